From an optimization exercise on the open Yosys and OpenROAD flow, aimed at small area and a short achievable clock period; shortcuts taken in it are not production practice. RTL that was checked went through simulation tests only; none was proved equivalent to the original. The runs stand in the order in which they began. Some may have run side by side, so a run need not build on the results above it, and the first need not be the original design. Some runs may be left out. An edit can pass the tests and still lose a function that they never use. No functional check of the RTL was part of runs 1 to 3.

## flow/config.mk

```make
export PLATFORM = sky130hd
export DESIGN_NAME = viterbi_decode
export DESIGN_NICKNAME = viterbi_decode
export VERILOG_FILES = /design/flow/design.v
export SDC_FILE = /design/flow/constraint.sdc
export NUM_CORES = 8
export LEC_CHECK = 0
export CAP_MARGIN = 20
export CORE_MARGIN = 2
export CORE_UTILIZATION = 40
export SLEW_MARGIN = 20
export SYNTH_MEMORY_MAX_BITS = 65536
```

## flow/constraint.sdc

```tcl
create_clock -name core_clock -period 6.0 [get_ports {clk}]
set_input_delay 1.2000 -clock core_clock [delete_from_list [all_inputs] [get_ports {clk}]]
set_output_delay 1.2000 -clock core_clock [all_outputs]
set_load 0.01 [all_outputs]
```

## flow/design.v

```verilog
module viterbi_add_select(
    x,
    y,
    bma,
    bmb,
    dab,
    dba,
    m_lo,
    m_hi,
    d_lo,
    d_hi
);
input  [11:0] x;
input  [11:0] y;
input  [11:0] bma;
input  [11:0] bmb;
input  [11:0] dab;      
input  [11:0] dba;      
output [11:0] m_lo;
output [11:0] m_hi;
output        d_lo;
output        d_hi;
wire [11:0] ny = ~y;
wire [11:0] nd = dba;
wire [11:0] s_lo = x ^ ny ^ dab;
wire [11:0] c_lo = (x & ny) | (x & dab) | (ny & dab);
wire [11:0] s_hi = x ^ ny ^ nd;
wire [11:0] c_hi = (x & ny) | (x & nd) | (ny & nd);
wire [11:0] diff_lo = s_lo + {c_lo[10:0], 1'b1};
wire [11:0] diff_hi = s_hi + {c_hi[10:0], 1'b1};
assign d_lo = ~diff_lo[11];
assign d_hi = ~diff_hi[11];
wire [11:0] up_lo = x + bma;
wire [11:0] dn_lo = y + bmb;
wire [11:0] up_hi = x + bmb;
wire [11:0] dn_hi = y + bma;
assign m_lo = d_lo ? dn_lo : up_lo;
assign m_hi = d_hi ? dn_hi : up_hi;
endmodule
module viterbi_data_forward(
    clk,
    rst,
    LLR0,
    LLR1,
    data_in_v,
    tail,
    dec,
    dec_v,
    dec_tail
);
input         clk;
input         rst;
input  [7:0]  LLR0;
input  [7:0]  LLR1;
input         data_in_v;
input         tail;
output [63:0] dec;
output        dec_v;
output        dec_tail;
reg  [11:0] bm1, bm2, bm3;    
reg  [11:0] df0, df1, df2;    
reg         v1, t1;
wire [11:0] a = {{4{LLR0[7]}}, LLR0};
wire [11:0] b = {{4{LLR1[7]}}, LLR1};
always @(posedge clk) begin
    if (rst) begin
        v1 <= 1'b0;
        t1 <= 1'b0;
    end
    else begin
        v1 <= data_in_v;
        t1 <= data_in_v & tail;
    end
    if (data_in_v) begin
        bm1 <= a;
        bm2 <= b;
        bm3 <= a + b;
        df0 <= -(a + b);
        df1 <= a - b;
        df2 <= b - a;
    end
end
wire [64*12-1:0] m_cur;
wire [64*12-1:0] m_new;
wire [63:0]      d_new;
genvar i;
generate
for (i = 0; i < 32; i = i + 1) begin : bf
    localparam [63:0] ATAB = 64'b00_01_00_01_11_10_11_10_11_10_11_10_00_01_00_01_10_11_10_11_01_00_01_00_01_00_01_00_10_11_10_11;
    localparam integer A = (ATAB >> (2*(31-i))) & 3;
    wire [11:0] bma = (A == 0) ? 12'd0 : (A == 1) ? bm1 : (A == 2) ? bm2 : bm3;
    wire [11:0] bmb = (A == 3) ? 12'd0 : (A == 2) ? bm1 : (A == 1) ? bm2 : bm3;
    wire [11:0] dab = (A == 0) ? df0 : (A == 1) ? df1 : (A == 2) ? df2 : bm3;
    wire [11:0] dba = (A == 3) ? df0 : (A == 2) ? df1 : (A == 1) ? df2 : bm3;
    viterbi_add_select u_acs(
        .x      (m_cur[(2*i)*12 +: 12]),
        .y      (m_cur[(2*i+1)*12 +: 12]),
        .bma    (bma),
        .bmb    (bmb),
        .dab    (dab),
        .dba    (dba),
        .m_lo   (m_new[i*12 +: 12]),
        .m_hi   (m_new[(i+32)*12 +: 12]),
        .d_lo   (d_new[i]),
        .d_hi   (d_new[i+32])
    );
end
endgenerate
reg [64*12-1:0] m;
reg [63:0]      d;
reg             v2, t2;
assign m_cur = m;
always @(posedge clk) begin
    if (rst) begin
        m  <= {64*12{1'b0}};
        v2 <= 1'b0;
        t2 <= 1'b0;
    end
    else begin
        v2 <= v1;
        t2 <= t1;
        if (v1)
            m <= t1 ? {64*12{1'b0}} : m_new;
    end
    if (v1)
        d <= d_new;
end
assign dec      = d;
assign dec_v    = v2;
assign dec_tail = t2;
endmodule
module viterbi_data_back(
    clk,
    rst,
    dec,
    dec_v,
    dec_tail,
    decode_out,
    decode_out_v,
    tail_v,
    tail_length
);
input          clk;
input          rst;
input  [63:0]  dec;
input          dec_v;
input          dec_tail;
output [127:0] decode_out;
output reg     decode_out_v;
output reg     tail_v;
output reg [7:0] tail_length;
reg        flush;       
reg  [6:0] ucnt;        
reg        ge;          
reg  [7:0] zcnt;        
wire       step = dec_v | flush;
wire [63:0] d = flush ? 64'd0 : dec;
wire [64*250-1:0] pw;
genvar j;
generate
for (j = 0; j < 64; j = j + 1) begin : st
    localparam integer P0 = (2 * j) % 64;
    localparam integer P1 = P0 + 1;
    reg [255:6] p;
    always @(posedge clk) begin
        if (step)
            p <= {d[j] ? pw[P1*250 +: 249] : pw[P0*250 +: 249], d[j]};
    end
    assign pw[j*250 +: 250] = p;
end
endgenerate
genvar k;
generate
for (k = 0; k < 128; k = k + 1) begin : ob
    assign decode_out[k] = pw[255-k-6];
end
endgenerate
wire       blk  = (ucnt == 7'd127) & ge;
wire       last = flush & zcnt[7] | flush & (zcnt == 8'd127);
always @(posedge clk) begin
    if (rst) begin
        flush        <= 1'b0;
        ucnt         <= 7'd0;
        ge           <= 1'b0;
        zcnt         <= 8'd0;
        decode_out_v <= 1'b0;
        tail_v       <= 1'b0;
    end
    else begin
        decode_out_v <= step & blk;
        tail_v       <= step & blk & last;
        if (step) begin
            ucnt <= ucnt + 7'd1;
            if (ucnt == 7'd127)
                ge <= 1'b1;
        end
        if (dec_v & dec_tail) begin
            flush <= 1'b1;
            zcnt  <= 8'd0;
        end
        else if (flush) begin
            zcnt <= zcnt + 8'd1;
            if (blk & last) begin
                flush <= 1'b0;
                ucnt  <= 7'd0;
                ge    <= 1'b0;
            end
        end
    end
    if (dec_v & dec_tail)
        tail_length <= {1'b0, ucnt} + 8'd1;
end
endmodule
module viterbi_decode(
    clk,
    rst,
    LLR0,
    LLR1,
    data_in_v,
    tail,
    decode_out,
    decode_out_v,
    tail_v,
    tail_length
);
input          clk;
input          rst;
input  [7:0]   LLR0;
input  [7:0]   LLR1;
input          data_in_v;
input          tail;
output [127:0] decode_out;
output         decode_out_v;
output         tail_v;
output [7:0]   tail_length;
wire [63:0] dec;
wire        dec_v;
wire        dec_tail;
viterbi_data_forward u_viterbi_data_forward(
    .clk       (clk),
    .rst       (rst),
    .LLR0      (LLR0),
    .LLR1      (LLR1),
    .data_in_v (data_in_v),
    .tail      (tail),
    .dec       (dec),
    .dec_v     (dec_v),
    .dec_tail  (dec_tail)
);
viterbi_data_back u_viterbi_data_back(
    .clk          (clk),
    .rst          (rst),
    .dec          (dec),
    .dec_v        (dec_v),
    .dec_tail     (dec_tail),
    .decode_out   (decode_out),
    .decode_out_v (decode_out_v),
    .tail_v       (tail_v),
    .tail_length  (tail_length)
);
endmodule
```

## flow/run.sh

```bash
#!/bin/bash
# synth_recipe.tcl (not shown) runs the flow's synth.tcl, then flattens the netlist and writes it again
# the make line also repeats each setting of config.mk as NAME=value (left out here)
make -C /OpenROAD-flow-scripts/flow DESIGN_CONFIG=/design/flow/config.mk WORK_HOME=/design/flow/orfs CLKGATE_MAP_FILE= SYNTH_SCRIPT=/design/flow/synth_recipe.tcl finish
```

==> out/results.ini, run 1 <==
[worst_setup_path]
reg2reg_depth=11
worstSetupEndpointType=register
worstPathRequired_ns=7.31
cpPeakStageDelay_ns=0.90
r2r_start=u_viterbi_data_forward.df1[4]
worstSetupStartpoint=u_viterbi_data_forward.df1[4]
path_delay_family=buffers and inverters
startpoint_type=register
cp_slowest_cell=mux2i_1
path_class=reg -> reg
cp_max_fo=15
arrival_ns=6.22
path_depth=11
critPathBufInv=2
cp_cell_sequence=buf_4 -> fa_1 -> ha_1 -> o211ai_1 -> a21oi_1 -> o21ai_1 -> a21oi_1 -> xnor2_2 -> buf_4 -> mux2i_1 -> a22o_1
reg2reg_slack_ns=1.09

[clock_tree]
cts_resized=0
cts_sinks=16594
cts_tree=yes
h-tree-depth=7
clockRootBuffer=clkbuf_16
cts_made_buffers=1776
clock_path_buffers=6
cts_setup_buffers=0
path_clk_slew_ns=0.06
insertion_delay_ns=1.53

[grt]
grt_pass1_vias=428587
grt_pass1_wl_mm=3530
gr-total-overflow=0
grt_use_total_pct=25.8
antenna_found_initial=147
grt_max_degree=187

[place]
dp_hpwl_mm=1730
gp_routability_congestion=0.901
portBuffers=157
pre_cts_ws_ns=1.17

[routing]
post_drt_wl_per_cell_um=34.7
dr.first_iter.drc_count=46492
ant_nets=0
first_pass_iters=6
viasPerCell=5.74
dr_total_vias=426199
drc=0
routed_wirelength_mm=2580

[timing]
fin_ws_ns=1.09
hold_violations=0
slew_violations=0
fmax_ghz=0.204
fin_crit_ns=4.91
rsz0062_at_grt=no
period_share_pct=81.9
fin_setup_tns_ns=0
fin_skew_ns=0.201
report.final.setup_viol=0
tightest_slew_ns=1.42
relSlewSlack_pct=5.24

[synthesis]
synth-async-reset-ratio_pct=0
ys_top_cells_by_count=edfxtp_1 (15,803), mux2_2 (15,621), ha_1 (1,899)
synth_most_common_cell=edfxtp_1
synth_top_area_share_pct=61.8
synth_area_leaders=edfxtp_1 (62%), mux2_2 (23%), ha_1 (3.1%)
syn_area_um2=768000
synth_top_area_cell=edfxtp_1
synth-seq-cells=16594
yosys_warnings=2
syn_inst=46033
yosysUniqueCellTypes=87
synth_edf_count=15803
synth_top_flop_cell=edfxtp_1
syn_area_per_cell_um2=16.7
synth-seq-area-share_pct=63.8

[cells_and_area]
layout-drive-gt1-share_pct=40.4
syn2layout_area_growth_pct=12.8
nets=49876

[floorplan]
die_w_mm=1.39
fp-row-count=509
pin_count=158
die-area_um2=1930000
dieHeight_mm=1.39
start_util_pct=40.1
design.core.area_um2=1920000

[hold_path]
hold_class=in -> reg
worstHoldStart=rst
hold_depth=3

[status]
status=no timing/DRC/antenna violations

[job]
max-cap-violations=0

==> metrics by stage <==
stage               hold slack (ns)  utilization, %  area, µm²  instances
finish                        0.350            45.2     866000      74237
detailed placement            0.458            42.2     809000      70954
global route                  0.291            45.2     866000      74198
global placement              0.450            42.2     809000      70921
CTS                           0.208            45.2     866000      74176
floorplan                     0.438               -     768000      46033
==> routing by layer <==
layer	global-route usage, %	vias to the layer above	share of wire (%)
li1	-	178678	-
met1	35.9	228369	43
met2	41.9	15688	47
met3	3.45	3444	5.9
met4	8.59	20	3.9
met5	0	-	0.0045
==> cell type report <==
class / instances / area (µm²)
antenna: 58 / 145
clock buffer: 2172 / 46500
clock inverter: 1049 / 10200
fill: 164017 / 1050000
inverter: 1604 / 6050
multi-input combinational: 25670 / 264000
sequential: 16594 / 490000
tap: 25550 / 32000
timing repair buffer: 1540 / 17500
==> state kept, by name (all words and copies together), names as in the netlist, 7 cells and up <==
name,count
u_viterbi_data_forward.bm1,8
u_viterbi_data_back.ucnt,7
u_viterbi_data_back.st.p,15679
u_viterbi_data_forward.df0,11
u_viterbi_data_back.zcnt,8
u_viterbi_data_back.tail_length,8
u_viterbi_data_forward.m,768
u_viterbi_data_forward.bm2,8
u_viterbi_data_forward.df1,8
u_viterbi_data_forward.df2,9
u_viterbi_data_forward.d,64
u_viterbi_data_forward.bm3,8
==> worst min-delay path: stages <==
cell	delay [ns]
buf_2	0.21
buf_4	0.23
nor2_1	0.09
==> cell usage in the layout (no fill, tap or decap), types with 55 or more instances in the layout <==
master           synthesis  final
xor2_1                 397    393
buf_12                   0    425
nor2b_1                248    184
dfxtp_1                791    785
nand2_1                967    967
clkinv_2                 0    311
o21ai_0               1048   1047
a22o_1                 115    115
nand2b_1               186    186
fa_1                   771    771
a21o_1                 341    341
buf_4                  152    947
a211oi_1                63     63
clkbuf_16                0   1793
mux2_2               15621  15621
a31oi_1                 67     67
clkinv_1                 2    429
xnor2_2                 13     55
o31ai_1                 86     86
clkdlybuf4s50_1          0    149
bufinv_16                0    169
inv_1                 1602   1587
nor2b_4                  0     64
edfxtp_1             15803  15803
xnor2_1                850    802
nor3_1                 116    116
o21a_1                 171    171
ha_1                  1899   1899
o21bai_1               100    100
nor2_1                 593    590
mux2i_1                541    538
clkbuf_1              1545    359
a21oi_1                744    743
diode_2                  0     58
==> repair_timing <==
action / CTS / global route
hold buffers: 1 / 0
hold endpoints to repair: 7 / 0
setup endpoints to repair: 0 / 0
==> kinds of logic (layout without fill, tap and decap cells) <==
kind of cell | after synthesis | after routing | share of synthesized area [%]
other | 0 | 58 | 0
and+or+nand+nor | 2369 | 2369 | 1.41
adders and majority gates | 2670 | 2670 | 5.10
buffers and inverters | 3769 | 6365 | 1.96
muxes | 16162 | 16162 | 23.6
DFF | 16594 | 16594 | 63.8
AOI/OAI and AO/OA | 3208 | 3208 | 2.63
xor gates and xnor gates | 1261 | 1261 | 1.45
==> path summary, 6_finish.rpt <==
kind | endpoint
worst max-delay path | u_viterbi_data_forward.m[241]
worst min-delay path | u_viterbi_data_forward.t2
worst max register to register | u_viterbi_data_forward.m[241]
worst min register to register | u_viterbi_data_back.st[46].p[80]
Power of run 1 is not shown: the default activity estimate is doubtful for this run.
==> inputs of run 2 (changes only) <==
--- a/flow/design.v
+++ b/flow/design.v
@@ -48,3 +48,4 @@
     dec_v,
-    dec_tail
+    dec_tail,
+    pre_v
 );
@@ -59,2 +60,5 @@
 output        dec_tail;
+output        pre_v;
+reg  [7:0]  la, lb;            
+reg         v0, t0;
 reg  [11:0] bm1, bm2, bm3;    
@@ -62,6 +66,8 @@
 reg         v1, t1;
-wire [11:0] a = {{4{LLR0[7]}}, LLR0};
-wire [11:0] b = {{4{LLR1[7]}}, LLR1};
+wire [11:0] a = {{4{la[7]}}, la};
+wire [11:0] b = {{4{lb[7]}}, lb};
 always @(posedge clk) begin
     if (rst) begin
+        v0 <= 1'b0;
+        t0 <= 1'b0;
         v1 <= 1'b0;
@@ -70,6 +76,12 @@
     else begin
-        v1 <= data_in_v;
-        t1 <= data_in_v & tail;
+        v0 <= data_in_v;
+        t0 <= data_in_v & tail;
+        v1 <= v0;
+        t1 <= t0;
     end
     if (data_in_v) begin
+        la <= LLR0;
+        lb <= LLR1;
+    end
+    if (v0) begin
         bm1 <= a;
@@ -109,4 +121,4 @@
 reg [64*12-1:0] m;
-reg [63:0]      d;
-reg             v2, t2;
+reg [63:0]      d, d2;
+reg             v2, t2, v3, t3;
 assign m_cur = m;
@@ -117,2 +129,4 @@
         t2 <= 1'b0;
+        v3 <= 1'b0;
+        t3 <= 1'b0;
     end
@@ -121,2 +135,4 @@
         t2 <= t1;
+        v3 <= v2;
+        t3 <= t2;
         if (v1)
@@ -124,8 +140,9 @@
     end
-    if (v1)
-        d <= d_new;
-end
-assign dec      = d;
-assign dec_v    = v2;
-assign dec_tail = t2;
+    d  <= v1 ? d_new : 64'd0;
+    d2 <= d;
+end
+assign dec      = d2;
+assign dec_v    = v3;
+assign dec_tail = t3;
+assign pre_v    = v2;
 endmodule
@@ -137,2 +154,3 @@
     dec_tail,
+    pre_v,
     decode_out,
@@ -147,2 +165,3 @@
 input          dec_tail;
+input          pre_v;       
 output [127:0] decode_out;
@@ -152,2 +171,3 @@
 reg        flush;       
+reg        step;        
 reg  [6:0] ucnt;        
@@ -155,5 +175,3 @@
 reg  [7:0] zcnt;        
-wire       step = dec_v | flush;
-wire [63:0] d = flush ? 64'd0 : dec;
-wire [64*250-1:0] pw;
+wire [64*250-1:0] qw;
 genvar j;
@@ -163,8 +181,8 @@
     localparam integer P1 = P0 + 1;
-    reg [255:6] p;
+    reg [255:6] q;
     always @(posedge clk) begin
         if (step)
-            p <= {d[j] ? pw[P1*250 +: 249] : pw[P0*250 +: 249], d[j]};
-    end
-    assign pw[j*250 +: 250] = p;
+            q <= {~(dec[j] ? qw[P1*250 +: 249] : qw[P0*250 +: 249]), dec[j]};
+    end
+    assign qw[j*250 +: 250] = q;
 end
@@ -174,3 +192,6 @@
 for (k = 0; k < 128; k = k + 1) begin : ob
-    assign decode_out[k] = pw[255-k-6];
+    if ((255 - k) % 2)
+        assign decode_out[k] = ~qw[255-k-6];
+    else
+        assign decode_out[k] = qw[255-k-6];
 end
@@ -178,3 +199,5 @@
 wire       blk  = (ucnt == 7'd127) & ge;
-wire       last = flush & zcnt[7] | flush & (zcnt == 8'd127);
+wire       last = flush & (zcnt[7] | (zcnt == 8'd127));
+wire       fin  = blk & last;                   
+wire       flush_nx = (dec_v & dec_tail) | (flush & ~fin);
 always @(posedge clk) begin
@@ -182,2 +205,3 @@
         flush        <= 1'b0;
+        step         <= 1'b0;
         ucnt         <= 7'd0;
@@ -189,4 +213,6 @@
     else begin
+        flush        <= flush_nx;
+        step         <= pre_v | flush_nx;
         decode_out_v <= step & blk;
-        tail_v       <= step & blk & last;
+        tail_v       <= step & fin;
         if (step) begin
@@ -196,12 +222,9 @@
         end
-        if (dec_v & dec_tail) begin
-            flush <= 1'b1;
-            zcnt  <= 8'd0;
-        end
+        if (dec_v & dec_tail)
+            zcnt <= 8'd0;
         else if (flush) begin
             zcnt <= zcnt + 8'd1;
-            if (blk & last) begin
-                flush <= 1'b0;
-                ucnt  <= 7'd0;
-                ge    <= 1'b0;
+            if (fin) begin
+                ucnt <= 7'd0;
+                ge   <= 1'b0;
             end
@@ -238,2 +261,3 @@
 wire        dec_tail;
+wire        pre_v;
 viterbi_data_forward u_viterbi_data_forward(
@@ -247,3 +271,4 @@
     .dec_v     (dec_v),
-    .dec_tail  (dec_tail)
+    .dec_tail  (dec_tail),
+    .pre_v     (pre_v)
 );
@@ -255,2 +280,3 @@
     .dec_tail     (dec_tail),
+    .pre_v        (pre_v),
     .decode_out   (decode_out),
--- a/flow/config.mk
+++ b/flow/config.mk
@@ -9,3 +9,4 @@
 export CORE_MARGIN = 2
-export CORE_UTILIZATION = 40
+export CORE_UTILIZATION = 60
+export CTS_BUF_LIST = sky130_fd_sc_hd__clkbuf_4 sky130_fd_sc_hd__clkbuf_8
 export SLEW_MARGIN = 20
==> run 2 against run 1 <==
  * Routed wire length is 3.4% lower
  * Critical path depth increased by 2
  * Maximum frequency down 4.2%
  * Largest cell class unchanged
  * Utilization up 21 points
  * Setup slack worse by 0.21 ns
  * Synthesized cell count increased by 0.83%
  * Highest routed layer unchanged
  * Clock skew up 0.030 ns
  * Cell count decreased by 9.4%
==> out/results.ini, run 2 <==
[status]
status=no timing/DRC/antenna violations

[synthesis]
syn_inst=46416  ; +0.83%
synth_edf_count=15755  ; -0.30%
yosysUniqueCellTypes=90  ; +3.4%
syn_area_um2=752000  ; -2.1%
synth-async-reset-ratio_pct=0  ; unchanged
ys_top_cells_by_count=mux2i_1 (16,251), edfxtp_1 (15,755), ha_1 (1,899)
synth_top_area_share_pct=62.9  ; +1.1 points
syn_area_per_cell_um2=16.2  ; -2.9%
synth_most_common_cell=mux2i_1
synth_area_leaders=edfxtp_1 (63%), mux2i_1 (22%), ha_1 (3.2%)
synth_top_area_cell=edfxtp_1
yosys_warnings=2  ; unchanged
synth-seq-cells=16679  ; +0.51%
synth_top_flop_cell=edfxtp_1
synth-seq-area-share_pct=65.4  ; +1.5 points

[place]
dp_hpwl_mm=1650  ; -4.4%
gp_routability_congestion=0.931  ; +3.3%
dpl_cell_area_um2=781000  ; -3.5%
portBuffers=157  ; unchanged

[timing]
slew_violations=0  ; unchanged
relSlewSlack_pct=14.4  ; +9.1 points
fmax_ghz=0.195  ; -4.2%
fin_setup_tns_ns=0  ; unchanged
fin_crit_ns=5.13  ; +0.215 ns
rsz0062_at_grt=no
fin_skew_ns=0.231  ; +0.0299 ns
hold_violations=0  ; unchanged
period_share_pct=85.5  ; +3.6 points
tightest_slew_ns=1.28  ; -0.137 ns
report.final.setup_viol=0  ; unchanged

[cells_and_area]
syn2layout_area_growth_pct=10.7
layout-drive-gt1-share_pct=10.9  ; -29 points
final_cell_area_um2=832000  ; -3.9%
largest_reg_flops=15679  ; unchanged
final_common_cell=mux2i_1
final_cell_mix=mux2i_1 (16,251), edfxtp_1 (15,755), clkbuf_8 (2,801)
nets=51120  ; +2.5%
layout_top_registers=u_viterbi_data_back.st.q: 15679 flops, u_viterbi_data_forward.m: 768 flops
postLayoutCoreUtil_pct=66.5  ; +21 points
regMostFlops=u_viterbi_data_back.st.q

[routing]
post_drt_wl_per_cell_um=37.1  ; +6.7%
dr.first_iter.drc_count=64744  ; +39%
drc=0  ; unchanged
viasPerCell=6.64  ; +16%
dr_total_vias=446367  ; +4.7%
routed_wirelength_mm=2490  ; -3.4%
ant_nets=0  ; unchanged
first_pass_iters=8  ; +2

[clock_tree]
clock_path_buffers=6  ; unchanged
path_clk_slew_ns=0.06  ; about the same
cts_made_buffers=2711  ; +53%
clockRootBuffer=clkbuf_8
h-tree-depth=8  ; +1
cts_tree=yes
cts_resized=0  ; unchanged
cts_setup_buffers=0  ; unchanged
cts_hold_buf=1  ; unchanged
cts_sinks=16679  ; +0.51%
insertion_delay_ns=1.65  ; +0.12 ns

[worst_setup_path]
arrival_ns=6.48  ; +0.26 ns
startpoint_type=register
worstPathRequired_ns=7.35  ; +0.04 ns
cp_max_fo=14  ; -1
worstSetupEndpointType=register
reg2reg_slack_ns=0.87  ; -0.21 ns
path_class=reg -> reg

[floorplan]
pin_count=158  ; unchanged
start_util_pct=60.1  ; +20 points
die_w_mm=1.12  ; -19%
design.core.area_um2=1250000  ; -35%
die-area_um2=1260000  ; -35%
dieHeight_mm=1.12  ; -19%
fp-row-count=411  ; -19%

[grt]
antenna_found_initial=118  ; -20%
grt_use_total_pct=38.6  ; +13 points
grt_max_degree=193  ; +3.2%
grt_pass1_wl_mm=3410  ; -3.3%
grt_pass1_vias=438554  ; +2.3%
gr-total-overflow=0  ; unchanged

[hold_path]
hold_class=in -> reg

[job]
max-cap-violations=0  ; unchanged

run 2: cell count changes after synthesis, moves of 372 or more:
cell and change:
buf_1 +1065, clkbuf_1 -969, mux2_2 -15585, mux2i_1 +15710, nand2_1 -372, nor2_1 +373
o22ai_1 +390
run 2: layout make-up:
class	instances	area (µm²)
Timing Repair Buffer	1390	15800
Inverter	1635	6160
Multi-Input combinational cell	26013	246000
Tap cell	16726	20900
Clock buffer	3612	44600
Clock inverter	1113	6460
Antenna cell	62	155
Fill cell	85367	418000
Sequential cell	16679	492000
run 2: worst max-delay path: stages (launching register included):
cell and delay [ns]:
edfxtp_1 0.34, clkinv_1 0.83, buf_4 0.60, fa_1 0.54, inv_1 0.04, ha_1 0.18, a21o_1 0.17, a211oi_1 0.27
a21oi_1 0.14, o211ai_1 0.19, a21oi_1 0.13, xnor2_2 0.87, mux2_2 0.42, o22ai_1 0.10
run 2: path summary, 6_finish.rpt:
check                                  end                     startpoint  cells past startpoint
max          u_viterbi_data_forward.m[157]  u_viterbi_data_forward.df1[3]                     13
min           u_viterbi_data_forward.lb[7]                        LLR1[7]                      1
min reg2reg  u_viterbi_data_forward.d2[20]   u_viterbi_data_forward.d[20]                      0
max reg2reg  u_viterbi_data_forward.m[157]  u_viterbi_data_forward.df1[3]                     13
run 2: kinds of logic (layout without fill, tap and decap cells):
family                     after synthesis  after routing  share of synthesized area, %
adders and majority gates             2670           2670                          5.21
other                                    0             62                             0
muxes                                16289          16289                          21.7
buffers and inverters                 3724           7750                          1.93
and+or+nand+nor                       2887           2887                          1.83
xor gates and xnor gates              1123           1123                          1.33
DFF                                  16679          16679                          65.4
AOI/OAI and AO/OA                     3044           3044                          2.63
run 2: stage by stage:
step | worst slack [ns] | instances | hold slack, ns
after floorplan | -102.91 | 46416 | 0.310
final | 0.873 | 67230 | 0.167
after global routing | 0.875 | 67181 | 0.119
after CTS | 0.935 | 67166 | 0.0299
after detailed placement | 1.14 | 62440 | 0.312
after global placement | 0.998 | 62422 | 0.309
run 2: routing by layer:
metal / wire length [µm] / up-vias / GRT usage (%)
met5: 491 / - / 0
met4: 119000 / 56 / 16.2
met3: 282000 / 4764 / 9.58
met2: 1110000 / 28301 / 57.9
met1: 984000 / 230607 / 54.4
li1: - / 182639 / -
Power of run 2 is not shown: the default activity estimate is doubtful for this run.
==> inputs of run 3 (changes only) <==
--- a/flow/config.mk
+++ b/flow/config.mk
@@ -7,2 +7,3 @@
 export LEC_CHECK = 0
+export ABC_CLOCK_PERIOD_IN_PS = 2500
 export CAP_MARGIN = 20
@@ -11,2 +12,3 @@
 export CTS_BUF_LIST = sky130_fd_sc_hd__clkbuf_4 sky130_fd_sc_hd__clkbuf_8
+export SETUP_SLACK_MARGIN = 3.0
 export SLEW_MARGIN = 20
==> run 3 against run 2 <==
  * Maximum frequency increased by 29%
  * Cell count rose by 1.4%
  * Clock skew down 0.0030 ns
  * Critical path type is now reg -> out
==> out/results.ini, run 3 <==
[synthesis]
synth-seq-cells=16679  ; unchanged
synth_top_area_cell=edfxtp_1
syn_inst=46416  ; unchanged
synth_area_leaders=edfxtp_1 (63%), mux2i_1 (22%), ha_1 (3.2%)
yosys_warnings=2  ; unchanged
synth-seq-area-share_pct=65.4  ; unchanged
yosysUniqueCellTypes=90  ; unchanged
ys_top_cells_by_count=mux2i_1 (16,251), edfxtp_1 (15,755), ha_1 (1,899)
synth_top_flop_cell=edfxtp_1
synth_top_area_share_pct=62.9  ; unchanged
syn_area_per_cell_um2=16.2  ; unchanged
synth_edf_count=15755  ; unchanged
synth-async-reset-ratio_pct=0  ; unchanged
synth_most_common_cell=mux2i_1
syn_area_um2=752000  ; unchanged

[grt]
gr-total-overflow=0  ; unchanged
grt_pass1_vias=444658  ; +1.4%
antenna_found_initial=117  ; -0.85%
grt_pass1_wl_mm=3470  ; +1.8%
grt_use_total_pct=39.4  ; +0.78 points
grt_max_degree=193  ; unchanged

[place]
gp_routability_congestion=0.931  ; unchanged
portBuffers=157  ; unchanged
dp_hpwl_mm=1650  ; unchanged
placed_cells=62440  ; unchanged
dpl_cell_area_um2=781000  ; unchanged

[worst_setup_path]
r2r-end=u_viterbi_data_forward.m[103]
path_class=reg -> out
worstSetupEndpointType=output pin
r2r_start=u_viterbi_data_forward.bm3[2]
arrival_ns=2.77  ; -3.71 ns
worstPathRequired_ns=4.80  ; -2.55 ns
cp_max_fo=2  ; -12
reg2reg_depth=14  ; +1
reg2reg_slack_ns=2.23  ; +1.36 ns
startpoint_type=register

[routing]
first_pass_iters=6  ; -2
drc=0  ; unchanged
post_drt_wl_per_cell_um=37.4  ; +0.82%
dr_total_vias=452033  ; +1.3%
viasPerCell=6.63  ; -0.11%
routed_wirelength_mm=2550  ; +2.2%
ant_nets=0  ; unchanged
dr.first_iter.drc_count=64929  ; +0.29%

[clock_tree]
cts_sinks=16679  ; unchanged
h-tree-depth=8  ; unchanged
clock_path_buffers=6  ; unchanged
clockRootBuffer=clkbuf_8
insertion_delay_ns=1.64  ; about the same
cts_tree=yes
cts_made_buffers=2711  ; unchanged
path_clk_slew_ns=0.06  ; about the same

[cells_and_area]
register_area_um2=492000  ; about the same
layout_top_registers=u_viterbi_data_back.st.q: 15679 flops, u_viterbi_data_forward.m: 768 flops
final_common_cell=mux2i_1
final_cell_area_um2=853000  ; +2.5%
layout-drive-gt1-share_pct=15.3  ; +4.3 points
regMostFlops=u_viterbi_data_back.st.q
instances_no_fill=68160  ; +1.4%
syn2layout_area_growth_pct=13.5
multi_input_area_um2=255000  ; +3.5%
nets=52053  ; +1.8%
final_cell_mix=mux2i_1 (16,085), edfxtp_1 (15,755), clkbuf_8 (2,801)
n_fill_cell=83760  ; -1.9%
largest_reg_flops=15679  ; unchanged

[timing]
fin_skew_ns=0.228  ; -0.00304 ns
fin_crit_ns=3.97  ; -1.16 ns
fin_setup_tns_ns=0  ; unchanged
period_share_pct=66.2  ; -19 points
fmax_ghz=0.252  ; +29%
rsz0062_at_grt=yes
slew_violations=0  ; unchanged
whs_ns=0.166  ; -0.000996 ns
report.final.setup_viol=0  ; unchanged
tightest_slew_ns=1.34  ; +0.0556 ns
hold_violations=0  ; unchanged
relSlewSlack_pct=10.7  ; -3.7 points

[floorplan]
start_util_pct=60.1  ; unchanged
die_w_mm=1.12  ; unchanged
dieHeight_mm=1.12  ; unchanged
die-area_um2=1260000  ; unchanged
design.core.area_um2=1250000  ; unchanged
pin_count=158  ; unchanged
fp-row-count=411  ; unchanged

[hold_path]
hold_depth=1  ; unchanged
hold_path_end=u_viterbi_data_forward.lb[7]
worstHoldStart=LLR1[7]
hold_class=in -> reg

[status]
status=no timing/DRC/antenna violations

[job]
max-cap-violations=0  ; unchanged

run 3: layout make-up:
class,instances,area share [%]
sequential,16679,57.7
multi-input combinational,26021,29.9
inverter,1635,0.761
antenna,59,0.0173
tap,16726,2.45
clock inverter,1113,0.757
timing repair inverter,4,0.00704
timing repair buffer,2311,3.26
clock buffer,3612,5.23
run 3: repair_timing:
item / in CTS / in global routing
hold buffers: 1 / 0
resized for setup: 2543 / 869
cloned: 70 / 6
pin swaps: 358 / 411
setup endpoints to repair: 2739 / 978
endpoints found under the hold margin: 6 / 0
buffers inserted: 671 / 187
run 3: cells by family (layout without fill, tap and decap cells):
logic type      Yosys count  after routing  share of synthesized area, %
compound gates         3044           3044                          2.63
xor+xnor               1123           1128                          1.33
fa+ha+maj              2670           2670                          5.21
buf+inv                3724           8675                          1.93
flops                 16679          16679                          65.4
mux                   16289          16289                          21.7
other cells               0             59                             0
simple gates           2887           2890                          1.83
run 3: critical path, stage by stage, from the launching register on:
cell and delay, ns:
edfxtp_1 0.46, clkinvlp_4 0.43, buf_12 0.32
run 3: layer usage:
| metal | share of wire (%) | vias to the layer above | track usage [%] |
|---|---|---|---|
| met5 | 0.024 | - | 0.0602 |
| met4 | 5.6 | 78 | 18.5 |
| met3 | 12 | 5230 | 9.90 |
| met2 | 44 | 29049 | 58.4 |
| met1 | 39 | 233040 | 55.2 |
| li1 | - | 184636 | - |
run 3: stage by stage:
| step | worst slack (ns) | utilization [%] |
|---|---|---|
| 2_1_floorplan | -102.91 | - |
| 3_3_place_gp | 0.998 | 62.4 |
| 3_5_place_dp | 1.14 | 62.4 |
| 4_1_cts | 2.03 | 67.7 |
| 5_1_grt | 2.03 | 68.2 |
| 6_report | 2.03 | 68.2 |
run 3: worst max path at each step:
stage	start	end	slack (ns)	cells after the start
6_report	u_viterbi_data_back.st[0].q[129]	decode_out[126]	2.03	2
4_1_cts	u_viterbi_data_back.st[0].q[129]	decode_out[126]	2.03	2
3_3_place_gp	u_viterbi_data_forward.df1[3]	u_viterbi_data_forward.m[502]	1.0	12
2_1_floorplan	u_viterbi_data_back.step	u_viterbi_data_back.st[0].q[100]	-102.91	0
3_5_place_dp	u_viterbi_data_forward.df1[3]	u_viterbi_data_forward.m[157]	1.14	13
5_1_grt	u_viterbi_data_back.st[0].q[133]	decode_out[122]	2.03	2
Power of run 3 is not shown: the default activity estimate is doubtful for this run.
==> inputs of run 4 (changes only) <==
==> flow/design.v (replaced) <==
module viterbi_add_select #(
    parameter integer A   = 0,
    parameter integer ODD = 0       
) (
    x,
    y_n,
    bm1,
    bm2,
    bm3,
    df0,
    df1,
    df2,
    df3,
    zero,
    m_lo,
    m_hi,
    d_lo,
    d_hi
);
input  [11:0] x;           
input  [11:0] y_n;         
input  [11:0] bm1;
input  [11:0] bm2;
input  [11:0] bm3;
input  [11:0] df0;
input  [11:0] df1;
input  [11:0] df2;
input  [11:0] df3;
input         zero;      
output [11:0] m_lo;        
output [11:0] m_hi;
output        d_lo;
output        d_hi;
wire [11:0] bma = (A == 0) ? 12'd256 : (A == 1) ? bm1 : (A == 2) ? bm2 : bm3;
wire [11:0] bmb = (A == 3) ? 12'd256 : (A == 2) ? bm1 : (A == 1) ? bm2 : bm3;
wire [11:0] dab = (A == 0) ? df0 : (A == 1) ? df1 : (A == 2) ? df2 : df3;    
wire [11:0] dba = (A == 3) ? df0 : (A == 2) ? df1 : (A == 1) ? df2 : df3;    
wire [11:0] ny = y_n;
wire [11:0] y  = ~y_n;
wire [11:0] s_lo = x ^ ny ^ dab;
wire [11:0] c_lo = (x & ny) | (x & dab) | (ny & dab);
wire [11:0] s_hi = x ^ ny ^ dba;
wire [11:0] c_hi = (x & ny) | (x & dba) | (ny & dba);
wire [11:0] diff_lo = s_lo + {c_lo[10:0], 1'b1};
wire [11:0] diff_hi = s_hi + {c_hi[10:0], 1'b1};
assign d_lo = ~diff_lo[11];
assign d_hi = ~diff_hi[11];
wire [11:0] up_lo = x + bma;
wire [11:0] dn_lo = y + bmb;
wire [11:0] up_hi = x + bmb;
wire [11:0] dn_hi = y + bma;
wire [11:0] nz = {12{~zero}};
wire [11:0] inv = {12{ODD != 0}};
assign m_lo = (d_lo ? (dn_lo & nz) : (up_lo & nz)) ^ inv;
assign m_hi = (d_hi ? (dn_hi & nz) : (up_hi & nz)) ^ inv;
endmodule
module viterbi_data_forward(
    clk,
    rst,
    LLR0,
    LLR1,
    data_in_v,
    tail,
    dec,
    dec_v,
    dec_tail
);
input         clk;
input         rst;
input  [7:0]  LLR0;
input  [7:0]  LLR1;
input         data_in_v;
input         tail;
output [63:0] dec;
output        dec_v;
output        dec_tail;
reg  [7:0]  la, lb;            
reg         v0, t0;
reg  [11:0] bm1, bm2, bm3;    
reg  [11:0] df0, df1, df2, df3;  
reg         v1, t1;
wire [11:0] a = {{4{la[7]}}, la};
wire [11:0] b = {{4{lb[7]}}, lb};
always @(posedge clk) begin
    if (rst) begin
        v0 <= 1'b0;
        t0 <= 1'b0;
        v1 <= 1'b0;
        t1 <= 1'b0;
    end
    else begin
        v0 <= data_in_v;
        t0 <= data_in_v & tail;
        v1 <= v0;
        t1 <= t0;
    end
    la  <= LLR0;
    lb  <= LLR1;
    bm1 <= a + 12'd256;
    bm2 <= b + 12'd256;
    bm3 <= a + b + 12'd256;
    df0 <= -(a + b);
    df1 <= a - b;
    df2 <= b - a;
    df3 <= a + b;
end
wire [64*12-1:0] m_cur;
wire [64*12-1:0] m_new;
wire [63:0]      d_new;
genvar i;
generate
for (i = 0; i < 32; i = i + 1) begin : bf
    localparam [63:0] ATAB = 64'b00_01_00_01_11_10_11_10_11_10_11_10_00_01_00_01_10_11_10_11_01_00_01_00_01_00_01_00_10_11_10_11;
    localparam integer A = (ATAB >> (2*(31-i))) & 3;
    viterbi_add_select #(.A(A), .ODD(i % 2)) u_acs(
        .x      (m_cur[(2*i)*12 +: 12]),
        .y_n    (m_cur[(2*i+1)*12 +: 12]),
        .bm1    (bm1),
        .bm2    (bm2),
        .bm3    (bm3),
        .df0    (df0),
        .df1    (df1),
        .df2    (df2),
        .df3    (df3),
        .zero   (zero),
        .m_lo   (m_new[i*12 +: 12]),
        .m_hi   (m_new[(i+32)*12 +: 12]),
        .d_lo   (d_new[i]),
        .d_hi   (d_new[i+32])
    );
end
endgenerate
reg [64*12-1:0] m;
reg [63:0]      d;
reg             v2, t2;
reg             rst_r;
wire            zero = t1 | rst_r;
assign m_cur = m;
always @(posedge clk) begin
    rst_r <= rst;
    if (rst) begin
        v2 <= 1'b0;
        t2 <= 1'b0;
    end
    else begin
        v2 <= v1;
        t2 <= t1;
    end
    if (v1 | rst_r)
        m <= m_new;
    d <= v1 ? d_new : 64'd0;
end
assign dec      = d;
assign dec_v    = v2;
assign dec_tail = t2;
endmodule
module viterbi_data_back(
    clk,
    rst,
    dec,
    pre_v,
    pre_tail,
    decode_out,
    decode_out_v,
    tail_v,
    tail_length
);
input          clk;
input          rst;
input  [63:0]  dec;         
input          pre_v;       
input          pre_tail;    
output reg [127:0] decode_out;
output reg     decode_out_v;
output reg     tail_v;
output reg [7:0] tail_length;
reg        flush;       
reg        dv, dt;      
reg        step;        
reg [63:0] sel1;        
wire       pol = 1'b0;
reg  [6:0] ucnt;        
reg        ge;          
reg  [7:0] zcnt;        
wire [64*251-1:0] sw;   
genvar j;
generate
for (j = 0; j < 64; j = j + 1) begin : st
    localparam integer P0 = (2 * j) % 64;
    localparam integer P1 = P0 + 1;
    reg [255:6] s;
    assign sw[j*251] = (j % 2) ? pol : ~pol;
    assign sw[j*251+1 +: 250] = s;
    always @(posedge clk)
        if (step)
            s <= ~(sel1[j] ? sw[P1*251 +: 250] : sw[P0*251 +: 250]);
end
endgenerate
wire [127:0] blk_bits;
genvar k;
generate
for (k = 0; k < 128; k = k + 1) begin : ob
    assign blk_bits[k] = sw[255-k-5] ^ pol ^ ((255 - k) % 2);
end
endgenerate
reg blk_v, blk_last;
always @(posedge clk) begin
    decode_out <= blk_bits;
    if (rst) begin
        decode_out_v <= 1'b0;
        tail_v       <= 1'b0;
    end
    else begin
        decode_out_v <= blk_v;
        tail_v       <= blk_last;
    end
end
wire       blk  = (ucnt == 7'd127) & ge;
wire       last = flush & (zcnt[7] | (zcnt == 8'd127));
wire       fin  = blk & last;                   
wire       flush_nx = (dv & dt) | (flush & ~fin);
wire       step_nx  = pre_v | flush_nx;
always @(posedge clk) begin
    if (rst) begin
        flush        <= 1'b0;
        dv           <= 1'b0;
        dt           <= 1'b0;
        ucnt         <= 7'd0;
        ge           <= 1'b0;
        zcnt         <= 8'd0;
        blk_v        <= 1'b0;
        blk_last     <= 1'b0;
    end
    else begin
        flush        <= flush_nx;
        dv           <= pre_v;
        dt           <= pre_tail;
        blk_v        <= step & blk;
        blk_last     <= step & fin;
        if (step) begin
            ucnt <= ucnt + 7'd1;
            if (ucnt == 7'd127)
                ge <= 1'b1;
        end
        if (dv & dt)
            zcnt <= 8'd0;
        else if (flush) begin
            zcnt <= zcnt + 8'd1;
            if (fin) begin
                ucnt <= 7'd0;
                ge   <= 1'b0;
            end
        end
    end
    if (dv & dt)
        tail_length <= {1'b0, ucnt} + 8'd1;
end
always @(posedge clk) begin
    if (rst) begin
        step <= 1'b0;
        sel1 <= 64'd0;
    end
    else begin
        step <= step_nx;
        sel1 <= dec;
    end
end
endmodule
module viterbi_decode(
    clk,
    rst,
    LLR0,
    LLR1,
    data_in_v,
    tail,
    decode_out,
    decode_out_v,
    tail_v,
    tail_length
);
input          clk;
input          rst;
input  [7:0]   LLR0;
input  [7:0]   LLR1;
input          data_in_v;
input          tail;
output [127:0] decode_out;
output         decode_out_v;
output         tail_v;
output [7:0]   tail_length;
wire [63:0] dec;
wire        dec_v;
wire        dec_tail;
viterbi_data_forward u_viterbi_data_forward(
    .clk       (clk),
    .rst       (rst),
    .LLR0      (LLR0),
    .LLR1      (LLR1),
    .data_in_v (data_in_v),
    .tail      (tail),
    .dec       (dec),
    .dec_v     (dec_v),
    .dec_tail  (dec_tail)
);
viterbi_data_back u_viterbi_data_back(
    .clk          (clk),
    .rst          (rst),
    .dec          (dec),
    .pre_v        (dec_v),
    .pre_tail     (dec_tail),
    .decode_out   (decode_out),
    .decode_out_v (decode_out_v),
    .tail_v       (tail_v),
    .tail_length  (tail_length)
);
endmodule
==> flow/config.mk (replaced) <==
export PLATFORM = sky130hd
export DESIGN_NAME = viterbi_decode
export DESIGN_NICKNAME = viterbi_decode
export VERILOG_FILES = /design/flow/design.v
export SDC_FILE = /design/flow/constraint.sdc
export NUM_CORES = 8
export LEC_CHECK = 0
export CAP_MARGIN = 20
export CORE_MARGIN = 2
export CORE_UTILIZATION = 60
export CTS_BUF_LIST = sky130_fd_sc_hd__clkbuf_16
export CTS_CLUSTER_DIAMETER = 100
export CTS_CLUSTER_SIZE = 30
export SETUP_SLACK_MARGIN = 2.8
export SLEW_MARGIN = 20
==> run 4 against run 3 <==
  * Now fails the layout checks on max-slew violations
  * Worst hold slack improved by 0.19 ns
  * Synthesized area decreased by 0.18%
  * Count of clock-buffer cells in the layout down 2910
  * Critical path type is now reg -> reg
  * Critical endpoint is now u_viterbi_data_forward.m[604]
==> out/results.ini, run 4 <==
[cells_and_area]
layout_top_registers=u_viterbi_data_back.st.s: 15679 flops, u_viterbi_data_forward.m: 768 flops, u_viterbi_data_back.decode_out: 128 flops
final_common_cell=edfxtp_1
regMostFlops=u_viterbi_data_back.st.s
layout-drive-gt1-share_pct=10.9  ; -4.4 points
syn2layout_area_growth_pct=9.84
largest_reg_flops=15679  ; unchanged
nets=48680  ; -6.5%
final_cell_mix=edfxtp_1 (16,455), mux2i_1 (15,705), inv_1 (1,484)
register_area_um2=502000  ; +2.0%
n_fill_cell=84906  ; +1.4%
multi_input_area_um2=249000  ; -2.4%

[routing]
routed_wirelength_mm=2480  ; -2.6%
viasPerCell=6.88  ; +3.8%
first_pass_iters=9  ; +3
ant_nets=0  ; unchanged
dr.first_iter.drc_count=61083  ; -5.9%
drc=0  ; unchanged
post_drt_wl_per_cell_um=39.3  ; +5.0%
dr_total_vias=435124  ; -3.7%

[synthesis]
synth_top_area_share_pct=65.8  ; +2.9 points
ys_top_cells_by_count=edfxtp_1 (16,455), mux2i_1 (15,731), ha_1 (1,563)
synth_top_flop_cell=edfxtp_1
syn_inst=45291  ; -2.4%
yosys_warnings=2  ; unchanged
synth-seq-cells=16813  ; +0.80%
synth_area_leaders=edfxtp_1 (66%), mux2i_1 (21%), ha_1 (2.6%)
synth_top_area_cell=edfxtp_1
synth-seq-area-share_pct=66.8  ; +1.4 points
syn_area_per_cell_um2=16.6  ; +2.3%
yosysUniqueCellTypes=86  ; -4.4%
synth_most_common_cell=edfxtp_1
synth_edf_count=16455  ; +4.4%
synth-async-reset-ratio_pct=0  ; unchanged
syn_area_um2=751000  ; -0.18%

[place]
portBuffers=157  ; unchanged
gp_routability_congestion=0.949  ; +2.0%
dp_hpwl_mm=1650  ; -0.24%

[hold_path]
worstHoldStart=u_viterbi_data_forward.d[43]
hold_class=reg -> reg

[worst_setup_path]
startpoint_type=register
arrival_ns=4.79  ; +2.02 ns
cp_max_fo=7  ; +5
worstPathRequired_ns=7.05  ; +2.25 ns
worstSetupStartpoint=u_viterbi_data_forward.m[450]
worstSetupEndpointType=register
path_class=reg -> reg
r2r_start=u_viterbi_data_forward.m[450]

[floorplan]
die-area_um2=1260000  ; -0.18%
pin_count=158  ; unchanged
start_util_pct=60.2  ; +0.085 points
dieHeight_mm=1.12  ; about the same
die_w_mm=1.12  ; about the same
design.core.area_um2=1250000  ; -0.33%
fp-row-count=410  ; -0.24%

[status]
status=complete, but fails checks
so.violations=max-slew violations

[timing]
tightest_slew_ns=1.54  ; +0.202 ns
slew_violations=29  ; +29
hold_violations=0  ; unchanged
fmax_ghz=0.267  ; +6.0%
report.final.setup_viol=0  ; unchanged
fin_crit_ns=3.75  ; -0.223 ns
rsz0062_at_grt=yes
relSlewSlack_pct=-2.79  ; -13 points
fin_skew_ns=0.145  ; -0.0832 ns
period_share_pct=62.4  ; -3.7 points
fin_setup_tns_ns=0  ; unchanged

[grt]
gr-total-overflow=0  ; unchanged
grt_pass1_vias=424392  ; -4.6%
grt_use_total_pct=38.4  ; -0.99 points
grt_pass1_wl_mm=3370  ; -2.9%
grt_max_degree=204  ; +5.7%
antenna_found_initial=149  ; +27%

[clock_tree]
cts_made_buffers=689  ; -75%
cts_hold_buf=0  ; -1
cts_sinks=16813  ; +0.80%
h-tree-depth=6  ; -2
insertion_delay_ns=1.28  ; -0.36 ns
clock_path_buffers=5  ; -1
cts_tree=yes
path_clk_slew_ns=0.11  ; +0.05 ns
clockRootBuffer=clkbuf_16

[job]
max-cap-violations=0  ; unchanged

-- run 4: final cells by class --
cell class                      instances  area share (%)
Timing Repair inverter                  1         0.00243
Antenna cell                           45          0.0137
Tap cell                            16480            2.50
Inverter                             1411           0.690
Timing Repair Buffer                 2298            3.34
Clock buffer                          702            2.13
Sequential cell                     16813            60.9
Clock inverter                        356           0.309
Multi-Input combinational cell      25112            30.1
-- run 4: logic make-up (layout without fill, tap and decap cells) --
logic type                 count (synthesis)  count (layout)  synth area share (%)
DFF                                    16813           16813                  66.8
muxes                                  15748           15748                  21.0
buffers and inverters                   3483            4768                  1.79
AOI/OAI and AO/OA                       3223            3226                  2.86
and+or+nand+nor                         2681            2795                  1.72
adders and majority gates               2334            2334                  4.66
xor gates and xnor gates                1009            1009                  1.18
other                                      0              45                     0
-- run 4: path summary, 6_finish.rpt --
check	to	slack [ns]	cells past startpoint
setup / recovery	u_viterbi_data_forward.m[604]	2.25	13
hold / removal	u_viterbi_data_back.sel1[43]	0.36	1
setup reg to reg	u_viterbi_data_forward.m[604]	2.25	13
hold reg to reg	u_viterbi_data_back.sel1[43]	0.36	1
-- run 4: per-layer routing --
layer,track usage (%),wire (µm),vias to the layer above,share of wire (%)
met5,0,556,-,0.022
met4,17.3,140000,86,5.7
met3,7.94,257000,4829,10
met2,59.8,1130000,25685,46
met1,52.8,951000,227964,38
li1,-,-,176560,-
-- run 4: worst max-delay path, cell delays in order, from the launching register on --
cell	delay [ns]
edfxtp_1	0.83
clkinvlp_4	0.24
buf_6	0.16
fa_1	0.51
inv_2	0.05
ha_4	0.28
a21oi_4	0.06
o22ai_2	0.19
o21ai_2	0.13
buf_4	0.14
and4_4	0.19
or3_4	0.45
a2111oi_4	0.23
a31o_4	0.13
-- run 4: repair_timing --
item | 4_1_cts | 5_1_grt
pin swaps | 668 | 555
setup buffers | 801 | 232
endpoints found under the hold margin | 0 | 0
setup endpoints to repair | 972 | 813
gates resized for setup | 2297 | 1144
gates cloned | 134 | 24
-- run 4: stage by stage --
stage | area, µm² | hold slack (ns) | util [%] | cells | worst slack, ns
finish | 824000 | 0.357 | 66.1 | 63218 | 2.25
detailed placement | 778000 | 0.372 | 62.4 | 60923 | 1.40
floorplan | 751000 | 0.347 | - | 45291 | -102.91
global route | 824000 | 0.341 | 66.1 | 63178 | 2.23
global placement | 777000 | 0.369 | 62.3 | 60910 | 1.44
CTS | 816000 | 0.290 | 65.5 | 62916 | 2.38
Power of run 4 is not shown: the default activity estimate is doubtful for this run.
==> inputs of run 5 (changes only) <==
--- a/flow/config.mk
+++ b/flow/config.mk
@@ -11,5 +11,6 @@
 export CTS_BUF_LIST = sky130_fd_sc_hd__clkbuf_16
-export CTS_CLUSTER_DIAMETER = 100
-export CTS_CLUSTER_SIZE = 30
+export CTS_CLUSTER_DIAMETER = 80
+export CTS_CLUSTER_SIZE = 24
 export SETUP_SLACK_MARGIN = 2.8
 export SLEW_MARGIN = 20
+export SYNTH_HIERARCHICAL = 1
==> run 5 against run 4 <==
  * Now clean on timing, DRC and antenna
  * Register-to-register slack worse by 0.08 ns
  * Global-route usage is 0.54 points higher
  * Sequential share of layout area is 1.9 points lower
  * Non-clock buffer count is 330 higher
  * Critical path depth is 2 lower
  * Setup slack worse by 0.078 ns
  * Critical path type unchanged
  * Synthesized cell count is 4.9% higher
  * Count of clock-buffer cells in the layout is 156 higher
  * Worst hold slack worse by 0.051 ns
  * Cell count is 5.8% higher
  * Synthesized area is 2.5% higher
  * First-iteration DRC count is 3.1% higher
==> out/results.ini, run 5 <==
[worst_setup_path]
reg2reg_depth=11  ; -2
cp_max_fo=8  ; +1
arrival_ns=4.99  ; +0.20 ns
worstSetupEndpointType=register
path_class=reg -> reg
reg2reg_slack_ns=2.18  ; -0.08 ns
r2r_start=u_viterbi_data_forward.df3[5]
r2r-end=u_viterbi_data_forward.m[233]
crit_end=u_viterbi_data_forward.m[233]
worstPathRequired_ns=7.16  ; +0.11 ns
startpoint_type=register
worstSetupStartpoint=u_viterbi_data_forward.df3[5]

[timing]
fin_crit_ns=3.82  ; +0.0776 ns
fin_skew_ns=0.198  ; +0.0530 ns
rsz0062_at_grt=yes
relSlewSlack_pct=8.25  ; +11 points
period_share_pct=63.7  ; +1.3 points
fmax_ghz=0.262  ; -2.0%
report.final.setup_viol=0  ; unchanged
hold_violations=0  ; unchanged
fin_setup_tns_ns=0  ; unchanged
tightest_slew_ns=1.38  ; -0.166 ns
fin_ws_ns=2.18  ; -0.0776 ns
slew_violations=0  ; -100%

[routing]
routed_wirelength_mm=2590  ; +4.2%
dr.first_iter.drc_count=62967  ; +3.1%
first_pass_iters=8  ; -1
ant_nets=0  ; unchanged
post_drt_wl_per_cell_um=38.7  ; -1.5%
dr_total_vias=458420  ; +5.4%
viasPerCell=6.86  ; -0.38%
drc=0  ; unchanged

[cells_and_area]
largest_reg_flops=15679  ; unchanged
layout-drive-gt1-share_pct=12.3  ; +1.4 points
final_cell_mix=edfxtp_1 (16,455), mux2i_1 (15,745), inv_1 (1,996)
final_cell_area_um2=852000  ; +3.3%
nets=51894  ; +6.6%
n_fill_cell=87702  ; +3.3%
final_common_cell=edfxtp_1
register_area_um2=502000  ; about the same
layout_top_registers=u_viterbi_data_back.st.s: 15679 flops, u_viterbi_data_forward.m: 768 flops, u_viterbi_data_back.decode_out: 128 flops
regMostFlops=u_viterbi_data_back.st.s
multi_input_area_um2=265000  ; +6.5%
syn2layout_area_growth_pct=10.7

[clock_tree]
clockRootBuffer=clkbuf_16
h-tree-depth=6  ; unchanged
insertion_delay_ns=1.32  ; +0.04 ns
cts_made_buffers=851  ; +24%
cts_tree=yes
cts_hold_buf=0  ; unchanged
clock_path_buffers=5  ; unchanged
path_clk_slew_ns=0.09  ; -0.02 ns
cts_sinks=16813  ; unchanged

[synthesis]
synth_top_area_cell=edfxtp_1
syn_area_um2=769000  ; +2.5%
yosysUniqueCellTypes=121  ; +41%
synth_most_common_cell=edfxtp_1
synth-seq-area-share_pct=65.2  ; -1.6 points
synth-seq-cells=16813  ; unchanged
yosys_warnings=8  ; +6
ys_top_cells_by_count=edfxtp_1 (16,455), mux2i_1 (15,762), inv_1 (1,884)
synth_area_leaders=edfxtp_1 (64%), mux2i_1 (21%), ha_1 (2.9%)
syn_area_per_cell_um2=16.2  ; -2.3%
syn_inst=47497  ; +4.9%
synth-async-reset-ratio_pct=0  ; unchanged
synth_top_area_share_pct=64.2  ; -1.6 points
synth_top_flop_cell=edfxtp_1
synth_edf_count=16455  ; unchanged

[grt]
grt_pass1_wl_mm=3510  ; +4.1%
antenna_found_initial=143  ; -4.0%
gr-total-overflow=0  ; unchanged
grt_use_total_pct=38.9  ; +0.54 points
grt_pass1_vias=443891  ; +4.6%
grt_max_degree=198  ; -2.9%

[place]
pre_cts_ws_ns=1.36  ; -0.0403 ns
gp_routability_congestion=0.951  ; +0.17%
dpl_cell_area_um2=796000  ; +2.4%
portBuffers=157  ; unchanged
dp_hpwl_mm=1680  ; +2.2%

[floorplan]
start_util_pct=60.1  ; -0.14 points
design.core.area_um2=1280000  ; +2.7%
fp-row-count=416  ; +1.5%
die-area_um2=1290000  ; +2.5%
dieHeight_mm=1.14  ; +1.2%
die_w_mm=1.14  ; +1.2%
pin_count=158  ; unchanged

[hold_path]
worstHoldStart=LLR0[1]
hold_class=in -> reg

[job]
max-cap-violations=0  ; unchanged

[status]
status=no timing/DRC/antenna violations

==> run 5: cell families after synthesis <==
kind of cell	Yosys count	share of synthesized area (%)
other cells	1	0.000488
compound gates	4118	3.63
mux	15766	20.5
buf+inv	3916	2.26
fa+ha+maj	2558	4.94
xor+xnor	1040	1.24
flops	16813	65.2
simple gates	3285	2.24
==> run 5: metrics by stage <==
step	hold WS (ns)	std cells	util [%]
2_1_floorplan	0.347	47784	-
3_3_place_gp	0.362	63914	62.2
3_5_place_dp	0.369	63927	62.2
4_1_cts	0.232	66382	65.7
5_1_grt	0.267	66790	66.5
6_report	0.305	66856	66.5
==> run 5: Yosys stat by module, one instance, submodules excluded, excerpt <==
| module | area [µm²] | cells inside |
|---|---|---|
| viterbi_data_forward | 27700 | 1165 |
| viterbi_data_back | 642000 | 33472 |
==> run 5: repair_timing <==
action	CTS	global route
endpoints found under the hold margin	0	0
setup endpoints to repair	971	825
gates resized for setup	2776	1502
buffers inserted	984	367
pin swaps	882	912
cloned	94	19
==> run 5: worst min-delay path by stage <==
stage / endpoint / slack, ns / depth (start not counted)
3_5_place_dp: u_viterbi_data_back.decode_out[1] / 0.37 / 0
2_1_floorplan: u_viterbi_data_back.decode_out[1] / 0.35 / 0
6_report: u_viterbi_data_forward.la[1] / 0.31 / 1
3_3_place_gp: u_viterbi_data_back.decode_out[1] / 0.36 / 0
5_1_grt: u_viterbi_data_forward.la[1] / 0.27 / 1
4_1_cts: u_viterbi_data_forward.la[0] / 0.23 / 1
==> run 5: area by class of cell <==
class / instances / share of cell area [%]
Clock buffer: 858 / 2.52
Sequential cell: 16813 / 58.9
Timing Repair Buffer: 2628 / 3.62
Inverter: 1906 / 0.876
Multi-Input combinational cell: 27113 / 31.1
Clock inverter: 519 / 0.444
Tap cell: 16929 / 2.49
Timing Repair inverter: 3 / 0.00250
Antenna cell: 87 / 0.0256
==> run 5: metal layers <==
layer | global-route usage [%] | up-vias | wire length, µm | share of wire, %
met3 | 8.39 | 5394 | 279000 | 11
met5 | 0.0331 | - | 501 | 0.019
met4 | 19.1 | 74 | 160000 | 6.2
li1 | - | 186027 | - | -
met2 | 58.7 | 28109 | 1150000 | 44
met1 | 54.3 | 238816 | 999000 | 39
==> run 5: critical path: stages, from the launching register on <==
cell and delay, ns:
dfxtp_4 0.47, buf_12 0.16, buf_4 0.27, fa_1 0.51, ha_1 0.30, o21ai_0 0.28, a21oi_4 0.10, o211ai_4 0.24
nor2_4 0.08, buf_4 0.13, o211ai_1 0.84, buf_8 0.26
Power of run 5 is not shown: the default activity estimate is doubtful for this run.
==> inputs of run 6 (changes only) <==
--- a/flow/design.v
+++ b/flow/design.v
@@ -80,2 +80,4 @@
 reg  [11:0] df0, df1, df2, df3;  
+reg  [11:0] bm1_b, bm2_b, bm3_b;
+reg  [11:0] df0_b, df1_b, df2_b, df3_b;
 reg         v1, t1;
@@ -105,2 +107,9 @@
     df3 <= a + b;
+    bm1_b <= a - 12'hf00;
+    bm2_b <= b - 12'hf00;
+    bm3_b <= a - (~b) + 12'd255;
+    df0_b <= ~b - a + 12'd1;
+    df1_b <= a + ~b + 12'd1;
+    df2_b <= b + ~a + 12'd1;
+    df3_b <= a - (~b) - 12'd1;
 end
@@ -117,9 +126,9 @@
         .y_n    (m_cur[(2*i+1)*12 +: 12]),
-        .bm1    (bm1),
-        .bm2    (bm2),
-        .bm3    (bm3),
-        .df0    (df0),
-        .df1    (df1),
-        .df2    (df2),
-        .df3    (df3),
+        .bm1    (i < 16 ? bm1 : bm1_b),
+        .bm2    (i < 16 ? bm2 : bm2_b),
+        .bm3    (i < 16 ? bm3 : bm3_b),
+        .df0    (i < 16 ? df0 : df0_b),
+        .df1    (i < 16 ? df1 : df1_b),
+        .df2    (i < 16 ? df2 : df2_b),
+        .df3    (i < 16 ? df3 : df3_b),
         .zero   (zero),
@@ -136,3 +145,4 @@
 reg             rst_r;
-wire            zero = t1 | rst_r;
+wire            zero = t1;
+localparam [64*12-1:0] MZERO = {32{{12{1'b1}}, 12'd0}};
 assign m_cur = m;
@@ -148,3 +158,5 @@
     end
-    if (v1 | rst_r)
+    if (rst_r)
+        m <= MZERO;
+    else if (v1)
         m <= m_new;
--- a/flow/config.mk
+++ b/flow/config.mk
@@ -7,3 +7,3 @@
 export LEC_CHECK = 0
-export CAP_MARGIN = 20
+export CAP_MARGIN = 30
 export CORE_MARGIN = 2
@@ -13,4 +13,4 @@
 export CTS_CLUSTER_SIZE = 24
-export SETUP_SLACK_MARGIN = 2.8
-export SLEW_MARGIN = 20
-export SYNTH_HIERARCHICAL = 1
+export SETUP_SLACK_MARGIN = 3.0
+export SLEW_MARGIN = 40
+export TNS_END_PERCENT = 0
==> run 6 against run 5 <==
  * Synthesized cell count decreased by 4.9%
  * Design area is 5.4% lower
  * Utilization down 1.5 points
  * Clock skew rose by 0.016 ns
  * Critical path type unchanged
  * Critical endpoint is now u_viterbi_data_forward.m[116]
  * Largest cell class unchanged
==> out/results.ini, run 6 <==
[synthesis]
synth-seq-cells=16845  ; +0.19%
ys_top_cells_by_count=mux2i_1 (16,110), edfxtp_1 (15,687), ha_1 (1,609)
synth-async-reset-ratio_pct=0  ; unchanged
syn_area_um2=746000  ; -3.1%
yosys_warnings=2  ; -6
synth_top_family_by_area=multiplexers
syn_area_per_cell_um2=16.5  ; +2.0%
synth_area_leaders=edfxtp_1 (63%), mux2i_1 (22%), dfxtp_1 (3.1%)
syn_inst=45162  ; -4.9%
yosysUniqueCellTypes=89  ; -26%
synth-xor-area-share_pct=1.53  ; +0.29 points
synth_most_common_cell=mux2i_1
synth_top_area_cell=edfxtp_1
synth_top_area_share_pct=63.2  ; -1.1 points
synthSimpleGateAreaFrac_pct=1.31  ; -0.93 points
synth_edf_count=15687  ; -4.7%
synth-seq-area-share_pct=66.3  ; +1.1 points
synth_compound_area_share_pct=2.61  ; -1.0 points
synth_top_flop_cell=edfxtp_1
synth_adder_area_share_pct=4.78  ; -0.16 points
synth_mux_area_share_pct=21.7  ; +1.2 points

[timing]
fmax_ghz=0.273  ; +4.4%
fin_setup_tns_ns=0  ; unchanged
relSlewSlack_pct=26.3  ; +18 points
whs_ns=0.337  ; +0.0314 ns
fin_crit_ns=3.66  ; -0.161 ns
slew_violations=0  ; unchanged
period_share_pct=61.0  ; -2.7 points
report.final.setup_viol=0  ; unchanged
fin_skew_ns=0.214  ; +0.0161 ns
hold_violations=0  ; unchanged
rsz0062_at_grt=yes
tightest_slew_ns=1.08  ; -0.301 ns

[routing]
drc=0  ; unchanged
ant_nets=0  ; unchanged
dr_total_vias=428231  ; -6.6%
routed_wirelength_mm=2500  ; -3.4%
dr.first_iter.drc_count=61004  ; -3.1%
viasPerCell=6.83  ; -0.33%
post_drt_wl_per_cell_um=39.9  ; +3.1%
first_pass_iters=9  ; +1

[cells_and_area]
final_common_cell=mux2i_1
instances_no_fill=62658  ; -6.3%
postLayoutCoreUtil_pct=65.0  ; -1.5 points
final_cell_mix=mux2i_1 (16,047), edfxtp_1 (15,687), inv_1 (1,618)
regMostFlops=u_viterbi_data_back.st.s
syn2layout_area_growth_pct=8.00
layout_top_registers=u_viterbi_data_back.st.s: 15679 flops, u_viterbi_data_forward.m: 768 flops, u_viterbi_data_back.decode_out: 128 flops
layout-drive-gt1-share_pct=6.70  ; -5.6 points
largest_reg_flops=15679  ; unchanged
nets=47979  ; -7.5%

[floorplan]
pin_count=158  ; unchanged
die-area_um2=1250000  ; -3.0%
fp-row-count=409  ; -1.7%
die_w_mm=1.12  ; -1.5%
dieHeight_mm=1.12  ; -1.5%
design.core.area_um2=1240000  ; -3.2%
start_util_pct=60.2  ; +0.090 points

[worst_setup_path]
cp_cell_sequence=buf_12 -> buf_12 -> fa_1 -> ha_1 -> nor2b_1 -> o21a_1 -> o21a_1 -> o2111ai_2 -> a31oi_2 -> o22ai_2 -> xnor2_2 -> buf_6 -> buf_12 -> mux2i_1 -> a22oi_1
cp_max_fo=7  ; -1
cp_slowest_cell=fa_1
cpPeakStageDelay_ns=0.42  ; -0.42 ns
worstSetupStartpoint=u_viterbi_data_forward.df2[1]
r2r-end=u_viterbi_data_forward.m[116]
startpoint_type=register
r2r_start=u_viterbi_data_forward.df2[1]
worstPathRequired_ns=7.00  ; -0.16 ns
reg2reg_slack_ns=2.34  ; +0.16 ns
path_class=reg -> reg
reg2reg_depth=15  ; +4
arrival_ns=4.66  ; -0.33 ns
worstSetupEndpointType=register
crit_top_cell=buf_12
crit_end=u_viterbi_data_forward.m[116]

[clock_tree]
clockRootBuffer=clkbuf_16
insertion_delay_ns=1.34  ; +0.02 ns
h-tree-depth=6  ; unchanged
cts_sinks=16845  ; +0.19%
cts_made_buffers=856  ; +0.59%
clock_path_buffers=5  ; unchanged
path_clk_slew_ns=0.08  ; about the same
cts_tree=yes

[hold_path]
hold_class=in -> reg

[grt]
grt_use_total_pct=39.0  ; about the same
grt_pass1_vias=417435  ; -6.0%
met2_usage_pct=59.6  ; +0.87 points
met3_usage_pct=7.98  ; -0.41 points
antenna_found_initial=159  ; +11%
grt_pass1_wl_mm=3380  ; -3.5%
grt_util_met1_pct=54.4  ; +0.086 points
gr-total-overflow=0  ; unchanged
busiest_layer=met2
grt_max_degree=171  ; -14%

[job]
max-cap-violations=0  ; unchanged

[place]
placed_cells=61002  ; -4.6%
dp_hpwl_mm=1710  ; +1.5%
gp_routability_congestion=0.953  ; +0.25%
portBuffers=157  ; unchanged

[status]
status=no timing/DRC/antenna violations

[run 6: changes by cell type after synthesis, sizes merged, moves of 216 or more]
cell / change
o21ai: -352
mux2i: +348
a22oi: +235
edfxtp: -768
inv: -537
nand3: -253
a211oi: -247
buf: -399
dfxtp: +800
xor2: +216
clkbuf: +448
a21oi: -361
[run 6: worst max-delay path: cells and delay by family (launching register included)]
family                   cells  cell delay, ns
multiplexers                 1            0.23
AND/OR/NAND/NOR              1            0.13
flip-flops                   1            0.39
buffers and inverters        4            0.64
AO/OA/AOI/OAI                6            0.98
adder cells (fa/ha/maj)      2            0.71
XOR/XNOR                     1            0.21
[run 6: worst min path at each step]
stage,start,end,slack [ns],cells past startpoint
after floorplan,u_viterbi_data_back.st[0].s[254],u_viterbi_data_back.decode_out[1],0.35,0
after global placement,u_viterbi_data_back.st[0].s[254],u_viterbi_data_back.decode_out[1],0.35,0
after detailed placement,u_viterbi_data_back.st[0].s[252],u_viterbi_data_back.decode_out[3],0.36,0
after CTS,LLR0[6],u_viterbi_data_forward.la[6],0.26,1
after global routing,LLR1[2],u_viterbi_data_forward.lb[2],0.31,1
final,LLR0[6],u_viterbi_data_forward.la[6],0.34,1
[run 6: cells by family (layout without fill, tap and decap cells)]
kind of cell,after synthesis,count (layout)
AO/OA/AOI/OAI,2977,2977
XOR/XNOR,1282,1289
adder cells (fa/ha/maj),2386,2386
buffers and inverters,3422,4286
flip-flops,16845,16845
multiplexers,16181,16181
other,0,185
AND/OR/NAND/NOR,2069,2069
[run 6: stage by stage]
step / area (µm²) / worst slack (ns)
after detailed placement: 776000 / 1.69
after floorplan: 746000 / -102.91
after CTS: 804000 / 2.44
final: 805000 / 2.34
after global routing: 805000 / 2.26
after global placement: 774000 / 1.17
[run 6: per-layer routing]
| metal | vias up | part of all wire, % |
|---|---|---|
| met5 | - | 0.018 |
| met4 | 70 | 5.7 |
| met3 | 4411 | 11 |
| met2 | 25693 | 45 |
| met1 | 224495 | 39 |
| li1 | 173562 | - |
[run 6: final cells by class]
cell class                 count  area, µm²
clock inverter               445       3240
timing repair buffer        1609      19400
sequential                 16845     495000
inverter                    1363       5190
clock buffer                 869      21700
antenna                      185        463
tap                        16440      20600
fill                       86235     434000
multi-input combinational  24902     240000
[run 6: repair_timing]
item / in CTS / in global routing
setup buffers: 92 / 32
pin swaps: 20 / 21
resized for setup: 309 / 51
hold buffers: 0 / 0
endpoints found under the setup margin: 1048 / 1389
cloned: 5 / 4
Power of run 6 is not shown: the default activity estimate is doubtful for this run.
==> inputs of run 7 (changes only) <==
--- a/flow/design.v
+++ b/flow/design.v
@@ -14,2 +14,5 @@
     zero,
+    ld,
+    q_lo,
+    q_hi,
     m_lo,
@@ -29,2 +32,5 @@
 input         zero;      
+input         ld;        
+input  [11:0] q_lo;      
+input  [11:0] q_hi;
 output [11:0] m_lo;        
@@ -51,6 +57,10 @@
 wire [11:0] dn_hi = y + bma;
-wire [11:0] nz = {12{~zero}};
 wire [11:0] inv = {12{ODD != 0}};
-assign m_lo = (d_lo ? (dn_lo & nz) : (up_lo & nz)) ^ inv;
-assign m_hi = (d_hi ? (dn_hi & nz) : (up_hi & nz)) ^ inv;
+wire [11:0] zw  = inv;                        
+wire [11:0] lo0 = zero ? zw : ld ? (up_lo ^ inv) : q_lo;
+wire [11:0] lo1 = zero ? zw : ld ? (dn_lo ^ inv) : q_lo;
+wire [11:0] hi0 = zero ? zw : ld ? (up_hi ^ inv) : q_hi;
+wire [11:0] hi1 = zero ? zw : ld ? (dn_hi ^ inv) : q_hi;
+assign m_lo = d_lo ? lo1 : lo0;
+assign m_hi = d_hi ? hi1 : hi0;
 endmodule
@@ -134,2 +144,5 @@
         .zero   (zero),
+        .ld     (ld),
+        .q_lo   (m_cur[i*12 +: 12]),
+        .q_hi   (m_cur[(i+32)*12 +: 12]),
         .m_lo   (m_new[i*12 +: 12]),
@@ -145,4 +158,4 @@
 reg             rst_r;
-wire            zero = t1;
-localparam [64*12-1:0] MZERO = {32{{12{1'b1}}, 12'd0}};
+wire            zero = t1 | rst_r;
+wire            ld   = v1;
 assign m_cur = m;
@@ -158,6 +171,3 @@
     end
-    if (rst_r)
-        m <= MZERO;
-    else if (v1)
-        m <= m_new;
+    m <= m_new;
     d <= v1 ? d_new : 64'd0;
--- a/flow/config.mk
+++ b/flow/config.mk
@@ -15,2 +15,3 @@
 export SLEW_MARGIN = 40
+export SYNTH_HIERARCHICAL = 1
 export TNS_END_PERCENT = 0
==> run 7 against run 6 <==
  * Clock skew is 0.043 ns lower
  * Cell count is 5.8% higher
  * First-iteration DRC count is 6.9% higher
  * Critical endpoint is now u_viterbi_data_forward.m[70]
  * Non-clock buffer count is 137 higher
  * Largest cell class unchanged
  * Via count is 6.6% higher
  * Die area is 2.8% higher
  * Highest routed layer unchanged
  * Flip-flop and latch count stayed put
  * Count of clock-buffer cells in the layout is 2 lower
==> out/results.ini, run 7 <==
[timing]
report.final.setup_viol=0  ; unchanged
slew_violations=0  ; unchanged
fin_crit_ns=3.51  ; -0.148 ns
rsz0062_at_grt=yes
tightest_slew_ns=1.13  ; +0.0518 ns
fmax_ghz=0.285  ; +4.2%
hold_violations=0  ; unchanged
relSlewSlack_pct=24.8  ; -1.4 points
fin_skew_ns=0.171  ; -0.0426 ns
fin_setup_tns_ns=0  ; unchanged
period_share_pct=58.6  ; -2.5 points

[clock_tree]
clock_path_buffers=5  ; unchanged
cts_tree=yes
cts_hold_buf=0  ; unchanged
h-tree-depth=6  ; unchanged
insertion_delay_ns=1.31  ; -0.03 ns
clockRootBuffer=clkbuf_16
path_clk_slew_ns=0.10  ; +0.02 ns
cts_made_buffers=858  ; +0.23%
cts_sinks=16845  ; unchanged

[grt]
grt_use_total_pct=39.1  ; +0.19 points
grt_pass1_wl_mm=3510  ; +3.8%
gr-total-overflow=0  ; unchanged
grt_pass1_vias=441206  ; +5.7%
grt_max_degree=168  ; -1.8%
antenna_found_initial=176  ; +11%

[routing]
dr.first_iter.drc_count=65195  ; +6.9%
viasPerCell=6.89  ; +0.75%
first_pass_iters=7  ; -2
ant_nets=0  ; unchanged
drc=0  ; unchanged
post_drt_wl_per_cell_um=39.0  ; -2.2%
routed_wirelength_mm=2580  ; +3.5%
dr_total_vias=456319  ; +6.6%

[synthesis]
yosysUniqueCellTypes=123  ; +38%
yosys_warnings=8  ; +6
synth-seq-cells=16845  ; unchanged
synth_top_flop_cell=edfxtp_1
synth-seq-area-share_pct=64.5  ; -1.8 points
syn_area_per_cell_um2=15.9  ; -3.5%
synth_top_area_share_pct=61.5  ; -1.7 points
synth_top_area_cell=edfxtp_1
synth_most_common_cell=mux2i_1
synth_edf_count=15687  ; unchanged
syn_inst=48089  ; +6.5%
syn_area_um2=766000  ; +2.8%
synth_area_leaders=edfxtp_1 (61%), mux2i_1 (21%), dfxtp_1 (3.0%)
synth-async-reset-ratio_pct=0  ; unchanged
ys_top_cells_by_count=mux2i_1 (15,808), edfxtp_1 (15,687), inv_1 (1,804)

[worst_setup_path]
cp_max_fo=21  ; +14
path_class=reg -> reg
worstSetupEndpointType=register
arrival_ns=4.58  ; -0.08 ns
startpoint_type=register
worstPathRequired_ns=7.07  ; +0.07 ns

[floorplan]
die-area_um2=1290000  ; +2.8%
design.core.area_um2=1280000  ; +2.9%
dieHeight_mm=1.13  ; +1.4%
fp-row-count=415  ; +1.5%
pin_count=158  ; unchanged
start_util_pct=60.1  ; -0.076 points
die_w_mm=1.13  ; +1.4%

[cells_and_area]
nets=51338  ; +7.0%
largest_reg_flops=15679  ; unchanged
final_cell_mix=mux2i_1 (15,773), edfxtp_1 (15,687), inv_1 (2,035)
final_common_cell=mux2i_1
layout-drive-gt1-share_pct=7.29  ; +0.59 points
n_fill_cell=89747  ; +4.1%
regMostFlops=u_viterbi_data_back.st.s
layout_top_registers=u_viterbi_data_back.st.s: 15679 flops, u_viterbi_data_forward.m: 768 flops, u_viterbi_data_back.decode_out: 128 flops
syn2layout_area_growth_pct=7.81

[place]
portBuffers=157  ; unchanged
gp_routability_congestion=0.974  ; +2.2%
dp_hpwl_mm=1760  ; +2.8%

[job]
max-cap-violations=0  ; unchanged

[status]
status=no timing/DRC/antenna violations

[hold_path]
hold_class=reg -> reg

run 7: path summary, 6_finish.rpt:
kind | endpoint | cells past startpoint | slack [ns] | from
max | u_viterbi_data_forward.m[70] | 10 | 2.49 | u_viterbi_data_forward.bm1_b[2]
min | u_viterbi_data_forward.v1 | 1 | 0.38 | u_viterbi_data_forward.v0
max reg2reg | u_viterbi_data_forward.m[70] | 10 | 2.49 | u_viterbi_data_forward.bm1_b[2]
min reg2reg | u_viterbi_data_forward.v1 | 1 | 0.38 | u_viterbi_data_forward.v0
run 7: area by class of cell:
type                    count  area (µm²)  area share, %
diodes                    190         475         0.0576
clock buffers             867       21700           2.63
clock inverters           443        3580          0.434
inverters                1827        6940          0.840
multi-input cells       27465      257000           31.1
flip-flops and latches  16845      495000           59.9
well taps               16888       21100           2.56
repair buffers           1746       20400           2.47
run 7: kinds of logic (layout without fill, tap and decap cells):
logic type               Yosys count  in the layout  share of synthesized area [%]
multiplexers                   15852          15852                           20.7
XOR/XNOR                        1114           1117                           1.32
flip-flops                     16845          16845                           64.5
AO/OA/AOI/OAI                   4348           4349                           3.89
AND/OR/NAND/NOR                 3328           3330                           2.27
buffers and inverters           4024           4883                           2.30
adder cells (fa/ha/maj)         2577           2577                           5.00
other                              1            430                       0.000489
run 7: timing repair:
item                                     CTS  global route
pin swaps                                 64            15
resized for setup                        556            91
endpoints found under the setup margin  1414          2556
cloned                                    10             3
buffers inserted                         247            27
run 7: Yosys stat by module (local to each module, per instance), a selection:
module                flops+latches  cell area [µm²]  copies in the design  cells
viterbi_data_back             15903           642000                     1  33472
viterbi_data_forward            942            21400                     1   1313
run 7: critical path, cell delays in order, from the launching register on:
cell	delay [ns]
dfxtp_4	0.51
buf_12	0.21
buf_16	0.34
ha_1	0.36
nor2b_1	0.20
o31a_1	0.29
o31ai_1	0.23
a21boi_1	0.11
o21ai_0	0.37
a41oi_1	0.20
a221o_1	0.35
run 7: metal layers:
metal | vias up | track usage (%) | part of all wire [%]
met3 | 4868 | 7.72 | 10
met4 | 80 | 18.3 | 5.7
met5 | - | 0 | 0.021
met1 | 238258 | 54.6 | 39
li1 | 185819 | - | -
met2 | 27294 | 59.9 | 45
run 7: stage by stage:
| step | std cells | hold WS (ns) | util [%] | cell area [µm²] | setup slack (ns) |
|---|---|---|---|---|---|
| final | 66271 | 0.378 | 64.8 | 826000 | 2.49 |
| after global routing | 66216 | 0.373 | 64.8 | 826000 | 2.45 |
| after CTS | 66041 | 0.308 | 64.7 | 825000 | 2.60 |
| after detailed placement | 64474 | 0.358 | 62.4 | 795000 | 1.75 |
| after global placement | 64408 | 0.353 | 62.2 | 793000 | 0.927 |
| after floorplan | 48328 | 0.347 | - | 767000 | -102.91 |
Power of run 7 is not shown: the default activity estimate is doubtful for this run.
==> inputs of run 8 (changes only) <==
--- a/flow/config.mk
+++ b/flow/config.mk
@@ -9,3 +9,3 @@
 export CORE_MARGIN = 2
-export CORE_UTILIZATION = 60
+export CORE_UTILIZATION = 66
 export CTS_BUF_LIST = sky130_fd_sc_hd__clkbuf_16
==> run 8 against run 7 <==
  * Non-clock buffer count is 11 higher
  * Cell count is 2.0% lower
  * Flip-flop and latch count stayed put
  * Critical path depth is 4 lower
  * Sequential share of layout area is 0.13 points higher
  * Highest routed layer unchanged
==> out/results.ini, run 8 <==
[cells_and_area]
layout_top_registers=u_viterbi_data_back.st.s: 15679 flops, u_viterbi_data_forward.m: 768 flops, u_viterbi_data_back.decode_out: 128 flops
register_area_um2=495000  ; about the same
n_fill_cell=73105  ; -19%
regMostFlops=u_viterbi_data_back.st.s
syn2layout_area_growth_pct=7.58
multi_input_area_um2=257000  ; about the same
final_common_cell=mux2i_1
nets=51346  ; +0.016%
final_cell_mix=mux2i_1 (15,774), edfxtp_1 (15,687), inv_1 (2,061)
instances_no_fill=64946  ; -2.0%
layout-drive-gt1-share_pct=7.29  ; about the same
largest_reg_flops=15679  ; unchanged

[floorplan]
fp-row-count=395  ; -4.8%
design.core.area_um2=1160000  ; -9.3%
die-area_um2=1170000  ; -9.1%
start_util_pct=66.2  ; +6.1 points
dieHeight_mm=1.08  ; -4.6%
pin_count=158  ; unchanged
die_w_mm=1.08  ; -4.6%

[timing]
relSlewSlack_pct=28.2  ; +3.4 points
tightest_slew_ns=1.08  ; -0.0507 ns
fin_skew_ns=0.168  ; -0.00329 ns
period_share_pct=57.8  ; -0.74 points
fin_ws_ns=2.53  ; +0.0446 ns
slew_violations=0  ; unchanged
hold_violations=0  ; unchanged
fmax_ghz=0.288  ; +1.3%
report.final.setup_viol=0  ; unchanged
fin_setup_tns_ns=0  ; unchanged
rsz0062_at_grt=yes
fin_crit_ns=3.47  ; -0.0446 ns

[worst_setup_path]
worstPathRequired_ns=7.07  ; about the same
arrival_ns=4.54  ; -0.04 ns
startpoint_type=register
path_class=reg -> reg
cp_max_fo=66  ; +210%
worstSetupEndpointType=register

[clock_tree]
h-tree-depth=6  ; unchanged
clock_path_buffers=5  ; unchanged
cts_made_buffers=854  ; -0.47%
cts_tree=yes
cts_hold_buf=0  ; unchanged
clockRootBuffer=clkbuf_16
insertion_delay_ns=1.32  ; about the same
path_clk_slew_ns=0.09  ; about the same
cts_sinks=16845  ; unchanged

[grt]
grt_use_total_pct=42.7  ; +3.6 points
grt_max_degree=172  ; +2.4%
grt_pass1_vias=447308  ; +1.4%
gr-total-overflow=0  ; unchanged
grt_pass1_wl_mm=3480  ; -1.0%
antenna_found_initial=203  ; +15%

[routing]
dr_total_vias=462752  ; +1.4%
dr.first_iter.drc_count=72677  ; +11%
post_drt_wl_per_cell_um=39.3  ; +0.91%
drc=0  ; unchanged
routed_wirelength_mm=2560  ; -1.1%
first_pass_iters=9  ; +2
viasPerCell=7.13  ; +3.5%
ant_nets=0  ; unchanged

[synthesis]
yosysUniqueCellTypes=123  ; unchanged
synth-seq-area-share_pct=64.5  ; unchanged
synth-seq-cells=16845  ; unchanged
synth-async-reset-ratio_pct=0  ; unchanged
synth_top_flop_cell=edfxtp_1
yosys_warnings=8  ; unchanged
syn_area_per_cell_um2=15.9  ; unchanged
synth_edf_count=15687  ; unchanged
synth_most_common_cell=mux2i_1
synth_area_leaders=edfxtp_1 (61%), mux2i_1 (21%), dfxtp_1 (3.0%)
syn_area_um2=766000  ; unchanged
synth_top_area_cell=edfxtp_1
syn_inst=48089  ; unchanged
synth_top_area_share_pct=61.5  ; unchanged
ys_top_cells_by_count=mux2i_1 (15,808), edfxtp_1 (15,687), inv_1 (1,804)

[hold_path]
hold_class=reg -> reg

[job]
max-cap-violations=0  ; unchanged

[place]
placed_cells=63027  ; -2.2%
gp_routability_congestion=0.983  ; +0.93%
pre_cts_ws_ns=1.82  ; +0.0645 ns
portBuffers=157  ; unchanged
dp_hpwl_mm=1720  ; -2.3%

[status]
status=no timing/DRC/antenna violations

run 8: changes by cell type in the layout (fill, tap and decap cells not counted), moves of 12 or more:
cell | previous run | this run
clkdlybuf4s15_2 | 0 | 12
diode_2 | 190 | 250
buf_6 | 81 | 55
clkdlybuf4s50_1 | 39 | 21
buf_4 | 990 | 1023
inv_1 | 2035 | 2061
dfxtp_2 | 156 | 127
dfxtp_4 | 146 | 170
run 8: cells by family after synthesis:
group                    synth area share, %
buffers and inverters                   2.30
AO/OA/AOI/OAI                           3.89
XOR/XNOR                                1.32
other                               0.000489
AND/OR/NAND/NOR                         2.27
adder cells (fa/ha/maj)                 5.00
multiplexers                            20.7
flip-flops                              64.5
run 8: final timing paths:
kind                                                   start                       endpoint  slack [ns]  cells past startpoint
worst max-delay path               u_viterbi_data_forward.v1  u_viterbi_data_forward.m[347]        2.53                      6
worst min-delay path            u_viterbi_data_back.blk_last     u_viterbi_data_back.tail_v        0.34                      1
worst max register to register     u_viterbi_data_forward.v1  u_viterbi_data_forward.m[347]        2.53                      6
worst min register to register  u_viterbi_data_back.blk_last     u_viterbi_data_back.tail_v        0.34                      1
run 8: per-stage QoR:
| step | util [%] | cell area, µm² | hold slack [ns] |
|---|---|---|---|
| 6_report | 71.2 | 824000 | 0.345 |
| 5_1_grt | 71.2 | 824000 | 0.346 |
| 4_1_cts | 71.1 | 822000 | 0.272 |
| 3_5_place_dp | 68.5 | 793000 | 0.360 |
| 3_3_place_gp | 68.4 | 791000 | 0.368 |
| 2_1_floorplan | - | 767000 | 0.347 |
run 8: critical path, stage by stage (launching register included):
cell	delay, ns
dfxtp_4	0.71
buf_12	0.40
buf_4	0.67
inv_1	0.16
nor2_2	0.50
nand4_1	0.36
o211ai_1	0.26
run 8: cell type report:
class | instances | share of cell area (%)
flip-flops and latches | 16845 | 60.1
clock buffers | 858 | 2.60
diodes | 250 | 0.0759
repair buffers | 1757 | 2.49
clock inverters | 460 | 0.420
well taps | 15483 | 2.35
inverters | 1827 | 0.845
multi-input cells | 27466 | 31.2
run 8: per-layer routing:
| metal | part of all wire [%] | routed length, µm | GRT usage, % | vias up |
|---|---|---|---|---|
| li1 | - | - | - | 185890 |
| met1 | 36 | 929000 | 58.6 | 236057 |
| met2 | 43 | 1110000 | 62.4 | 34397 |
| met3 | 14 | 345000 | 11.6 | 6293 |
| met4 | 6.8 | 174000 | 23.8 | 115 |
| met5 | 0.033 | 852 | 0 | - |
run 8: repair_timing:
item                                    in CTS  in global routing
gates resized for setup                    611                125
pin swaps                                   66                 30
endpoints found under the setup margin    1011               1001
gates cloned                                 8                  5
buffers inserted                           269                 48
run 8: modules after synthesis, one instance, submodules excluded, a selection:
module	flops+latches	cells
viterbi_data_back	15903	33472
viterbi_data_forward	942	1313
Power of run 8 is not shown: the default activity estimate is doubtful for this run.
==> inputs of run 9 (changes only) <==
--- a/flow/config.mk
+++ b/flow/config.mk
@@ -9,6 +9,6 @@
 export CORE_MARGIN = 2
-export CORE_UTILIZATION = 66
+export CORE_UTILIZATION = 60
 export CTS_BUF_LIST = sky130_fd_sc_hd__clkbuf_16
-export CTS_CLUSTER_DIAMETER = 80
-export CTS_CLUSTER_SIZE = 24
+export CTS_CLUSTER_DIAMETER = 90
+export CTS_CLUSTER_SIZE = 27
 export SETUP_SLACK_MARGIN = 3.0
==> run 9 against run 8 <==
  * Clock skew decreased by 0.042 ns
  * Flip-flop and latch count unchanged
  * Critical path type unchanged
  * Setup slack got worse by 0.082 ns
  * Maximum frequency decreased by 2.3%
  * First-iteration DRC count decreased by 11%
  * Count of clock-buffer cells in the layout decreased by 85
  * Worst hold slack improved by 0.030 ns
  * Still clean
  * Critical path depth increased by 4
  * Highest routed layer unchanged
==> out/results.ini, run 9 <==
[synthesis]
yosysUniqueCellTypes=123  ; unchanged
syn_area_um2=766000  ; unchanged
synth_edf_count=15687  ; unchanged
syn_inst=48089  ; unchanged
synth_area_leaders=edfxtp_1 (61%), mux2i_1 (21%), dfxtp_1 (3.0%)
synth-async-reset-ratio_pct=0  ; unchanged
yosys_warnings=8  ; unchanged
synth_top_flop_cell=edfxtp_1
synth-seq-cells=16845  ; unchanged
syn_area_per_cell_um2=15.9  ; unchanged
ys_top_cells_by_count=mux2i_1 (15,808), edfxtp_1 (15,687), inv_1 (1,804)
synth_top_area_share_pct=61.5  ; unchanged
synth_top_area_cell=edfxtp_1
synth-seq-area-share_pct=64.5  ; unchanged
synth_most_common_cell=mux2i_1

[timing]
relSlewSlack_pct=19.8  ; -8.5 points
fmax_ghz=0.282  ; -2.3%
report.final.setup_viol=0  ; unchanged
slew_violations=0  ; unchanged
fin_setup_tns_ns=0  ; unchanged
fin_skew_ns=0.126  ; -0.0425 ns
tightest_slew_ns=1.20  ; +0.127 ns
hold_violations=0  ; unchanged
period_share_pct=59.2  ; +1.4 points
rsz0062_at_grt=yes
fin_crit_ns=3.55  ; +0.0818 ns

[clock_tree]
h-tree-depth=6  ; unchanged
cts_tree=yes
path_clk_slew_ns=0.11  ; +0.02 ns
insertion_delay_ns=1.29  ; -0.03 ns
clock_path_buffers=5  ; unchanged
cts_hold_buf=0  ; unchanged
clockRootBuffer=clkbuf_16
cts_sinks=16845  ; unchanged
cts_made_buffers=764  ; -11%

[floorplan]
die_w_mm=1.13  ; +4.9%
die-area_um2=1290000  ; +10%
dieHeight_mm=1.13  ; +4.9%
fp-row-count=415  ; +5.1%
pin_count=158  ; unchanged
design.core.area_um2=1280000  ; +10%
start_util_pct=60.1  ; -6.1 points

[cells_and_area]
regMostFlops=u_viterbi_data_back.st.s
final_cell_mix=mux2i_1 (15,767), edfxtp_1 (15,687), inv_1 (2,020)
layout_top_registers=u_viterbi_data_back.st.s: 15679 flops, u_viterbi_data_forward.m: 768 flops, u_viterbi_data_back.decode_out: 128 flops
largest_reg_flops=15679  ; unchanged
layout-drive-gt1-share_pct=7.16  ; -0.13 points
syn2layout_area_growth_pct=7.47
final_common_cell=mux2i_1
nets=51276  ; -0.14%

[hold_path]
hold_class=reg -> reg
hold_depth=1  ; unchanged

[grt]
grt_max_degree=168  ; -2.3%
grt_pass1_vias=439264  ; -1.8%
grt_use_total_pct=39.1  ; -3.6 points
antenna_found_initial=176  ; -13%
gr-total-overflow=0  ; unchanged
grt_pass1_wl_mm=3510  ; +0.85%

[worst_setup_path]
path_class=reg -> reg
startpoint_type=register
worstSetupEndpointType=register
arrival_ns=4.60  ; +0.06 ns
worstPathRequired_ns=7.05  ; -0.02 ns
reg2reg_depth=10  ; +4
cp_max_fo=14  ; -79%

[routing]
first_pass_iters=10  ; +1
routed_wirelength_mm=2580  ; +0.99%
ant_nets=0  ; unchanged
viasPerCell=6.88  ; -3.4%
dr.first_iter.drc_count=64895  ; -11%
dr_total_vias=455434  ; -1.6%
post_drt_wl_per_cell_um=39.0  ; -0.89%
drc=0  ; unchanged

[place]
gp_routability_congestion=0.974  ; -0.93%
portBuffers=157  ; unchanged
dp_hpwl_mm=1760  ; +2.3%

[job]
max-cap-violations=0  ; unchanged

[status]
status=no timing/DRC/antenna violations

-- run 9: cell counts after synthesis --
Identical to the previous run, type by type.
-- run 9: worst max-delay path, cell delays in order, from the launching register on --
cell and delay, ns:
dfxtp_4 0.42, buf_12 0.20, ha_1 0.28, fa_1 0.45, a211o_1 0.35, a21oi_2 0.17
o21ai_1 0.14, a21oi_1 0.19, xnor2_1 0.22, o21ai_2 0.14, a311oi_4 0.74
-- run 9: layer usage --
metal / vias up / share of wire [%] / GRT usage [%] / routed length (µm)
li1: 185580 / - / - / -
met1: 238494 / 39 / 54.5 / 1010000
met2: 26749 / 45 / 60.0 / 1160000
met3: 4523 / 10 / 7.70 / 267000
met4: 88 / 5.6 / 18.0 / 145000
met5: - / 0.023 / 0 / 585
-- run 9: cell families (layout without fill, tap and decap cells) --
family / count (synthesis) / in the layout / synth area share [%]
AND/OR/NAND/NOR: 3328 / 3330 / 2.27
AO/OA/AOI/OAI: 4348 / 4349 / 3.89
buffers and inverters: 4024 / 4769 / 2.30
flip-flops: 16845 / 16845 / 64.5
adder cells (fa/ha/maj): 2577 / 2577 / 5.00
other: 1 / 453 / 0.000489
multiplexers: 15852 / 15852 / 20.7
XOR/XNOR: 1114 / 1117 / 1.32
-- run 9: cell type report --
class / count / area, µm²
fill: 90034 / 452000
clock inverter: 391 / 2850
timing repair buffer: 1778 / 20700
antenna: 213 / 533
clock buffer: 773 / 19300
sequential: 16845 / 495000
multi-input combinational: 27465 / 257000
inverter: 1827 / 6940
tap: 16888 / 21100
-- run 9: worst paths after layout --
path                                   startpoint                             to  slack [ns]
setup reg to reg  u_viterbi_data_forward.bm1_b[0]  u_viterbi_data_forward.m[728]        2.45
hold reg to reg      u_viterbi_data_forward.d[28]   u_viterbi_data_back.sel1[28]        0.37
hold / removal       u_viterbi_data_forward.d[28]   u_viterbi_data_back.sel1[28]        0.37
setup / recovery  u_viterbi_data_forward.bm1_b[0]  u_viterbi_data_forward.m[728]        2.45
-- run 9: per-stage QoR --
step,util (%),hold WS (ns),instance area [µm²],std cells,setup WS (ns)
global route,64.6,0.369,823000,66121,2.45
floorplan,-,0.347,767000,48328,-102.91
finish,64.6,0.374,823000,66180,2.45
CTS,64.4,0.326,822000,65907,2.62
detailed placement,62.4,0.358,795000,64474,1.75
global placement,62.2,0.353,793000,64408,0.927
-- run 9: what timing repair did --
| item | CTS | global route |
|---|---|---|
| setup buffers | 262 | 42 |
| endpoints found under the setup margin | 1629 | 2919 |
| pin swaps | 64 | 32 |
| resized for setup | 578 | 120 |
| hold endpoints to repair | 0 | 0 |
| gates cloned | 7 | 7 |
-- run 9: modules after synthesis (local to each module, per instance), excerpt --
module	area (µm²)	cells inside	flip-flops and latches
viterbi_data_back	642000	33472	15903
viterbi_data_forward	21400	1313	942
Power of run 9 is not shown: the default activity estimate is doubtful for this run.

-- re-timing with driven ports --
Ports are ideal in the flow. The routed layouts listed here were re-timed in OpenROAD. Step 1: set_driving_cell puts a clkbuf_16 on clk and a buf_2 on each other input, an assumption about the parent block. Step 2, shift: input delay + t, output delay - t, t = (earliest + latest rising clock arrival at the registers) / 2. This alone moves slack from input paths to output paths. Three values: ideal ports, drivers, drivers and shift; two values: the first two.
run	shift t [ns]	slack for setup (ns)	worst setup path after step 2
run 1	1.619	1.088 / 1.088 / 0.928	input to register
run 2	1.702	0.873 / 0.873 / 0.873	register to register
run 3	1.708	2.031 / 1.855 / 1.575	input to register
run 4	1.385	2.254 / 2.254 / 2.254	register to register
run 5	1.398	2.177 / 2.177 / 2.177	register to register
run 6	1.415	2.338 / 2.293 / 2.338	register to register
run 7	1.425	2.486 / 2.458 / 2.486	register to register
run 8	1.405	2.530 / 2.398 / 2.530	register to register
run 9	1.417	2.449 / 2.449 / 2.449	register to register
For run 3, which loses most, drivers alone change the setup slack by -0.176 ns; drivers and shift together by -0.456 ns.
